This design comes from an exercise in tuning for small area and a short achievable clock period on the open sky130 flow, not from production work.
At most, simulation tests tie the RTL to the original design; equivalence was not proved.
Runs are listed by start time; runs that overlapped did not see each other's results, and the first one shown may already differ from the original design.
The series may have gaps, and a smaller design here may also do less where the tests do not look.
For run 3, only the layout was checked, not whether the RTL still works.

File: flow/config.mk
export PLATFORM = sky130hd
export DESIGN_NAME = sw_top
export DESIGN_NICKNAME = sw_top
export VERILOG_FILES = /design/flow/design.v
export SDC_FILE = /design/flow/constraint.sdc
export NUM_CORES = 4
export LEC_CHECK = 0
export CAP_MARGIN = 20
export CORE_MARGIN = 2
export CORE_UTILIZATION = 40
export PLACE_DENSITY = 0.6
export SLEW_MARGIN = 20
File: flow/constraint.sdc
create_clock -name core_clock -period 11.0 [get_ports {clk}]
set_input_delay 2.2000 -clock core_clock [delete_from_list [all_inputs] [get_ports {clk}]]
set_output_delay 2.2000 -clock core_clock [all_outputs]
set_load 0.01 [all_outputs]
File: flow/design.v
module pe #(
  parameter int SCORE_W = 8     
)(
  input  logic                         clk,
  input  logic                         rst_n,
  input  logic                         compute_en,     
  input  logic                         clear_en,       
  input  logic                         in_valid,       
  input  logic                          read_load_en,
  input  logic       [1:0]              read_base_in,
  input  logic       [1:0]              ref_base_in,
  input  logic signed [SCORE_W-1:0]     in1_up,        
  input  logic signed [SCORE_W-1:0]     in2_diag,      
  output logic signed [SCORE_W-1:0]     out1,          
  output logic signed [SCORE_W-1:0]     out2,          
  output logic                          out_valid,
  output logic        [1:0]             dir,           
  output logic signed [SCORE_W-1:0]     pe_score      
);
  logic        [1:0]         read_r;
  logic        [SCORE_W-1:0] out1_r, out2_r;
  logic signed [SCORE_W-1:0] cand_diag, cand_up, cand_left;
  logic signed [SCORE_W-1:0] best_raw;
  logic signed [SCORE_W-1:0] best;
  logic        [1:0]         best_dir;
  logic signed [SCORE_W-1:0]     match_score;
  logic signed [SCORE_W-1:0]     gap_penalty;   
  always_comb begin
    match_score    = 8'sd9;     
    gap_penalty    = 8'sd5;     
  end
  always_comb begin
    cand_diag = '0;
    cand_up   = '0;
    cand_left = '0;
    best_raw  = '0;
    if (compute_en) begin
      cand_diag = (ref_base_in == read_r) ? in2_diag + match_score : in2_diag - match_score;
      cand_up   = in1_up   - gap_penalty;
      cand_left = out1_r  - gap_penalty;
      best_raw = cand_diag;
      if (cand_up   > best_raw) best_raw = cand_up;
      if (cand_left > best_raw) best_raw = cand_left;
      if (!in_valid || (best_raw <= 0)) begin
        best     = '0;
        best_dir = 2'd0;  
      end else begin
        best = best_raw;
        if (cand_diag == best_raw)      
          best_dir = 2'd1;  
        else if (cand_up == best_raw)   
          best_dir = 2'd2;  
        else                            
          best_dir = 2'd3;  
      end
    end else begin
      best     = '0;
      best_dir = 2'd0;
    end
  end
  always_ff @(posedge clk) begin
    if (!rst_n) begin
      read_r       <= '0;
      out1_r       <= '0;
      out2_r       <= '0;
    end else begin
      out1_r       <= '0;
      out2_r       <= '0;
      if (read_load_en) begin
        read_r     <= read_base_in;
      end
      if (clear_en) begin
        out1_r      <= '0;
        out2_r      <= '0;
      end else if (compute_en) begin
        out2_r      <= out1_r;
        out1_r      <= best;
      end
    end
  end
  assign out1      = out1_r;
  assign out2      = out2_r;
  assign out_valid = in_valid;
  assign dir       = best_dir;
  assign pe_score  = best;
endmodule
module systolic #(
  parameter int N       = 5,
  parameter int SCORE_W = 8
)(
  input  logic                         clk,
  input  logic                         rst_n,
  input  logic                         compute_en,
  input  logic                         clear_en,
  input  logic                         read_load_en,
  input  logic [N-1:0][1:0]            read_base_in,
  input  logic                         ref_valid_in,
  input  logic       [1:0]             ref_in,
  output logic [N-1:0][SCORE_W-1:0]     pe_score,
  output logic [N-1:0][1:0]              pe_dir,
  output logic [N-1:0]                   pe_valid
);
  logic [N-1:0][1:0] ref_pipe;
  logic [N-1:0]      v_pipe;
  logic [N-1:0][1:0] ref_to_pe;
  logic [N-1:0]      v_to_pe;
  assign ref_to_pe[0] = ref_in;
  assign v_to_pe[0]   = ref_valid_in;
  genvar gi;
  generate
    for (gi = 1; gi < N; gi++) begin 
      assign ref_to_pe[gi] = ref_pipe[gi];
      assign v_to_pe[gi]   = v_pipe[gi];
    end
  endgenerate
  always_ff @(posedge clk) begin
    ref_pipe[1] <= ref_in;
    v_pipe[1]   <= ref_valid_in;
    if (!rst_n) begin
      for (int k = 1; k < N; k++) begin
        ref_pipe[k] <= '0;
        v_pipe[k]   <= 1'b0;
      end
    end else if (clear_en) begin
      for (int k = 1; k < N; k++) begin
        ref_pipe[k] <= '0;
        v_pipe[k]   <= 1'b0;
      end
    end else if (compute_en) begin
      for (int k = N-1; k >= 2; k--) begin
        ref_pipe[k] <= ref_pipe[k-1];
        v_pipe[k]   <= v_pipe[k-1];
      end
    end
  end
  logic [N-1:0][SCORE_W-1:0] in1_up;
  logic [N-1:0][SCORE_W-1:0] in2_diag;
  logic [N-1:0][SCORE_W-1:0] out1;
  logic [N-1:0][SCORE_W-1:0] out2;
  generate
    for (gi = 0; gi < N; gi++) begin 
      if (gi == 0) begin
        assign in1_up[gi]   = '0;
        assign in2_diag[gi] = '0;
      end else begin
        assign in1_up[gi]   = out1[gi-1];
        assign in2_diag[gi] = out2[gi-1];
      end
    end
  endgenerate
  generate
    for (gi = 0; gi < N; gi++) begin 
      pe #(.SCORE_W(SCORE_W)) u_pe (
        .clk         (clk),
        .rst_n       (rst_n),
        .compute_en  (compute_en),
        .clear_en    (clear_en),
        .in_valid    (v_to_pe[gi]),
        .read_load_en(read_load_en),
        .read_base_in(read_base_in[gi]),
        .ref_base_in (ref_to_pe[gi]),
        .in1_up      (in1_up[gi]),
        .in2_diag    (in2_diag[gi]),
        .out1        (out1[gi]),
        .out2        (out2[gi]),
        .out_valid   (pe_valid[gi]),
        .dir         (pe_dir[gi]),
        .pe_score    (pe_score[gi])
      );
    end
  endgenerate
endmodule
module sw_top #(
  parameter int N       = 32,
  parameter int SCORE_W = 10
)(
  input  logic                   clk,
  input  logic                   rst_n,
  input  logic                   compute_en,
  input  logic                   clear_en,
  input  logic                   read_load_en,
  input  logic [2*N-1:0]         read_base_in,
  input  logic                   ref_valid_in,
  input  logic [1:0]             ref_in,
  output logic [SCORE_W*N-1:0]   pe_score,
  output logic [2*N-1:0]         pe_dir,
  output logic [N-1:0]           pe_valid
);
  systolic #(.N(N), .SCORE_W(SCORE_W)) u_sys (
    .clk          (clk),
    .rst_n        (rst_n),
    .compute_en   (compute_en),
    .clear_en     (clear_en),
    .read_load_en (read_load_en),
    .read_base_in (read_base_in),
    .ref_valid_in (ref_valid_in),
    .ref_in       (ref_in),
    .pe_score     (pe_score),
    .pe_dir       (pe_dir),
    .pe_valid     (pe_valid)
  );
endmodule
File: flow/run.sh
#!/bin/bash
# synth_recipe.tcl (not shown) runs the flow's synth.tcl, then flattens the netlist and writes it again
# the make line also repeats each setting of config.mk as NAME=value (left out here)
make -C /OpenROAD-flow-scripts/flow DESIGN_CONFIG=/design/flow/config.mk WORK_HOME=/design/flow/orfs CLKGATE_MAP_FILE= SYNTH_SCRIPT=/design/flow/synth_recipe.tcl finish
==> flow_metrics.py, run 1 <==
metrics = {
    "timing": {
        "finalCriticalPeriod_ns": 10.62,
        "fin_skew_ns": 0.0381,
        "relSlewSlack_pct": 21.4,
        "hold_viol": 0,
        "max_freq_mhz": 94.2,
        "slew_viol_final": 0,
        "setup_viol": 0,
        "setup_tns_ns": 0,
        "worst_pin_slew_ns": 1.17,
        "period_share_pct": 96.6,
    },
    "drt": {
        "firstDrtPassIters": 6,
        "vias": 80500,
        "avgViaCountPerCell": 5.86,
        "ant_nets": 0,
        "wl_per_cell_um": 22.0,
        "drt-total-wl_um": 303000,
        "drt_iter0_markers": 6826,
        "drc": 0,
    },
    "final_layout": {
        "fill_cells": 19800,
        "layout.nets": 12000,
        "drive_gt1_share_pct": 9.37,
        "area_growth_pct": 17.7,
    },
    "worst_setup_path": {
        "worst_r2r_endpoint": "u_sys.genblk3[30].u_pe.out1_r[4]",
        "crit_arrival_ns": 8.42,
        "worst-path-buf-inv": 4,
        "crit_path_start_kind": "flop",
        "required_ns": 8.80,
        "end_kind": "output pin",
        "critical_path_class": "reg -> out",
        "ff2ff_path_depth": 27,
        "cpMaxStageDelayCell": "clkdlybuf4s50_1",
        "crit_family": "compound AO/OA/AOI/OAI gates",
        "r2r_start": "u_sys.ref_pipe[60]",
        "crit_fanout": 14,
        "max_stage_delay_ns": 0.59,
        "regToRegSetupSlack_ns": 3.61,
        "crit_cells": 30,
    },
    "global_route": {
        "gr-total-overflow": 0,
        "grt_pass1_wl_um": 459000,
        "grt_pass1_vias": 78100,
        "grt_max_degree": 84,
        "antenna_found_initial": 8,
        "grt_util_all_layers_pct": 28.3,
    },
    "status": {
        "outcome": "complete, no violations",
    },
    "min_path": {
        "hold_path_class": "reg -> reg",
        "whs_path_depth": 2,
        "holdCritStartpoint": "u_sys.genblk3[7].u_pe.out1_r[1]",
        "holdPathEnd": "u_sys.genblk3[7].u_pe.out2_r[1]",
    },
    "cts": {
        "htree_levels": 3,
        "clock_latency_ns": 0.76,
        "cts_buffers": 100,
        "clk_pin_slew_ns": 0.06,
        "clockBufferDepth": 3,
        "clock-root-buffer": "clkbuf_16",
        "clkSinkCount": 787,
        "cts_tree": "built",
    },
    "yosys": {
        "dominantRegCellSynth": "dfxtp_1",
        "async_flop_share_pct": 0,
        "synth_top_cell_by_area": "dfxtp_1",
        "yosys-top-cells-area": "dfxtp_1 20%, ha_1 13%, xnor2_1 8.5%, nor2_1 6.0%, xor2_1 4.5%",
        "yosysSeqAreaShare_pct": 19.7,
        "synth_edf_count": 0,
        "ys_warn_count": 2,
        "synth.avg_cell_area_um2": 7.72,
        "ys_ff_latch": 787,
        "synth_top_area_share_pct": 19.7,
        "synth_area_mm2": 0.0801,
        "synth_cells": 10400,
        "synth.distinct_cells": 118,
    },
    "floorplan": {
        "rows": 164,
        "die_y_um": 452,
        "boundaryPins": 488,
        "start_util_pct": 40.2,
        "dieArea_mm2": 0.204,
        "chipWidth_um": 452,
        "fp.coreArea_mm2": 0.199,
    },
    "flow_run": {
        "drv_cap": 0,
    },
    "placement": {
        "port_buffers": 455,
        "place_hpwl_um": 234000,
        "place_congestion": 1.01,
    },
}
[stage by stage]
stage                     util [%]  setup slack [ns]  instances  hold WS, ns  area (µm²)
after floorplan                  -              1.65      10400        0.431       80400
after global placement        44.9             0.508      13500        0.448       89600
after detailed placement      44.9             0.426      13500        0.450       89600
after CTS                     46.7           0.00700      13700        0.457       93200
after global routing          47.3           -0.0764      13800        0.490       94400
final                         47.3             0.379      13800        0.442       94400
[Yosys cell counts, types with 203 or more instances]
| master | instances |
|---|---|
| ha_1 | 844 |
| nor3_1 | 275 |
| xor2_1 | 408 |
| dfxtp_1 | 787 |
| a21oi_1 | 544 |
| and3_1 | 297 |
| o21ai_0 | 433 |
| inv_1 | 591 |
| nor2b_1 | 218 |
| mux2i_1 | 284 |
| nand3_1 | 203 |
| nor2_1 | 1286 |
| xnor2_1 | 775 |
| clkbuf_1 | 336 |
| nand2_1 | 590 |
[worst reg2reg max path, cell delays in order (launching register included)]
cell and delay, ns:
dfxtp_1 0.36, xor2_1 0.27, nor2_2 0.10, inv_1 0.20, ha_1 0.30, a211oi_1 0.34, o21bai_1 0.15, a2111oi_0 0.41
nor3_1 0.15, xor2_2 0.21, inv_1 0.06, ha_1 0.18, or3_1 0.30, a221oi_1 0.29, a21o_1 0.19, a22o_1 0.25
a31oi_1 0.16, nor2_2 0.27, buf_4 0.16, mux2_2 0.38, ha_1 0.32, nand3_1 0.07, o32ai_1 0.45, a21o_4 0.23
buf_4 0.25, o2111ai_1 0.40, nand2b_1 0.51, nor2_1 0.33
[registers in the layout, summed over array words and instances, names as in the netlist]
| register | count |
|---|---|
| u_sys.genblk3.u_pe.out1_r | 320 |
| u_sys.ref_pipe | 62 |
| u_sys.genblk3.u_pe.out2_r | 310 |
| u_sys.genblk3.u_pe.read_r | 64 |
| u_sys.v_pipe | 31 |
[layout by cell type, fill, tap and decap left out, types with 44 or more instances in the layout]
cell	Yosys	final
a2111oi_0	55	45
a211oi_1	114	106
a21o_1	144	140
a21oi_1	544	531
a31oi_1	111	105
and2_1	83	81
and3_1	297	297
and4_1	44	44
buf_4	65	459
clkbuf_16	0	100
clkdlybuf4s50_1	0	443
conb_1	1	64
dfxtp_1	787	787
ha_1	844	842
inv_1	591	588
mux2_2	98	98
mux2i_1	284	276
nand2_1	590	583
nand2b_1	118	117
nand3_1	203	202
nand4_1	195	195
nor2_1	1286	1266
nor2b_1	218	216
nor3_1	275	268
nor4_1	102	100
o2111ai_1	55	53
o211ai_1	79	79
o21a_1	140	135
o21ai_0	433	421
o221ai_1	55	53
o22ai_1	65	63
o31ai_1	74	70
or2_2	48	46
or3_1	92	91
xnor2_1	775	759
xor2_1	408	394
[metal layers]
metal	global-route usage [%]	share of wire (%)	routed length (µm)	vias to the layer above
met5	0	0.0053	16	-
met4	16.3	6.2	18900	2
met3	3.40	5.6	16900	719
met2	46.1	46	138000	2974
met1	36.0	43	129000	38300
li1	-	-	-	38500
[cells by family (layout without fill, tap and decap cells)]
logic type,count (synthesis),count (layout),synth area share (%)
AOI/OAI and AO/OA,2331,2331,19.6
buffers and inverters,1083,1731,5.44
adders and majority gates,906,906,14.3
muxes,387,387,5.00
xor gates and xnor gates,1194,1194,13.2
and+or+nand+nor,3693,3693,22.7
DFF,787,787,19.7
other,1,67,0.00468
[cell type report]
| type | instances | area, µm² | share of cell area [%] |
|---|---|---|---|
| Multi-Input combinational cell | 8575 | 61300 | 65.0 |
| Sequential cell | 787 | 15800 | 16.7 |
| Timing Repair Buffer | 920 | 8130 | 8.62 |
| Tap cell | 2656 | 3320 | 3.52 |
| Clock buffer | 134 | 2830 | 3.00 |
| Inverter | 631 | 2380 | 2.52 |
| Clock inverter | 46 | 592 | 0.627 |
| Antenna cell | 3 | 7.51 | 0.00796 |
[worst max path at each step]
stage / start / to
floorplan: u_sys.ref_pipe[45] / pe_dir[44]
global placement: u_sys.ref_pipe[30] / pe_dir[30]
detailed placement: u_sys.ref_pipe[29] / pe_dir[28]
CTS: u_sys.ref_pipe[13] / pe_dir[13]
global route: u_sys.ref_pipe[47] / pe_dir[46]
finish: u_sys.ref_pipe[38] / pe_dir[38]
[what timing repair did]
item                       CTS  global route
setup endpoints to repair   42           200
resized for setup           35           198
hold buffers                 0             0
buffers inserted             5            33
pin swaps                    2            32
gates cloned                 0             1
Power of run 1 is not shown: the default activity estimate is doubtful for this run.
==> run 2, diff against run 1 <==
==> flow/design.v (replaced) <==
module pe #(
  parameter int W = 9
)(
  input  logic         clk,
  input  logic         adv,       
  input  logic         vnext,     
  input  logic         mnext,     
  input  logic [W-1:0] u,         
  input  logic [W-1:0] d,         
  output logic [W-1:0] s,
  output logic [1:0]   dir,
  output logic [W-1:0] o1
);
  logic [W-1:0] s_r, o1_r;
  logic [1:0]   dir_r;
  logic signed [W:0] ux, lx, dx, du, dl;
  assign ux = {1'b0, u};
  assign lx = {1'b0, s_r};
  assign dx = {1'b0, d};
  assign du = ux - dx;
  assign dl = lx - dx;
  logic u_ge_l;
  assign u_ge_l = (u >= s_r);
  logic [W-1:0] x;
  assign x = u_ge_l ? u : s_r;
  logic a_diag, b_diag;
  assign a_diag = (du <= 14) && (dl <= 14);
  assign b_diag = (du <= -4) && (dl <= -4);
  logic [W-1:0] dp9, dm9, xm5;
  assign dp9 = d + W'(9);
  assign dm9 = d - W'(9);
  assign xm5 = x - W'(5);
  logic         d_gt9, x_gt5;
  assign d_gt9 = (d > W'(9));
  assign x_gt5 = (x > W'(5));
  logic [W-1:0] a_val, b_val, nxt_val;
  logic [1:0]   a_dir, b_dir, nxt_dir;
  always_comb begin
    if (a_diag) begin a_val = dp9; a_dir = 2'd1; end
    else        begin a_val = xm5; a_dir = u_ge_l ? 2'd2 : 2'd3; end
    if (b_diag) begin
      if (d_gt9) begin b_val = dm9; b_dir = 2'd1; end
      else       begin b_val = '0;  b_dir = 2'd0; end
    end else begin
      if (x_gt5) begin b_val = xm5; b_dir = u_ge_l ? 2'd2 : 2'd3; end
      else       begin b_val = '0;  b_dir = 2'd0; end
    end
    if (!vnext) begin
      nxt_val = '0; nxt_dir = 2'd0;
    end else if (adv) begin
      nxt_val = mnext ? a_val : b_val;
      nxt_dir = mnext ? a_dir : b_dir;
    end else begin
      nxt_val = mnext ? W'(9) : '0;
      nxt_dir = mnext ? 2'd1 : 2'd0;
    end
  end
  always_ff @(posedge clk) begin
    s_r   <= nxt_val;
    dir_r <= nxt_dir;
    o1_r  <= adv ? s_r : '0;
  end
  assign s   = s_r;
  assign dir = dir_r;
  assign o1  = o1_r;
endmodule
module systolic #(
  parameter int N       = 32,
  parameter int SCORE_W = 10
)(
  input  logic                         clk,
  input  logic                         rst_n,
  input  logic                         compute_en,
  input  logic                         clear_en,
  input  logic                         read_load_en,
  input  logic [N-1:0][1:0]            read_base_in,
  input  logic                         ref_valid_in,
  input  logic       [1:0]             ref_in,
  output logic [N-1:0][SCORE_W-1:0]    pe_score,
  output logic [N-1:0][1:0]            pe_dir,
  output logic [N-1:0]                 pe_valid
);
  function automatic integer sw(input integer i);
    integer k;
    begin
      sw = 1;
      for (k = 1; k < 16; k = k + 1)
        if ((1 << k) <= 9*(i+1)) sw = k + 1;
    end
  endfunction
  localparam int WM = sw(N-1);
  logic adv, keep;
  assign keep = rst_n & ~clear_en;         
  assign adv  = keep & compute_en;         
  logic [N-1:0][1:0] read_r, read_nx;
  always_comb begin
    for (int k = 0; k < N; k++)
      read_nx[k] = !rst_n ? 2'b0 : read_load_en ? read_base_in[k] : read_r[k];
  end
  always_ff @(posedge clk) read_r <= read_nx;
  logic [N-1:1][1:0] ref_r, ref_nx;
  logic [N-1:1]      v_r, v_nx;
  always_comb begin
    ref_nx[1] = keep ? ref_in : 2'b0;
    v_nx[1]   = keep & ref_valid_in;
    for (int k = 2; k < N; k++) begin
      ref_nx[k] = !keep ? 2'b0 : compute_en ? ref_r[k-1] : ref_r[k];
      v_nx[k]   = keep & (compute_en ? v_r[k-1] : v_r[k]);
    end
  end
  always_ff @(posedge clk) begin
    ref_r <= ref_nx;
    v_r   <= v_nx;
  end
  logic o1_9, o1_4;        
  logic m0, s0_9, s0_4;
  assign m0   = (ref_in == read_r[0]);
  assign s0_9 = ref_valid_in & m0;
  assign s0_4 = ref_valid_in & ~m0 & o1_9;
  always_ff @(posedge clk) begin
    o1_9 <= adv & s0_9;
    o1_4 <= adv & s0_4;
  end
  logic [N-1:0][WM-1:0] s_v, o1_v;
  logic [N-1:0][1:0]    dir_v;
  assign s_v[0]  = s0_9 ? WM'(9) : s0_4 ? WM'(4) : '0;
  assign dir_v[0] = s0_9 ? 2'd1 : s0_4 ? 2'd3 : 2'd0;
  assign o1_v[0] = o1_9 ? WM'(9) : o1_4 ? WM'(4) : '0;
  genvar gi;
  generate
    for (gi = 1; gi < N; gi++) begin : g_pe
      localparam int W = sw(gi);
      logic [W-1:0] s, o1;
      logic [1:0]   dir;
      pe #(.W(W)) u_pe (
        .clk   (clk),
        .adv   (adv),
        .vnext (v_nx[gi]),
        .mnext (ref_nx[gi] == read_nx[gi]),
        .u     (W'(s_v[gi-1])),
        .d     (W'(o1_v[gi-1])),
        .s     (s),
        .dir   (dir),
        .o1    (o1)
      );
      assign s_v[gi]   = WM'(s);
      assign o1_v[gi]  = WM'(o1);
      assign dir_v[gi] = dir;
    end
  endgenerate
  generate
    for (gi = 0; gi < N; gi++) begin : g_out
      assign pe_score[gi] = compute_en ? SCORE_W'(s_v[gi]) : '0;
      assign pe_dir[gi]   = compute_en ? dir_v[gi] : 2'd0;
      assign pe_valid[gi] = (gi == 0) ? ref_valid_in : v_r[gi];
    end
  endgenerate
endmodule
module sw_top #(
  parameter int N       = 32,
  parameter int SCORE_W = 10
)(
  input  logic                   clk,
  input  logic                   rst_n,
  input  logic                   compute_en,
  input  logic                   clear_en,
  input  logic                   read_load_en,
  input  logic [2*N-1:0]         read_base_in,
  input  logic                   ref_valid_in,
  input  logic [1:0]             ref_in,
  output logic [SCORE_W*N-1:0]   pe_score,
  output logic [2*N-1:0]         pe_dir,
  output logic [N-1:0]           pe_valid
);
  systolic #(.N(N), .SCORE_W(SCORE_W)) u_sys (
    .clk          (clk),
    .rst_n        (rst_n),
    .compute_en   (compute_en),
    .clear_en     (clear_en),
    .read_load_en (read_load_en),
    .read_base_in (read_base_in),
    .ref_valid_in (ref_valid_in),
    .ref_in       (ref_in),
    .pe_score     (pe_score),
    .pe_dir       (pe_dir),
    .pe_valid     (pe_valid)
  );
endmodule
==> run 2 against run 1 <==
Effect of this change: critical path depth is 18 lower; critical path type is now in -> reg; via count is 16% lower; area after synthesis is 14% lower; non-clock buffer count is 479 lower; sequential share of layout area is 0.66 points higher; global-route usage is 1.2 points lower; critical endpoint is now u_sys.g_pe[18].u_pe.s_r[3]; hold slack better by 0.069 ns; setup slack better by 4.0 ns; still clean.
==> flow_metrics.py, run 2 <==
metrics = {
    "worst_setup_path": {
        "crit_path_start_kind": "input pin",
        "critical_path_class": "in -> reg",
        "setup.worst_path.start": "clear_en",
        "critical_path.cell_chain": "clkdlybuf4s50_1, nand2b_4, buf_4, nor2_1, xor2_1, nand2_1, nor4_1, a31oi_1, nor2_1, or2_1, nor2_1, o31a_1",
        "cpMaxStageDelayCell": "clkdlybuf4s50_1",
        "crit_arrival_ns": 7.17,
        "crit_fanout": 48,
        "end_kind": "flop",
        "r2r_start": "u_sys.g_pe[22].u_pe.s_r[4]",
        "max_stage_delay_ns": 1.09,
        "path_common_cell": "nor2_1",
        "required_ns": 11.59,
    },
    "timing": {
        "finalCriticalPeriod_ns": 6.58,
        "slew_viol_final": 0,
        "hold_viol": 0,
        "rsz0062_at_grt": "no",
        "worst_pin_slew_ns": 1.06,
        "relSlewSlack_pct": 28.6,
        "max_freq_mhz": 152,
        "fin_skew_ns": 0.0284,
        "period_share_pct": 59.8,
        "setup_tns_ns": 0,
        "setup_viol": 0,
    },
    "yosys": {
        "synth.most_common_cell": "nor2_1",
        "async_flop_share_pct": 0,
        "synth_common_cells": "932 x nor2_1, 828 x ha_1, 716 x inv_1",
        "synth-simple-area-share_pct": 23.2,
        "synth_compound_area_share_pct": 23.0,
        "ys_warn_count": 6,
        "synth.distinct_cells": 110,
        "yosysSeqAreaShare_pct": 19.6,
        "synth_top_area_share_pct": 19.6,
        "dominantRegCellSynth": "dfxtp_1",
        "synth_top_family_by_area": "simple AND/OR/NAND/NOR gates",
        "yosys-top-cells-area": "dfxtp_1 20%, ha_1 15%, nor2_1 5.1%, xnor2_1 5.0%, a21oi_1 3.9%",
        "ys_ff_latch": 674,
        "synth_edf_count": 0,
        "synthMuxAreaShare_pct": 4.53,
        "synth.avg_cell_area_um2": 7.65,
        "synth_xor_area_share_pct": 6.27,
        "synth_top_cell_by_area": "dfxtp_1",
        "synth_cells": 9001,
        "synth_area_mm2": 0.0688,
        "synthAdderAreaFrac_pct": 16.8,
    },
    "cts": {
        "cts_buffers": 89,
        "cts_setup_buffers": 0,
        "htree_levels": 3,
        "clk_pin_slew_ns": 0.06,
        "clockBufferDepth": 3,
        "cts_resized": 0,
        "clock_latency_ns": 0.70,
        "clock-root-buffer": "clkbuf_16",
        "clkSinkCount": 674,
        "cts_tree": "built",
        "cts_hold_buffers": 0,
    },
    "placement": {
        "placed_cells": 11500,
        "place_hpwl_um": 188000,
        "port_buffers": 401,
        "place_congestion": 0.964,
    },
    "floorplan": {
        "dieArea_mm2": 0.175,
        "rows": 152,
        "start_util_pct": 40.2,
        "die_y_um": 419,
        "boundaryPins": 488,
        "fp.coreArea_mm2": 0.171,
        "chipWidth_um": 419,
    },
    "final_layout": {
        "largest-register": "u_sys.g_pe.u_pe.s_r",
        "fill_cells": 17100,
        "mostFrequentLayoutCell": "nor2_1",
        "largest_register_ffs": 231,
        "drive_gt1_share_pct": 4.31,
        "layout.nets": 10200,
        "area_growth_pct": 13.0,
        "final_cells": 11700,
        "largestRegisters": "u_sys.g_pe.u_pe.s_r x231, u_sys.g_pe.u_pe.o1_r x222, u_sys.read_r x64",
        "final_cell_mix": "931 x nor2_1, 828 x ha_1, 716 x inv_1",
    },
    "flow_run": {
        "drv_cap": 0,
    },
    "drt": {
        "ant_nets": 0,
        "firstDrtPassIters": 6,
        "vias": 67800,
        "drt_iter0_markers": 5228,
        "avgViaCountPerCell": 5.82,
        "drt-total-wl_um": 247000,
        "drc": 0,
        "wl_per_cell_um": 21.2,
    },
    "global_route": {
        "grt_util_all_layers_pct": 27.0,
        "gr-usage-met2_pct": 45.9,
        "gr-total-overflow": 0,
        "grt_pass1_vias": 65300,
        "antenna_found_initial": 14,
        "use_met1_pct": 33.6,
        "grt_busiest_layer": "met2",
        "groute.layer.met3.usage_pct": 2.97,
        "grt_pass1_wl_um": 378000,
        "grt_max_degree": 141,
    },
    "min_path": {
        "holdCritStartpoint": "u_sys.g_pe[12].u_pe.o1_r[6]",
        "hold_path_class": "reg -> reg",
    },
    "status": {
        "outcome": "complete, no violations",
    },
}
run 2: logic make-up (layout without fill, tap and decap cells):
group / Yosys count / count (layout)
simple gates: 3195 / 3195
compound gates: 2374 / 2374
buf+inv: 1075 / 1331
fa+ha+maj: 888 / 888
flops: 674 / 674
xor+xnor: 493 / 493
mux: 301 / 301
other cells: 1 / 95
run 2: worst paths after layout:
check	to	slack (ns)	cells after the start
setup / recovery	u_sys.g_pe[18].u_pe.s_r[3]	4.42	12
hold / removal	u_sys.g_pe[13].u_pe.s_r[6]	0.51	2
setup reg to reg	u_sys.g_pe[22].u_pe.s_r[7]	5.98	17
hold reg to reg	u_sys.g_pe[13].u_pe.s_r[6]	0.51	2
run 2: per-stage QoR:
step | worst slack, ns | util (%) | area [µm²] | hold slack, ns
after floorplan | 4.67 | - | 69200 | 0.459
after global placement | 3.88 | 43.5 | 74600 | 0.502
after detailed placement | 3.77 | 43.5 | 74600 | 0.494
after CTS | 4.42 | 45.3 | 77700 | 0.507
after global routing | 4.18 | 45.4 | 77700 | 0.514
final | 4.42 | 45.4 | 77700 | 0.512
run 2: critical path: cells and delay by family:
family / cells / cell delay [ns]
and+or+nand+nor: 7 / 2.48
buffers and inverters: 2 / 1.67
AOI/OAI and AO/OA: 2 / 0.48
xor gates and xnor gates: 1 / 0.30
run 2: area by class of cell:
cell class	instances	area, µm²	share of cell area (%)
well taps	2310	2890	3.72
clock buffers	123	2590	3.33
diodes	9	22.5	0.0290
flip-flops and latches	674	13500	17.4
inverters	724	2720	3.50
clock inverters	43	524	0.674
multi-input cells	7337	51200	65.8
repair buffers	441	4320	5.56
run 2: layer usage:
| layer | share of wire (%) | up-vias |
|---|---|---|
| li1 | - | 32800 |
| met1 | 42 | 32200 |
| met2 | 47 | 2262 |
| met3 | 5.3 | 530 |
| met4 | 5.3 | 2 |
| met5 | 0.0053 | - |
Power of run 2 is not shown: the default activity estimate is doubtful for this run.
==> run 3, diff against run 2 <==
--- a/flow/design.v
+++ b/flow/design.v
@@ -12,37 +12,50 @@
   output logic [W-1:0] o1
 );
+  function automatic logic [W:0] add(input logic [W:0] a, input logic [W:0] b);
+    logic c;
+    c = 1'b0;
+    for (int k = 0; k <= W; k++) begin
+      add[k] = a[k] ^ b[k] ^ c;
+      c      = (a[k] & b[k]) | (c & (a[k] ^ b[k]));
+    end
+  endfunction
+  function automatic logic ge(input logic [W:0] a, input logic [W:0] b);
+    logic c;
+    c = 1'b1;
+    for (int k = 0; k <= W; k++)
+      c = (a[k] & ~b[k]) | (c & (a[k] | ~b[k]));
+    ge = c;
+  endfunction
   logic [W-1:0] s_r, o1_r;
   logic [1:0]   dir_r;
-  logic signed [W:0] ux, lx, dx, du, dl;
-  assign ux = {1'b0, u};
-  assign lx = {1'b0, s_r};
-  assign dx = {1'b0, d};
-  assign du = ux - dx;
-  assign dl = lx - dx;
+  logic [W:0] ue, le, de;
+  assign ue = {1'b0, u};
+  assign le = {1'b0, s_r};
+  assign de = {1'b0, d};
   logic u_ge_l;
-  assign u_ge_l = (u >= s_r);
-  logic [W-1:0] x;
-  assign x = u_ge_l ? u : s_r;
+  assign u_ge_l = ge(ue, le);
+  logic [W:0] xe;
+  assign xe = u_ge_l ? ue : le;
   logic a_diag, b_diag;
-  assign a_diag = (du <= 14) && (dl <= 14);
-  assign b_diag = (du <= -4) && (dl <= -4);
-  logic [W-1:0] dp9, dm9, xm5;
-  assign dp9 = d + W'(9);
-  assign dm9 = d - W'(9);
-  assign xm5 = x - W'(5);
-  logic         d_gt9, x_gt5;
-  assign d_gt9 = (d > W'(9));
-  assign x_gt5 = (x > W'(5));
+  assign a_diag = ge(add(de, (W+1)'(14)), xe);
+  assign b_diag = ge(de, add(xe, (W+1)'(4)));
+  logic [W:0] dp9, dm9, xm5;
+  assign dp9 = add(de, (W+1)'(9));
+  assign dm9 = add(de, ~(W+1)'(8));      
+  assign xm5 = add(xe, ~(W+1)'(4));      
+  logic d_gt9, x_gt5;
+  assign d_gt9 = ge(de, (W+1)'(10));
+  assign x_gt5 = ge(xe, (W+1)'(6));
   logic [W-1:0] a_val, b_val, nxt_val;
   logic [1:0]   a_dir, b_dir, nxt_dir;
   always_comb begin
-    if (a_diag) begin a_val = dp9; a_dir = 2'd1; end
-    else        begin a_val = xm5; a_dir = u_ge_l ? 2'd2 : 2'd3; end
+    if (a_diag) begin a_val = dp9[W-1:0]; a_dir = 2'd1; end
+    else        begin a_val = xm5[W-1:0]; a_dir = u_ge_l ? 2'd2 : 2'd3; end
     if (b_diag) begin
-      if (d_gt9) begin b_val = dm9; b_dir = 2'd1; end
-      else       begin b_val = '0;  b_dir = 2'd0; end
+      if (d_gt9) begin b_val = dm9[W-1:0]; b_dir = 2'd1; end
+      else       begin b_val = '0;         b_dir = 2'd0; end
     end else begin
-      if (x_gt5) begin b_val = xm5; b_dir = u_ge_l ? 2'd2 : 2'd3; end
-      else       begin b_val = '0;  b_dir = 2'd0; end
+      if (x_gt5) begin b_val = xm5[W-1:0]; b_dir = u_ge_l ? 2'd2 : 2'd3; end
+      else       begin b_val = '0;         b_dir = 2'd0; end
     end
     if (!vnext) begin
--- a/flow/config.mk
+++ b/flow/config.mk
@@ -8,5 +8,6 @@
 export CAP_MARGIN = 20
 export CORE_MARGIN = 2
-export CORE_UTILIZATION = 40
-export PLACE_DENSITY = 0.6
+export CORE_UTILIZATION = 60
+export PLACE_DENSITY = 0.7
+export SETUP_SLACK_MARGIN = 4.5
 export SLEW_MARGIN = 20
==> run 3 against run 2 <==
Effect of this change: maximum frequency increased by 1.9%; cell area fell by 25%; largest cell class unchanged; still clean on timing, DRC and antenna; critical path type is now in -> out; critical endpoint is now pe_dir[0]; clock skew shrank 0.0016 ns; hold slack better by 0.016 ns; die area fell by 50%.
==> flow_metrics.py, run 3 <==
metrics = {
    "placement": {
        "place_hpwl_um": 124000,
        "place_congestion": 0.977,
        "placed_cells": 7853,
        "port_buffers": 401,
    },
    "timing": {
        "period_share_pct": 58.7,
        "setup_tns_ns": 0,
        "setup_viol": 0,
        "finalCriticalPeriod_ns": 6.46,
        "fin_skew_ns": 0.0267,
        "worst_pin_slew_ns": 1.16,
        "hold_viol": 0,
        "rsz0062_at_grt": "yes",
        "max_freq_mhz": 155,
        "slew_viol_final": 0,
        "relSlewSlack_pct": 22.4,
    },
    "drt": {
        "wl_per_cell_um": 20.8,
        "firstDrtPassIters": 7,
        "ant_nets": 0,
        "drt_iter0_markers": 4804,
        "vias": 49700,
        "drt-total-wl_um": 166000,
        "drc": 0,
        "avgViaCountPerCell": 6.22,
    },
    "yosys": {
        "yosysSeqAreaShare_pct": 26.1,
        "synth_area_mm2": 0.0517,
        "async_flop_share_pct": 0,
        "ys_warn_count": 6,
        "dominantRegCellSynth": "dfxtp_1",
        "synth_top_area_share_pct": 26.1,
        "synth_top_cell_by_area": "dfxtp_1",
        "synth.most_common_cell": "nor2_1",
        "synth_edf_count": 0,
        "ys_ff_latch": 674,
        "yosys-top-cells-area": "dfxtp_1 26%, ha_1 14%, nor2_1 5.9%, inv_1 5.3%, mux2i_1 4.3%",
        "synth_common_cells": "808 x nor2_1, 723 x inv_1, 674 x dfxtp_1",
        "synth.distinct_cells": 114,
        "synth.avg_cell_area_um2": 7.91,
        "synth_cells": 6536,
    },
    "cts": {
        "clock-root-buffer": "clkbuf_16",
        "clockBufferDepth": 3,
        "cts_tree": "built",
        "clkSinkCount": 674,
        "cts_buffers": 78,
        "clock_latency_ns": 0.66,
        "htree_levels": 3,
        "cts_setup_buffers": 0,
        "clk_pin_slew_ns": 0.06,
    },
    "worst_setup_path": {
        "max_stage_delay_ns": 0.79,
        "worst-path-buf-inv": 2,
        "crit_fanout": 8,
        "crit_family": "buffers and inverters",
        "required_ns": 8.80,
        "end_kind": "output pin",
        "path_common_cell": "clkdlybuf4s50_1",
        "crit_arrival_ns": 4.26,
        "cpMaxStageDelayCell": "clkdlybuf4s50_1",
        "crit_path_start_kind": "input pin",
        "critical_path_class": "in -> out",
        "critical_path.cell_chain": "clkdlybuf4s50_1, nand2_1, a21o_1, a21oi_2, clkdlybuf4s50_1",
    },
    "global_route": {
        "grt_max_degree": 93,
        "gr-total-overflow": 0,
        "grt_pass1_vias": 46600,
        "grt_util_all_layers_pct": 35.9,
        "antenna_found_initial": 4,
        "grt_pass1_wl_um": 260000,
    },
    "floorplan": {
        "fp.coreArea_mm2": 0.0853,
        "die_y_um": 297,
        "boundaryPins": 488,
        "dieArea_mm2": 0.0885,
        "start_util_pct": 60.6,
        "chipWidth_um": 297,
        "rows": 107,
    },
    "final_layout": {
        "layout.nets": 7435,
        "area_growth_pct": 13.5,
        "fill_cells": 7186,
        "final_cell_mix": "805 x nor2_1, 722 x inv_1, 674 x dfxtp_1",
        "mostFrequentLayoutCell": "nor2_1",
        "final_cells": 7996,
        "largest_register_ffs": 231,
        "largestRegisters": "u_sys.g_pe.u_pe.s_r x231, u_sys.g_pe.u_pe.o1_r x222, u_sys.read_r x64",
        "drive_gt1_share_pct": 5.28,
        "largest-register": "u_sys.g_pe.u_pe.s_r",
    },
    "min_path": {
        "hold_path_class": "reg -> reg",
    },
    "flow_run": {
        "drv_cap": 0,
    },
    "status": {
        "outcome": "complete, no violations",
    },
}
-- run 3: kinds of logic after synthesis --
logic type	synth area share (%)
compound gates	20.6
xor+xnor	1.20
fa+ha+maj	17.3
buf+inv	8.54
flops	26.1
mux	6.63
other cells	0.00726
simple gates	19.6
-- run 3: repair_timing --
item                                    CTS  global route
hold buffers                              0             0
gates resized for setup                   9             6
gates cloned                              0             0
pin swaps                                 0             1
endpoints found under the setup margin   95           121
-- run 3: metal layers --
layer	share of wire, %	wire (µm)	track usage [%]	vias to the layer above
met4	4.6	7630	16.3	4
met3	8.1	13500	4.89	393
met1	43	70900	48.0	23500
met2	45	74300	57.6	2273
li1	-	-	-	23600
met5	0.016	26	0	-
-- run 3: worst reg2reg max path: stages (launching register included) --
cell and delay (ns):
dfxtp_1 0.56, inv_1 0.25, o221ai_1 0.28, o221ai_1 0.19, o2bb2ai_2 0.65, mux2i_1 0.48
inv_1 0.12, ha_1 0.20, ha_1 0.32, nand2b_1 0.11, a31oi_1 0.10, maj3_1 0.37
maj3_1 0.36, maj3_1 0.39, a21oi_1 0.15, o21ai_0 0.15, a21oi_1 0.37, nor2b_1 0.46
a221oi_1 0.15, a21oi_1 0.22
-- run 3: path summary, 6_finish.rpt --
path / endpoint / depth (start not counted) / slack, ns / startpoint
worst max-delay path: pe_dir[0] / 5 / 4.54 / ref_valid_in
worst min register to register: u_sys.g_pe[29].u_pe.s_r[2] / 2 / 0.53 / u_sys.g_pe[28].u_pe.o1_r[2]
worst max register to register: u_sys.g_pe[21].u_pe.s_r[3] / 19 / 5.02 / u_sys.g_pe[21].u_pe.s_r[6]
worst min-delay path: u_sys.g_pe[29].u_pe.s_r[2] / 2 / 0.53 / u_sys.g_pe[28].u_pe.o1_r[2]
-- run 3: area by class of cell --
cell class,count,area (µm²),share of cell area [%]
clock buffers,111,2210,3.76
flip-flops and latches,674,13500,23.0
diodes,1,2.50,0.00427
multi-input cells,4880,34200,58.3
repair buffers,421,4180,7.12
inverters,734,2760,4.71
well taps,1144,1430,2.44
clock inverters,31,407,0.693
-- run 3: per-stage QoR --
step / util, % / instance area [µm²] / hold WS [ns] / worst slack [ns]
CTS: 68.7 / 58600 / 0.523 / 4.51
global placement: 65.6 / 56000 / 0.491 / 3.92
floorplan: - / 52000 / 0.478 / 4.61
detailed placement: 65.6 / 56000 / 0.515 / 3.88
global route: 68.8 / 58700 / 0.563 / 4.46
finish: 68.8 / 58700 / 0.527 / 4.54
Power of run 3 is not shown: the default activity estimate is doubtful for this run.
==> run 4, diff against run 3 <==
--- a/flow/design.v
+++ b/flow/design.v
@@ -6,4 +6,5 @@
   input  logic         vnext,     
   input  logic         mnext,     
+  input  logic         mhold,     
   input  logic [W-1:0] u,         
   input  logic [W-1:0] d,         
@@ -37,34 +38,29 @@
   logic [W:0] xe;
   assign xe = u_ge_l ? ue : le;
-  logic a_diag, b_diag;
-  assign a_diag = ge(add(de, (W+1)'(14)), xe);
-  assign b_diag = ge(de, add(xe, (W+1)'(4)));
+  localparam logic [W:0] KM9 = (W+1)'((1 << (W+1)) - 9);    
+  localparam logic [W:0] KM5 = (W+1)'((1 << (W+1)) - 5);    
   logic [W:0] dp9, dm9, xm5;
   assign dp9 = add(de, (W+1)'(9));
-  assign dm9 = add(de, ~(W+1)'(8));      
-  assign xm5 = add(xe, ~(W+1)'(4));      
-  logic d_gt9, x_gt5;
-  assign d_gt9 = ge(de, (W+1)'(10));
-  assign x_gt5 = ge(xe, (W+1)'(6));
-  logic [W-1:0] a_val, b_val, nxt_val;
-  logic [1:0]   a_dir, b_dir, nxt_dir;
-  always_comb begin
-    if (a_diag) begin a_val = dp9[W-1:0]; a_dir = 2'd1; end
-    else        begin a_val = xm5[W-1:0]; a_dir = u_ge_l ? 2'd2 : 2'd3; end
-    if (b_diag) begin
-      if (d_gt9) begin b_val = dm9[W-1:0]; b_dir = 2'd1; end
-      else       begin b_val = '0;         b_dir = 2'd0; end
-    end else begin
-      if (x_gt5) begin b_val = xm5[W-1:0]; b_dir = u_ge_l ? 2'd2 : 2'd3; end
-      else       begin b_val = '0;         b_dir = 2'd0; end
-    end
+  assign dm9 = add(de, KM9);      
+  assign xm5 = add(xe, KM5);      
+  logic [W:0] t;
+  assign t = mnext ? dp9 : dm9;
+  logic diag;
+  assign diag = ge({~t[W], t[W-1:0]}, {~xm5[W], xm5[W-1:0]});
+  logic [W:0] best;
+  assign best = diag ? t : xm5;
+  logic pos;
+  assign pos = !best[W] && (best != '0);
+  logic [W-1:0] nxt_val;
+  logic [1:0]   nxt_dir;
+  always_comb begin
     if (!vnext) begin
       nxt_val = '0; nxt_dir = 2'd0;
     end else if (adv) begin
-      nxt_val = mnext ? a_val : b_val;
-      nxt_dir = mnext ? a_dir : b_dir;
+      nxt_val = pos ? best[W-1:0] : '0;
+      nxt_dir = !pos ? 2'd0 : diag ? 2'd1 : u_ge_l ? 2'd2 : 2'd3;
     end else begin
-      nxt_val = mnext ? W'(9) : '0;
-      nxt_dir = mnext ? 2'd1 : 2'd0;
+      nxt_val = mhold ? W'(9) : '0;
+      nxt_dir = mhold ? 2'd1 : 2'd0;
     end
   end
@@ -140,4 +136,16 @@
   assign dir_v[0] = s0_9 ? 2'd1 : s0_4 ? 2'd3 : 2'd0;
   assign o1_v[0] = o1_9 ? WM'(9) : o1_4 ? WM'(4) : '0;
+  logic [N-1:0][1:0] read_ld;
+  logic [N-1:1]      m_adv, m_hold;
+  always_comb begin
+    for (int k = 0; k < N; k++)
+      read_ld[k] = read_load_en ? read_base_in[k] : read_r[k];
+    m_adv[1]  = (ref_in == read_ld[1]);
+    m_hold[1] = m_adv[1];
+    for (int k = 2; k < N; k++) begin
+      m_adv[k]  = (ref_r[k-1] == read_ld[k]);
+      m_hold[k] = (ref_r[k]   == read_ld[k]);
+    end
+  end
   genvar gi;
   generate
@@ -150,5 +158,6 @@
         .adv   (adv),
         .vnext (v_nx[gi]),
-        .mnext (ref_nx[gi] == read_nx[gi]),
+        .mnext (m_adv[gi]),
+        .mhold (m_hold[gi]),
         .u     (W'(s_v[gi-1])),
         .d     (W'(o1_v[gi-1])),
==> flow/flow/run.sh (new file) <==
#!/bin/bash
set -uo pipefail
MARGIN=${MARGIN:-5.5}
bash standard.sh "BUFFER_PORTS_ARGS=-buffer_cell sky130_fd_sc_hd__buf_1" \
  SETUP_SLACK_MARGIN=$MARGIN finish > standard.log 2>&1
==> flow/standard.sh (new file) <==
#!/bin/bash
# synth_recipe.tcl (not shown) runs the flow's synth.tcl, then flattens the netlist and writes it again
# the make line also repeats each setting of config.mk as NAME=value (left out here)
make -C /OpenROAD-flow-scripts/flow DESIGN_CONFIG=/design/flow/config.mk WORK_HOME=/design/flow/orfs CLKGATE_MAP_FILE= SYNTH_SCRIPT=/design/flow/synth_recipe.tcl "${@:-finish}"
--- a/flow/config.mk
+++ b/flow/config.mk
@@ -10,4 +10,4 @@
 export CORE_UTILIZATION = 60
 export PLACE_DENSITY = 0.7
-export SETUP_SLACK_MARGIN = 4.5
+export SETUP_SLACK_MARGIN = 5
 export SLEW_MARGIN = 20
removed: flow/run.sh
==> run 4 against run 3 <==
Effect of this change: cell area fell by 4.2%; via count fell by 7.5%; setup slack improved by 0.97 ns; non-clock buffer count rose by 100; wire length fell by 6.8%; clock skew fell by 0.012 ns; critical endpoint is now pe_score[0]; first-iteration DRC count fell by 34%; synthesized cell count fell by 4.9%; count of clock-buffer cells in the layout rose by 1; register-to-register slack improved by 0.54 ns; maximum frequency rose by 18%.
==> flow_metrics.py, run 4 <==
metrics = {
    "cts": {
        "cts_buffers": 78,
        "clock_latency_ns": 0.62,
        "htree_levels": 3,
        "cts_tree": "built",
        "clockBufferDepth": 3,
        "clk_pin_slew_ns": 0.06,
        "cts_hold_buffers": 0,
        "clkSinkCount": 674,
        "clock-root-buffer": "clkbuf_16",
    },
    "yosys": {
        "synth_top_area_share_pct": 27.2,
        "ys_ff_latch": 674,
        "synth.most_common_cell": "nor2_1",
        "synth.avg_cell_area_um2": 7.97,
        "synth_area_mm2": 0.0496,
        "yosys-top-cells-area": "dfxtp_1 27%, ha_1 13%, nor2_1 6.8%, mux2i_1 6.5%, inv_1 5.1%",
        "synth.distinct_cells": 112,
        "synth_top_cell_by_area": "dfxtp_1",
        "yosysSeqAreaShare_pct": 27.2,
        "synth_cells": 6218,
        "async_flop_share_pct": 0,
        "ys_warn_count": 6,
        "synth_common_cells": "898 x nor2_1, 674 x dfxtp_1, 667 x inv_1",
        "dominantRegCellSynth": "dfxtp_1",
        "synth_edf_count": 0,
    },
    "floorplan": {
        "chipWidth_um": 291,
        "die_y_um": 291,
        "boundaryPins": 488,
        "fp.coreArea_mm2": 0.0820,
        "start_util_pct": 60.5,
        "dieArea_mm2": 0.0849,
        "rows": 105,
    },
    "flow_run": {
        "drv_cap": 0,
    },
    "worst_setup_path": {
        "required_ns": 8.80,
        "crit_family": "simple AND/OR/NAND/NOR gates",
        "regToRegSetupSlack_ns": 5.56,
        "crit_fanout": 4,
        "r2r_start": "u_sys.g_pe[18].u_pe.s_r[5]",
        "max_stage_delay_ns": 0.46,
        "setup.worst_path.start": "ref_in[1]",
        "ff2ff_path_depth": 21,
        "critical_path_class": "in -> out",
        "crit_cells": 5,
        "worst-path-buf-inv": 2,
        "crit_arrival_ns": 3.28,
        "crit_end": "pe_score[0]",
        "cpMaxStageDelayCell": "or3_4",
        "crit_path_start_kind": "input pin",
        "critical_path.cell_chain": "clkbuf_4, xor2_4, or3_4, nor2_2, buf_1",
        "worst_r2r_endpoint": "u_sys.g_pe[18].u_pe.s_r[0]",
        "end_kind": "output pin",
    },
    "global_route": {
        "grt_pass1_wl_um": 237000,
        "gr-usage-met2_pct": 56.3,
        "gr-total-overflow": 0,
        "grt_max_degree": 75,
        "groute.layer.met3.usage_pct": 4.94,
        "use_met1_pct": 45.0,
        "grt_util_all_layers_pct": 34.5,
        "grt_pass1_vias": 42900,
        "grt_busiest_layer": "met2",
        "antenna_found_initial": 16,
    },
    "timing": {
        "worst_pin_slew_ns": 0.998,
        "hold_viol": 0,
        "finalCriticalPeriod_ns": 5.48,
        "relSlewSlack_pct": 33.5,
        "slew_viol_final": 0,
        "max_freq_mhz": 182,
        "setup_tns_ns": 0,
        "period_share_pct": 49.8,
        "rsz0062_at_grt": "yes",
        "setup_viol": 0,
        "fin_skew_ns": 0.0143,
    },
    "drt": {
        "drt_iter0_markers": 3162,
        "vias": 46000,
        "ant_nets": 0,
        "drt-total-wl_um": 155000,
        "firstDrtPassIters": 8,
        "drc": 0,
        "avgViaCountPerCell": 5.93,
        "wl_per_cell_um": 20.0,
    },
    "final_layout": {
        "fill_cells": 7068,
        "mostFrequentLayoutCell": "nor2_1",
        "final_cell_mix": "884 x nor2_1, 664 x inv_1, 657 x dfxtp_1",
        "drive_gt1_share_pct": 9.27,
        "largest-register": "u_sys.g_pe.u_pe.s_r",
        "area_growth_pct": 13.4,
        "largest_register_ffs": 231,
        "layout.nets": 7219,
        "largestRegisters": "u_sys.g_pe.u_pe.s_r x231, u_sys.g_pe.u_pe.o1_r x222, u_sys.read_r x64",
    },
    "status": {
        "outcome": "complete, no violations",
    },
    "placement": {
        "place_congestion": 0.958,
        "port_buffers": 401,
        "place_hpwl_um": 111000,
    },
    "min_path": {
        "hold_path_class": "reg -> reg",
    },
}
-- run 4: changes by cell type after synthesis, moves of 49 or more --
cell      change
mux2i_1     +104
o21ai_0      -86
inv_1        -56
nand2b_1     -70
mux2_2       -49
nor2_1       +90
o22ai_1      -53
a22oi_1      -70
and2_1       +56
a222oi_1     -89
a21oi_1      +55
nand2_1     -147
ha_1         -49
xnor2_1      +67
-- run 4: stage by stage --
step	hold slack [ns]	utilization, %	cell area (µm²)	setup WS (ns)	instances
6_report	0.516	68.6	56200	5.52	7755
5_1_grt	0.551	68.6	56200	5.38	7755
4_1_cts	0.524	67.0	54900	5.51	7673
3_5_place_dp	0.511	62.8	51500	3.61	7509
3_3_place_gp	0.495	62.8	51500	3.67	7509
2_1_floorplan	0.468	-	50000	5.50	6303
-- run 4: worst min-delay path by stage --
stage | from | endpoint | slack [ns] | cells after the start
floorplan | u_sys.g_pe[12].u_pe.s_r[0] | u_sys.g_pe[12].u_pe.o1_r[0] | 0.47 | 2
global placement | u_sys.ref_r[60] | u_sys.ref_r[60] | 0.49 | 2
detailed placement | u_sys.ref_r[61] | u_sys.ref_r[61] | 0.51 | 2
CTS | u_sys.ref_r[61] | u_sys.ref_r[61] | 0.52 | 2
global route | u_sys.v_r[1] | u_sys.g_pe[2].u_pe.s_r[1] | 0.55 | 2
finish | u_sys.ref_r[61] | u_sys.ref_r[61] | 0.52 | 2
-- run 4: routing by layer --
| layer | vias to the layer above | share of wire, % |
|---|---|---|
| li1 | 22200 | - |
| met1 | 21700 | 43 |
| met2 | 1653 | 46 |
| met3 | 355 | 6.8 |
| met4 | 10 | 4.6 |
| met5 | - | 0.050 |
-- run 4: logic make-up after synthesis --
family                   Yosys count  synth area share, %
AND/OR/NAND/NOR                 2137                 20.8
AO/OA/AOI/OAI                   1223                 16.5
buffers and inverters            960                 8.24
flip-flops                       674                 27.2
adder cells (fa/ha/maj)          659                 16.0
multiplexers                     387                 8.01
XOR/XNOR                         177                 3.19
other                              1              0.00756
-- run 4: worst reg2reg max path, stage by stage, from the launching register on --
cell and delay [ns]:
dfxtp_1 0.39, inv_1 0.20, maj3_1 0.38, maj3_1 0.37, a31o_2 0.27, and3_1 0.21, or2_2 0.32, ha_1 0.19
inv_1 0.05, ha_1 0.13, inv_1 0.04, ha_1 0.17, ha_1 0.18, ha_1 0.32, or2_2 0.32, a2111oi_1 0.52
nor3_1 0.14, o21ai_1 0.28, a221oi_4 0.12, buf_12 0.20, or2_2 0.27, a31o_2 0.24
-- run 4: cell type report --
class	instances	area, µm²	area share [%]
flip-flops and latches	674	13500	24.1
inverters	672	2540	4.52
clock buffers	112	2300	4.10
well taps	1070	1340	2.38
clock inverters	26	380	0.677
diodes	5	12.5	0.0223
repair inverters	1	8.76	0.0156
multi-input cells	4674	33300	59.3
repair buffers	521	2770	4.92
-- run 4: what timing repair did --
action,CTS,global route
resized for setup,86,159
pin swaps,9,40
endpoints found under the setup margin,538,267
buffers inserted,18,69
cloned,8,8
Power of run 4 is not shown: the default activity estimate is doubtful for this run.
==> run 5, diff against run 4 <==
==> flow/flow/run.sh (replaced) <==
#!/bin/bash
# Layout flow: the standard ORFS flow (standard.sh, unchanged synthesis),
# with these changes to how the layout is made:
#  - the port buffers are sky130_fd_sc_hd__buf_1 cells instead of the
#    default (a clock delay buffer), so timing repair can size them;
#  - clock tree: smaller clock buffers, larger sink clusters, no dummy loads.
# The full output of the flow goes to standard.log; ORFS keeps its own
# per-step logs under orfs/logs.
set -uo pipefail
MARGIN=${MARGIN:-5.5}
bash standard.sh "BUFFER_PORTS_ARGS=-buffer_cell sky130_fd_sc_hd__buf_1" \
  SETUP_SLACK_MARGIN=$MARGIN \
  "CTS_ARGS=-sink_clustering_enable -repair_clock_nets -dont_use_dummy_load -buf_list {sky130_fd_sc_hd__clkbuf_8} -sink_clustering_size 14 -sink_clustering_max_diameter 70" \
  finish > standard.log 2>&1
==> run 5 against run 4 <==
Effect of this change: count of clock-buffer cells in the layout fell by 54; sequential share of layout area up 0.89 points; sequential cell count unchanged.
==> flow_metrics.py, run 5 <==
metrics = {
    "global_route": {
        "grt_pass1_wl_um": 234000,
        "gr-total-overflow": 0,
        "grt_busiest_layer": "met2",
        "gr-usage-met2_pct": 56.2,
        "grt_util_all_layers_pct": 34.2,
        "antenna_found_initial": 19,
        "grt_pass1_vias": 42300,
        "groute.layer.met3.usage_pct": 4.09,
        "use_met1_pct": 45.2,
        "grt_max_degree": 67,
    },
    "worst_setup_path": {
        "crit_path_start_kind": "input pin",
        "max_stage_delay_ns": 0.19,
        "crit_arrival_ns": 3.30,
        "path_common_cell": "clkbuf_16",
        "critical_path_class": "in -> out",
        "ff2ff_path_depth": 25,
        "crit_fanout": 19,
        "regToRegSetupSlack_ns": 5.62,
        "critical_path.cell_chain": "clkbuf_16, buf_16, buf_6, clkbuf_16, and2_1, buf_1",
        "r2r_start": "u_sys.g_pe[31].u_pe.s_r[0]",
        "required_ns": 8.80,
        "crit_family": "buffers and inverters",
        "end_kind": "output pin",
        "cpMaxStageDelayCell": "clkbuf_16",
        "worst_r2r_endpoint": "u_sys.g_pe[31].u_pe.dir_r[0]",
        "worst-path-buf-inv": 5,
    },
    "drt": {
        "firstDrtPassIters": 6,
        "ant_nets": 0,
        "avgViaCountPerCell": 5.96,
        "drt-total-wl_um": 154000,
        "drc": 0,
        "wl_per_cell_um": 20.0,
        "drt_iter0_markers": 3449,
        "vias": 45700,
    },
    "yosys": {
        "synth.distinct_cells": 112,
        "synth-simple-area-share_pct": 20.8,
        "yosys-top-cells-area": "dfxtp_1 27%, ha_1 13%, nor2_1 6.8%, mux2i_1 6.5%, inv_1 5.1%",
        "ys_warn_count": 6,
        "synth.most_common_cell": "nor2_1",
        "synth.avg_cell_area_um2": 7.97,
        "synth_cells": 6218,
        "dominantRegCellSynth": "dfxtp_1",
        "synth_top_cell_by_area": "dfxtp_1",
        "synth_top_family_by_area": "simple AND/OR/NAND/NOR gates",
        "synth_compound_area_share_pct": 16.5,
        "synth_edf_count": 0,
        "synth_top_area_share_pct": 27.2,
        "synthAdderAreaFrac_pct": 16.0,
        "async_flop_share_pct": 0,
        "ys_ff_latch": 674,
        "yosysSeqAreaShare_pct": 27.2,
        "synth_common_cells": "898 x nor2_1, 674 x dfxtp_1, 667 x inv_1",
        "synth_area_mm2": 0.0496,
        "synth_xor_area_share_pct": 3.19,
        "synthMuxAreaShare_pct": 8.01,
    },
    "cts": {
        "clock-root-buffer": "clkbuf_8",
        "cts_tree": "built",
        "cts_buffers": 58,
        "clockBufferDepth": 3,
        "cts_hold_buffers": 0,
        "clk_pin_slew_ns": 0.09,
        "htree_levels": 2,
        "clock_latency_ns": 0.73,
        "clkSinkCount": 674,
    },
    "min_path": {
        "holdPathEnd": "u_sys.ref_r[61]",
        "holdCritStartpoint": "u_sys.ref_r[61]",
        "hold_path_class": "reg -> reg",
        "whs_path_depth": 2,
    },
    "timing": {
        "setup_viol": 0,
        "fin_skew_ns": 0.0411,
        "hold_viol": 0,
        "slew_viol_final": 0,
        "worst_pin_slew_ns": 0.990,
        "setup_tns_ns": 0,
        "rsz0062_at_grt": "yes",
        "period_share_pct": 50.0,
        "max_freq_mhz": 182,
        "finalCriticalPeriod_ns": 5.50,
        "relSlewSlack_pct": 34.0,
    },
    "placement": {
        "port_buffers": 401,
        "place_congestion": 0.958,
        "place_hpwl_um": 111000,
    },
    "floorplan": {
        "fp.coreArea_mm2": 0.0820,
        "dieArea_mm2": 0.0849,
        "boundaryPins": 488,
        "rows": 105,
        "start_util_pct": 60.5,
        "chipWidth_um": 291,
        "die_y_um": 291,
    },
    "final_layout": {
        "mostFrequentLayoutCell": "nor2_1",
        "largestRegisters": "u_sys.g_pe.u_pe.s_r x231, u_sys.g_pe.u_pe.o1_r x222, u_sys.read_r x64",
        "layout.nets": 7195,
        "final_cell_mix": "886 x nor2_1, 663 x inv_1, 657 x dfxtp_1",
        "largest_register_ffs": 231,
        "drive_gt1_share_pct": 8.11,
        "largest-register": "u_sys.g_pe.u_pe.s_r",
        "area_growth_pct": 9.41,
    },
    "status": {
        "outcome": "complete, no violations",
    },
    "flow_run": {
        "drv_cap": 0,
    },
}
-- run 5: cell counts after synthesis --
No cell type changed its count.
-- run 5: metrics by stage --
step                setup slack [ns]  hold WS, ns  cell area [µm²]  std cells  util (%)
finish                          5.50        0.526            54200       7676      66.2
detailed placement              3.61        0.511            51500       7509      62.8
floorplan                       5.50        0.468            50000       6303         -
global placement                3.67        0.495            51500       7509      62.8
global route                    5.43        0.561            54200       7673      66.2
CTS                             5.45        0.533            53000       7595      64.7
-- run 5: worst register-to-register path: cells and delay by family (launching register included) --
| kind | cells | cell delay [ns] |
|---|---|---|
| buffers and inverters | 4 | 0.31 |
| muxes | 1 | 0.23 |
| and+or+nand+nor | 4 | 0.89 |
| DFF | 1 | 0.36 |
| adders and majority gates | 12 | 2.82 |
| AOI/OAI and AO/OA | 4 | 0.62 |
-- run 5: cell type report --
type | count | area [µm²]
timing repair buffer | 517 | 2770
inverter | 672 | 2540
clock buffer | 58 | 798
sequential | 674 | 13500
tap | 1070 | 1340
multi-input combinational | 4674 | 33200
antenna | 10 | 25.0
timing repair inverter | 1 | 8.76
fill | 7267 | 27700
-- run 5: per-layer routing --
layer,part of all wire [%],up-vias
met1,43,21600
met4,4.0,10
li1,-,22100
met5,0.042,-
met3,6.8,325
met2,46,1653
-- run 5: worst max path at each step --
stage	end	start	cells past startpoint
after floorplan	u_sys.g_pe[13].u_pe.dir_r[0]	read_load_en	17
after global placement	u_sys.g_pe[18].u_pe.s_r[0]	read_load_en	14
after detailed placement	u_sys.g_pe[18].u_pe.s_r[0]	read_load_en	14
after CTS	pe_score[297]	compute_en	6
after global routing	u_sys.g_pe[18].u_pe.s_r[0]	u_sys.g_pe[18].u_pe.s_r[5]	21
final	pe_score[64]	compute_en	6
-- run 5: what timing repair did --
action	4_1_cts	5_1_grt
setup buffers	19	63
resized for setup	81	142
pin swaps	9	34
gates cloned	9	8
endpoints found under the hold margin	0	0
setup endpoints to repair	522	293
-- run 5: cell families (layout without fill, tap and decap cells) --
| logic type | count (synthesis) | in the layout |
|---|---|---|
| mux | 387 | 387 |
| simple gates | 2137 | 2138 |
| fa+ha+maj | 659 | 662 |
| xor+xnor | 177 | 177 |
| buf+inv | 960 | 1248 |
| other cells | 1 | 96 |
| flops | 674 | 674 |
| compound gates | 1223 | 1224 |
Power of run 5 is not shown: the default activity estimate is doubtful for this run.
==> run 6, diff against run 5 <==
==> flow/flow/run.sh (replaced) <==
#!/bin/bash
# Layout flow: the standard ORFS flow (standard.sh, unchanged synthesis),
# with these changes to how the layout is made:
#  - the port buffers are sky130_fd_sc_hd__buf_1 cells instead of the
#    default (a clock delay buffer), so timing repair can size them;
#  - clock tree: larger sink clusters, no dummy loads.
# The full output of the flow goes to standard.log; ORFS keeps its own
# per-step logs under orfs/logs.
set -uo pipefail
MARGIN=${MARGIN:-5.5}
bash standard.sh "BUFFER_PORTS_ARGS=-buffer_cell sky130_fd_sc_hd__buf_1" \
  SETUP_SLACK_MARGIN=$MARGIN \
  "CTS_ARGS=-sink_clustering_enable -repair_clock_nets -dont_use_dummy_load -buf_list {sky130_fd_sc_hd__clkbuf_16} -sink_clustering_size 22 -sink_clustering_max_diameter 90" \
  finish > standard.log 2>&1
==> run 6 against run 5 <==
Effect of this change: critical path depth is 1 lower; hold slack got worse by 0.0063 ns; sequential share of layout area down 0.12 points; global-route usage is 0.17 points lower.
==> flow_metrics.py, run 6 <==
metrics = {
    "timing": {
        "fin_hold_ws_ns": 0.520,
        "setup_tns_ns": 0,
        "slew_viol_final": 0,
        "fin_skew_ns": 0.0327,
        "hold_viol": 0,
        "setup_viol": 0,
        "rsz0062_at_grt": "yes",
        "worst_pin_slew_ns": 1.01,
        "setup_slack_ns": 5.50,
        "relSlewSlack_pct": 32.7,
        "finalCriticalPeriod_ns": 5.50,
        "max_freq_mhz": 182,
        "period_share_pct": 50.0,
    },
    "final_layout": {
        "largest_register_ffs": 231,
        "drive_gt1_share_pct": 8.05,
        "final_cell_mix": "884 x nor2_1, 664 x inv_1, 658 x dfxtp_1",
        "layout.nets": 7179,
        "area_growth_pct": 9.87,
        "largestRegisters": "u_sys.g_pe.u_pe.s_r x231, u_sys.g_pe.u_pe.o1_r x222, u_sys.read_r x64",
        "fin_util_pct": 66.4,
        "mostFrequentLayoutCell": "nor2_1",
        "largest-register": "u_sys.g_pe.u_pe.s_r",
    },
    "drt": {
        "drt-total-wl_um": 153000,
        "vias": 45600,
        "wl_per_cell_um": 20.0,
        "firstDrtPassIters": 6,
        "ant_nets": 0,
        "drc": 0,
        "drt_iter0_markers": 3211,
        "avgViaCountPerCell": 5.96,
    },
    "placement": {
        "port_buffers": 401,
        "place_congestion": 0.958,
        "place_hpwl_um": 111000,
        "place_ws_ns": 3.61,
    },
    "yosys": {
        "async_flop_share_pct": 0,
        "yosys-top-cells-area": "dfxtp_1 27%, ha_1 13%, nor2_1 6.8%, mux2i_1 6.5%, inv_1 5.1%",
        "synth_area_mm2": 0.0496,
        "synth.distinct_cells": 112,
        "ys_warn_count": 6,
        "synth_common_cells": "898 x nor2_1, 674 x dfxtp_1, 667 x inv_1",
        "synth_top_area_share_pct": 27.2,
        "synth.avg_cell_area_um2": 7.97,
        "ys_ff_latch": 674,
        "dominantRegCellSynth": "dfxtp_1",
        "synth_top_cell_by_area": "dfxtp_1",
        "synth_edf_count": 0,
        "yosysSeqAreaShare_pct": 27.2,
        "synth_cells": 6218,
        "synth.most_common_cell": "nor2_1",
    },
    "min_path": {
        "hold_path_class": "reg -> reg",
    },
    "global_route": {
        "grt_pass1_vias": 42200,
        "grt_pass1_wl_um": 233000,
        "grt_max_degree": 67,
        "grt_util_all_layers_pct": 34.0,
        "antenna_found_initial": 15,
        "gr-total-overflow": 0,
    },
    "floorplan": {
        "fp.coreArea_mm2": 0.0820,
        "chipWidth_um": 291,
        "die_y_um": 291,
        "boundaryPins": 488,
        "dieArea_mm2": 0.0849,
        "start_util_pct": 60.5,
        "rows": 105,
    },
    "cts": {
        "cts_tree": "built",
        "htree_levels": 2,
        "clkSinkCount": 674,
        "cts_buffers": 40,
        "clock_latency_ns": 0.61,
        "clock-root-buffer": "clkbuf_16",
        "clk_pin_slew_ns": 0.07,
        "clockBufferDepth": 3,
    },
    "worst_setup_path": {
        "crit_fanout": 45,
        "crit_path_start_kind": "input pin",
        "critical_path_class": "in -> out",
        "end_kind": "output pin",
        "crit_arrival_ns": 3.30,
        "required_ns": 8.80,
    },
    "flow_run": {
        "drv_cap": 0,
    },
    "status": {
        "outcome": "complete, no violations",
    },
}
-- run 6: cell count changes in the layout (fill, tap and decap cells not counted), moves of 3 or more --
| cell | previous run | this run |
|---|---|---|
| xnor2_2 | 6 | 9 |
| mux2i_1 | 302 | 291 |
| clkbuf_16 | 2 | 41 |
| xnor2_1 | 93 | 90 |
| o31ai_1 | 40 | 43 |
| o31ai_2 | 8 | 5 |
| buf_4 | 95 | 100 |
| dfxtp_4 | 9 | 6 |
| mux2i_2 | 19 | 32 |
| clkbuf_8 | 59 | 0 |
| diode_2 | 10 | 5 |
| nor2_4 | 18 | 22 |
-- run 6: worst paths after layout --
path	start	depth (start not counted)	to	slack, ns
worst max-delay path	compute_en	5	pe_score[13]	5.50
worst max register to register	u_sys.g_pe[22].u_pe.s_r[5]	22	u_sys.g_pe[23].u_pe.s_r[3]	5.63
worst min-delay path	u_sys.ref_r[61]	2	u_sys.ref_r[61]	0.52
worst min register to register	u_sys.ref_r[61]	2	u_sys.ref_r[61]	0.52
-- run 6: per-layer routing --
metal,global-route usage [%],wire [µm],up-vias,share of wire (%)
li1,-,-,22100,-
met1,44.8,66200,21600,43
met2,56.3,70700,1604,46
met3,4.18,10100,307,6.6
met4,13.7,6130,10,4.0
met5,0,69,-,0.045
-- run 6: repair_timing --
| item | in CTS | in global routing |
|---|---|---|
| gates resized for setup | 94 | 144 |
| hold buffers | 0 | 0 |
| cloned | 8 | 7 |
| setup endpoints to repair | 539 | 273 |
| setup buffers | 25 | 61 |
| pin swaps | 12 | 39 |
-- run 6: stage by stage --
stage,instance area [µm²],std cells
2_1_floorplan,50000,6303
3_3_place_gp,51500,7509
3_5_place_dp,51500,7509
4_1_cts,53300,7582
5_1_grt,54500,7655
6_report,54500,7655
-- run 6: logic make-up (layout without fill, tap and decap cells) --
group                      Yosys count  count (layout)  share of synthesized area (%)
DFF                                674             674                           27.2
and+or+nand+nor                   2137            2139                           20.8
xor gates and xnor gates           177             177                           3.19
muxes                              387             387                           8.01
AOI/OAI and AO/OA                 1223            1224                           16.5
buffers and inverters              960            1232                           8.24
other                                1              91                        0.00756
adders and majority gates          659             661                           16.0
-- run 6: worst max-delay path: stages --
cell and delay (ns):
clkbuf_16 0.21, inv_16 0.10, buf_16 0.20, nor2_2 0.26, buf_1 0.20
-- run 6: final cells by class --
class                      count  area, µm²
antenna                        5       12.5
fill                        7242      27500
multi-input combinational   4674      33300
inverter                     672       2540
sequential                   674      13500
clock buffer                  40       1000
timing repair inverter         1       8.76
tap                         1070       1340
timing repair buffer         519       2740
Power of run 6 is not shown: the default activity estimate is doubtful for this run.
==> run 7, diff against run 6 <==
--- a/flow/design.v
+++ b/flow/design.v
@@ -8,6 +8,8 @@
   input  logic         mhold,     
   input  logic [W-1:0] u,         
+  input  logic [W:0]   um5,       
   input  logic [W-1:0] d,         
   output logic [W-1:0] s,
+  output logic [W:0]   sm5,       
   output logic [1:0]   dir,
   output logic [W-1:0] o1
@@ -28,4 +30,7 @@
     ge = c;
   endfunction
+  localparam logic [W:0] K9  = (W+1)'(9);
+  localparam logic [W:0] KM9 = (W+1)'((1 << (W+1)) - 9);    
+  localparam logic [W:0] KM5 = (W+1)'((1 << (W+1)) - 5);    
   logic [W-1:0] s_r, o1_r;
   logic [1:0]   dir_r;
@@ -34,14 +39,13 @@
   assign le = {1'b0, s_r};
   assign de = {1'b0, d};
+  logic [W:0] lm5;
+  assign lm5 = add(le, KM5);
   logic u_ge_l;
   assign u_ge_l = ge(ue, le);
-  logic [W:0] xe;
-  assign xe = u_ge_l ? ue : le;
-  localparam logic [W:0] KM9 = (W+1)'((1 << (W+1)) - 9);    
-  localparam logic [W:0] KM5 = (W+1)'((1 << (W+1)) - 5);    
-  logic [W:0] dp9, dm9, xm5;
-  assign dp9 = add(de, (W+1)'(9));
-  assign dm9 = add(de, KM9);      
-  assign xm5 = add(xe, KM5);      
+  logic [W:0] xm5;
+  assign xm5 = u_ge_l ? um5 : lm5;
+  logic [W:0] dp9, dm9;
+  assign dp9 = add(de, K9);
+  assign dm9 = add(de, KM9);
   logic [W:0] t;
   assign t = mnext ? dp9 : dm9;
@@ -71,4 +75,5 @@
   end
   assign s   = s_r;
+  assign sm5 = lm5;
   assign dir = dir_r;
   assign o1  = o1_r;
@@ -132,8 +137,11 @@
   end
   logic [N-1:0][WM-1:0] s_v, o1_v;
+  logic [N-1:0][WM:0]   sm5_v;            
   logic [N-1:0][1:0]    dir_v;
   assign s_v[0]  = s0_9 ? WM'(9) : s0_4 ? WM'(4) : '0;
   assign dir_v[0] = s0_9 ? 2'd1 : s0_4 ? 2'd3 : 2'd0;
   assign o1_v[0] = o1_9 ? WM'(9) : o1_4 ? WM'(4) : '0;
+  assign sm5_v[0] = s0_9 ? (WM+1)'(4) : s0_4 ? (WM+1)'((1 << (WM+1)) - 1)
+                                             : (WM+1)'((1 << (WM+1)) - 5);
   logic [N-1:0][1:0] read_ld;
   logic [N-1:1]      m_adv, m_hold;
@@ -153,4 +161,5 @@
       localparam int W = sw(gi);
       logic [W-1:0] s, o1;
+      logic [W:0]   sm5;
       logic [1:0]   dir;
       pe #(.W(W)) u_pe (
@@ -161,6 +170,8 @@
         .mhold (m_hold[gi]),
         .u     (W'(s_v[gi-1])),
+        .um5   (sm5_v[gi-1][W:0]),
         .d     (W'(o1_v[gi-1])),
         .s     (s),
+        .sm5   (sm5),
         .dir   (dir),
         .o1    (o1)
@@ -168,4 +179,5 @@
       assign s_v[gi]   = WM'(s);
       assign o1_v[gi]  = WM'(o1);
+      assign sm5_v[gi] = {{(WM-W){sm5[W]}}, sm5};
       assign dir_v[gi] = dir;
     end
==> flow/flow/run.sh (replaced) <==
#!/bin/bash
# Layout flow: the standard ORFS flow (standard.sh, unchanged synthesis),
# with these changes to how the layout is made:
#  - the port buffers are sky130_fd_sc_hd__buf_1 cells instead of the
#    default (a clock delay buffer), so timing repair can size them;
#  - clock tree: smaller clock buffers, larger sink clusters, no dummy loads.
# The full output of the flow goes to standard.log; ORFS keeps its own
# per-step logs under orfs/logs.
set -uo pipefail
MARGIN=${MARGIN:-5.5}
bash standard.sh "BUFFER_PORTS_ARGS=-buffer_cell sky130_fd_sc_hd__buf_1" \
  SETUP_SLACK_MARGIN=$MARGIN \
  "CTS_ARGS=-sink_clustering_enable -repair_clock_nets -dont_use_dummy_load -buf_list {sky130_fd_sc_hd__clkbuf_8} -sink_clustering_size 14 -sink_clustering_max_diameter 70" \
  finish > standard.log 2>&1
==> run 7 against run 6 <==
Effect of this change: still clean; via count fell by 0.51%; first-iteration DRC count rose by 13%; maximum frequency rose by 0.50%; largest cell class unchanged.
==> flow_metrics.py, run 7 <==
metrics = {
    "yosys": {
        "synth_top_area_share_pct": 27.0,
        "ys_ff_latch": 674,
        "synth.avg_cell_area_um2": 8.11,
        "synth_top_cell_by_area": "dfxtp_1",
        "synth_edf_count": 0,
        "synth_common_cells": "942 x nor2_1, 721 x inv_1, 674 x dfxtp_1",
        "async_flop_share_pct": 0,
        "ys_warn_count": 6,
        "synth_area_mm2": 0.0500,
        "yosysSeqAreaShare_pct": 27.0,
        "synth.most_common_cell": "nor2_1",
        "synth_cells": 6163,
        "dominantRegCellSynth": "dfxtp_1",
        "yosys-top-cells-area": "dfxtp_1 27%, ha_1 13%, mux2i_1 11%, nor2_1 7.1%, inv_1 5.4%",
        "synth.distinct_cells": 109,
    },
    "min_path": {
        "hold_path_class": "reg -> reg",
    },
    "timing": {
        "slew_viol_final": 0,
        "fin_skew_ns": 0.0561,
        "period_share_pct": 49.8,
        "setup_tns_ns": 0,
        "rsz0062_at_grt": "yes",
        "worst_pin_slew_ns": 1.10,
        "hold_viol": 0,
        "finalCriticalPeriod_ns": 5.48,
        "max_freq_mhz": 183,
        "setup_viol": 0,
        "relSlewSlack_pct": 26.7,
    },
    "drt": {
        "drt-total-wl_um": 158000,
        "avgViaCountPerCell": 6.01,
        "ant_nets": 0,
        "drc": 0,
        "wl_per_cell_um": 21.0,
        "firstDrtPassIters": 7,
        "vias": 45400,
        "drt_iter0_markers": 3621,
    },
    "cts": {
        "clockBufferDepth": 3,
        "clk_pin_slew_ns": 0.09,
        "clock_latency_ns": 0.75,
        "clkSinkCount": 674,
        "htree_levels": 2,
        "cts_tree": "built",
        "clock-root-buffer": "clkbuf_8",
        "cts_buffers": 61,
    },
    "worst_setup_path": {
        "max_stage_delay_ns": 0.30,
        "crit_arrival_ns": 3.28,
        "critical_path.cell_chain": "clkbuf_16, inv_16, buf_16, nor2_1, buf_1",
        "crit_path_start_kind": "input pin",
        "crit_fanout": 46,
        "critical_path_class": "in -> out",
        "end_kind": "output pin",
        "required_ns": 8.80,
        "cpMaxStageDelayCell": "buf_16",
    },
    "global_route": {
        "grt_util_all_layers_pct": 35.3,
        "gr-total-overflow": 0,
        "antenna_found_initial": 10,
        "grt_max_degree": 69,
        "grt_pass1_vias": 42800,
        "grt_pass1_wl_um": 240000,
    },
    "floorplan": {
        "die_y_um": 293,
        "rows": 105,
        "chipWidth_um": 293,
        "boundaryPins": 488,
        "fp.coreArea_mm2": 0.0822,
        "start_util_pct": 60.8,
        "dieArea_mm2": 0.0856,
    },
    "final_layout": {
        "layout.nets": 7074,
        "largest-register": "u_sys.g_pe.u_pe.s_r",
        "mostFrequentLayoutCell": "nor2_1",
        "area_growth_pct": 7.30,
        "final_cell_mix": "929 x nor2_1, 719 x inv_1, 674 x dfxtp_1",
        "largest_register_ffs": 231,
        "largestRegisters": "u_sys.g_pe.u_pe.s_r x231, u_sys.g_pe.u_pe.o1_r x222, u_sys.read_r x64",
        "drive_gt1_share_pct": 5.93,
        "fill_cells": 7421,
    },
    "status": {
        "outcome": "complete, no violations",
    },
    "flow_run": {
        "drv_cap": 0,
    },
    "placement": {
        "port_buffers": 401,
        "place_congestion": 0.983,
        "place_hpwl_um": 118000,
    },
}
-- run 7: cell count changes in the layout (fill, tap and decap cells not counted), moves of 31 or more --
cell       delta
nor2_1       +45
mux2i_1     +217
clkbuf_8     +61
o21ai_0      +43
nand2_1      -40
clkbuf_16    -39
inv_1        +55
a211oi_1     -31
nor3_1       -33
and2_1       -90
buf_4        -59
and3_1       -74
a21oi_1     -112
-- run 7: final timing paths --
check	depth (start not counted)	end	slack [ns]	start
worst max-delay path	5	pe_score[157]	5.52	compute_en
worst min-delay path	2	u_sys.ref_r[61]	0.54	u_sys.ref_r[61]
worst max register to register	13	u_sys.g_pe[25].u_pe.s_r[3]	6.18	u_sys.g_pe[24].u_pe.s_r[0]
worst min register to register	2	u_sys.ref_r[61]	0.54	u_sys.ref_r[61]
-- run 7: stage by stage --
step	util (%)	area, µm²	worst slack [ns]	hold WS, ns	instances
5_1_grt	65.2	53600	5.44	0.558	7547
3_3_place_gp	63.2	51900	3.77	0.498	7455
4_1_cts	64.8	53300	5.50	0.535	7525
6_report	65.2	53600	5.52	0.539	7550
2_1_floorplan	-	50500	5.44	0.465	6248
3_5_place_dp	63.2	51900	3.74	0.510	7455
-- run 7: cell type report --
cell class                 count  area (µm²)  area share, %
clock buffer                  61         840           1.57
inverter                     726        2740           5.11
sequential                   674       13500           25.2
timing repair inverter         2        17.5         0.0327
antenna                        5        12.5         0.0233
timing repair buffer         453        2150           4.01
tap                         1070        1340           2.50
multi-input combinational   4559       33000           61.6
-- run 7: per-layer routing --
metal	share of wire, %	vias to the layer above	track usage [%]	wire length (µm)
met5	0.049	-	0	77
met4	4.1	12	15.3	6550
met3	7.2	343	5.39	11500
met2	45	1713	56.3	70700
met1	44	21500	47.2	69500
li1	-	21800	-	-
-- run 7: what timing repair did --
action / in CTS / in global routing
buffers inserted: 2 / 17
pin swaps: 3 / 7
hold buffers: 0 / 0
gates cloned: 7 / 1
setup endpoints to repair: 382 / 267
gates resized for setup: 58 / 47
-- run 7: worst max-delay path, delay by kind of cell --
family,cells,cell delay (ns)
buf+inv,4,0.84
simple gates,1,0.13
-- run 7: cells by family (layout without fill, tap and decap cells) --
kind of cell             Yosys count  count (layout)  share of synthesized area (%)
AND/OR/NAND/NOR                 1926            1926                           17.9
AO/OA/AOI/OAI                   1094            1094                           14.9
buffers and inverters           1015            1242                           8.58
flip-flops                       674             674                           27.0
adder cells (fa/ha/maj)          662             662                           15.9
multiplexers                     618             618                           12.6
XOR/XNOR                         173             173                           3.09
other                              1              91                        0.00751
Power of run 7 is not shown: the default activity estimate is doubtful for this run.
==> run 8, diff against run 7 <==
--- a/flow/design.v
+++ b/flow/design.v
@@ -116,8 +116,8 @@
   logic [N-1:1]      v_r, v_nx;
   always_comb begin
-    ref_nx[1] = keep ? ref_in : 2'b0;
+    ref_nx[1] = ref_in;
     v_nx[1]   = keep & ref_valid_in;
     for (int k = 2; k < N; k++) begin
-      ref_nx[k] = !keep ? 2'b0 : compute_en ? ref_r[k-1] : ref_r[k];
+      ref_nx[k] = compute_en ? ref_r[k-1] : ref_r[k];
       v_nx[k]   = keep & (compute_en ? v_r[k-1] : v_r[k]);
     end
==> run 8 against run 7 <==
Effect of this change: still clean on timing, DRC and antenna; clock skew down 0.013 ns; setup slack about the same; sequential cell count unchanged; register-to-register slack better by 0.31 ns; first-iteration DRC count up 0.19%; cell area down 1.1%; maximum frequency about the same; hold slack worse by 0.047 ns; non-clock buffer count down 16; critical path depth unchanged; sequential share of layout area up 1.4 points; largest cell class unchanged.
==> flow_metrics.py, run 8 <==
metrics = {
    "status": {
        "outcome": "complete, no violations",
    },
    "yosys": {
        "synth_edf_count": 60,
        "synth.distinct_cells": 116,
        "dominantRegCellSynth": "dfxtp_1",
        "yosysSeqAreaShare_pct": 28.4,
        "synth_top_area_share_pct": 24.8,
        "synth.avg_cell_area_um2": 8.19,
        "synth_common_cells": "826 x nor2_1, 722 x inv_1, 614 x dfxtp_1",
        "ys_ff_latch": 674,
        "synth_cells": 6055,
        "synth_top_cell_by_area": "dfxtp_1",
        "yosys-top-cells-area": "dfxtp_1 25%, ha_1 13%, mux2i_1 7.9%, nor2_1 6.2%, inv_1 5.5%",
        "synth_area_mm2": 0.0496,
        "ys_warn_count": 6,
        "async_flop_share_pct": 0,
        "synth.most_common_cell": "nor2_1",
    },
    "floorplan": {
        "chipWidth_um": 292,
        "die_y_um": 292,
        "start_util_pct": 60.5,
        "boundaryPins": 488,
        "dieArea_mm2": 0.0850,
        "fp.coreArea_mm2": 0.0820,
        "rows": 105,
    },
    "cts": {
        "clockBufferDepth": 3,
        "clock-root-buffer": "clkbuf_8",
        "clk_pin_slew_ns": 0.09,
        "clock_latency_ns": 0.74,
        "clkSinkCount": 674,
        "htree_levels": 2,
        "cts_buffers": 59,
        "cts_tree": "built",
        "cts_hold_buffers": 0,
    },
    "timing": {
        "period_share_pct": 49.8,
        "setup_viol": 0,
        "hold_viol": 0,
        "worst_pin_slew_ns": 1.11,
        "fin_skew_ns": 0.0429,
        "finalCriticalPeriod_ns": 5.48,
        "slew_viol_final": 0,
        "max_freq_mhz": 183,
        "relSlewSlack_pct": 25.6,
        "setup_tns_ns": 0,
        "rsz0062_at_grt": "yes",
    },
    "final_layout": {
        "largestRegisters": "u_sys.g_pe.u_pe.s_r x231, u_sys.g_pe.u_pe.o1_r x222, u_sys.read_r x64",
        "largest-register": "u_sys.g_pe.u_pe.s_r",
        "mostFrequentLayoutCell": "nor2_1",
        "final_cell_mix": "814 x nor2_1, 722 x inv_1, 614 x dfxtp_1",
        "layout.nets": 6979,
        "area_growth_pct": 6.85,
        "fill_cells": 7330,
        "largest_register_ffs": 231,
        "drive_gt1_share_pct": 5.74,
        "fin_util_pct": 64.7,
        "final_cell_area_mm2": 0.0530,
    },
    "worst_setup_path": {
        "critical_path.cell_chain": "buf_2, xnor2_1, nand3_2, a21oi_4, buf_1",
        "crit_fanout": 6,
        "crit_arrival_ns": 3.28,
        "max_stage_delay_ns": 0.25,
        "end_kind": "output pin",
        "critical_path_class": "in -> out",
        "worst-path-buf-inv": 2,
        "crit_path_start_kind": "input pin",
        "required_ns": 8.80,
        "crit_family": "buffers and inverters",
        "cpMaxStageDelayCell": "xnor2_1",
    },
    "min_path": {
        "hold_path_class": "reg -> reg",
    },
    "drt": {
        "vias": 44800,
        "wl_per_cell_um": 20.7,
        "avgViaCountPerCell": 6.01,
        "firstDrtPassIters": 6,
        "drc": 0,
        "drt-total-wl_um": 155000,
        "drt_iter0_markers": 3628,
        "ant_nets": 0,
    },
    "global_route": {
        "gr-total-overflow": 0,
        "grt_pass1_vias": 42500,
        "gr-usage-met2_pct": 55.4,
        "grt_util_all_layers_pct": 34.7,
        "grt_max_degree": 156,
        "grt_pass1_wl_um": 236000,
        "grt_busiest_layer": "met2",
        "antenna_found_initial": 12,
        "groute.layer.met3.usage_pct": 5.11,
        "use_met1_pct": 46.7,
    },
    "placement": {
        "place_congestion": 1.00,
        "placed_area_mm2": 0.0516,
        "port_buffers": 401,
        "place_hpwl_um": 117000,
    },
    "flow_run": {
        "drv_cap": 0,
    },
}
[run 8: cell types whose count changed in the layout (fill, tap and decap cells not counted), moves of 25 or more]
cell | previous run | this run
dfxtp_1 | 674 | 614
edfxtp_1 | 0 | 60
maj3_1 | 114 | 88
mux2i_1 | 508 | 382
nand2_1 | 275 | 341
nor2_1 | 929 | 814
o211ai_1 | 63 | 38
[run 8: kinds of logic after synthesis]
group	Yosys count	synth area share (%)
other	1	0.00756
DFF	674	28.4
buffers and inverters	985	8.43
and+or+nand+nor	1908	18.0
AOI/OAI and AO/OA	1172	16.0
muxes	503	10.5
xor gates and xnor gates	182	3.27
adders and majority gates	630	15.4
[run 8: worst reg2reg max path: stages, from the launching register on]
cell and delay, ns:
dfxtp_1 0.53, nor2b_1 0.09, maj3_1 0.36, maj3_1 0.36, maj3_2 0.34, nor4_2 0.38
or2_1 0.56, mux2i_1 0.42, o22ai_1 0.17, o31ai_1 0.35, o211a_1 0.42, o21ai_0 0.21
o221ai_1 0.21
[run 8: timing repair]
item | CTS | global route
gates resized for setup | 39 | 43
gates cloned | 4 | 3
setup buffers | 2 | 8
endpoints found under the setup margin | 474 | 238
pin swaps | 1 | 4
[run 8: per-stage QoR]
step	hold slack, ns	std cells	setup slack [ns]
2_1_floorplan	0.429	6140	5.51
3_3_place_gp	0.439	7374	3.94
3_5_place_dp	0.447	7374	3.80
4_1_cts	0.463	7439	5.48
5_1_grt	0.497	7458	5.35
6_report	0.492	7460	5.52
[run 8: final timing paths]
check                                       to  slack (ns)                       start  depth (start not counted)
hold / removal                  u_sys.ref_r[2]        0.49              u_sys.ref_r[0]                          0
setup / recovery                     pe_dir[0]        5.52                   ref_in[0]                          5
setup reg to reg  u_sys.g_pe[27].u_pe.dir_r[0]        6.49  u_sys.g_pe[26].u_pe.s_r[0]                         12
hold reg to reg                 u_sys.ref_r[2]        0.49              u_sys.ref_r[0]                          0
[run 8: routing by layer]
| layer | share of wire (%) | up-vias |
|---|---|---|
| li1 | - | 21600 |
| met1 | 43 | 21100 |
| met2 | 45 | 1763 |
| met3 | 7.3 | 345 |
| met4 | 4.4 | 8 |
| met5 | 0.036 | - |
[run 8: final cells by class]
cell class,instances,area (µm²),share of cell area (%)
Clock buffer,59,812,1.53
Sequential cell,674,14100,26.6
Inverter,727,2750,5.18
Multi-Input combinational cell,4481,32000,60.3
Tap cell,1070,1340,2.53
Timing Repair Buffer,437,2020,3.81
Timing Repair inverter,2,20.0,0.0378
Antenna cell,10,25.0,0.0472
Power of run 8 is not shown: the default activity estimate is doubtful for this run.
==> run 9, diff against run 8 <==
--- a/flow/flow/run.sh
+++ b/flow/flow/run.sh
@@ -8,5 +8,5 @@
 # per-step logs under orfs/logs.
 set -uo pipefail
-MARGIN=${MARGIN:-5.5}
+MARGIN=${MARGIN:-5.3}
 bash standard.sh "BUFFER_PORTS_ARGS=-buffer_cell sky130_fd_sc_hd__buf_1" \
   SETUP_SLACK_MARGIN=$MARGIN \
==> run 9 against run 8 <==
Effect of this change: sequential share of layout area grew 0.056 points; final cell count barely moved; hold slack lost 0.0077 ns; first-iteration DRC count decreased by 6.6%; wire length down 1.6%; register-to-register slack worse by 0.22 ns; maximum frequency fell by 3.0%; non-clock buffer count up 9; critical endpoint is now pe_dir[37]; cell area is 0.21% lower; global-route usage decreased by 0.45 points; largest cell class unchanged; setup slack worse by 0.17 ns; area after synthesis did not move.
==> flow_metrics.py, run 9 <==
metrics = {
    "final_layout": {
        "final_cell_mix": "819 x nor2_1, 722 x inv_1, 614 x dfxtp_1",
        "multi_input_area_mm2": 0.0319,
        "largest-register": "u_sys.g_pe.u_pe.s_r",
        "largestRegisters": "u_sys.g_pe.u_pe.s_r x231, u_sys.g_pe.u_pe.o1_r x222, u_sys.read_r x64",
        "fill_cells": 7277,
        "drive_gt1_share_pct": 5.71,
        "largest_register_ffs": 231,
        "area_growth_pct": 6.63,
        "mostFrequentLayoutCell": "nor2_1",
        "layout.nets": 6987,
        "seq_area_mm2": 0.0141,
    },
    "status": {
        "outcome": "complete, no violations",
    },
    "yosys": {
        "synthMuxAreaShare_pct": 10.5,
        "yosys-top-cells-area": "dfxtp_1 25%, ha_1 13%, mux2i_1 7.9%, nor2_1 6.2%, inv_1 5.5%",
        "synth.distinct_cells": 116,
        "synth.avg_cell_area_um2": 8.19,
        "synth_compound_area_share_pct": 16.0,
        "synth-simple-area-share_pct": 18.0,
        "synth_area_mm2": 0.0496,
        "synth_common_cells": "826 x nor2_1, 722 x inv_1, 614 x dfxtp_1",
        "synthAdderAreaFrac_pct": 15.4,
        "synth.most_common_cell": "nor2_1",
        "synth_xor_area_share_pct": 3.27,
        "synth_top_cell_by_area": "dfxtp_1",
        "synth_cells": 6055,
        "dominantRegCellSynth": "dfxtp_1",
        "yosysSeqAreaShare_pct": 28.4,
        "async_flop_share_pct": 0,
        "synth_edf_count": 60,
        "synth_top_area_share_pct": 24.8,
        "synth_top_family_by_area": "simple AND/OR/NAND/NOR gates",
        "ys_ff_latch": 674,
        "ys_warn_count": 6,
    },
    "worst_setup_path": {
        "crit_end": "pe_dir[37]",
        "end_kind": "output pin",
        "regToRegSetupSlack_ns": 6.27,
        "crit_path_start_kind": "input pin",
        "crit_arrival_ns": 3.45,
        "worst_r2r_endpoint": "u_sys.g_pe[22].u_pe.s_r[7]",
        "critical_path_class": "in -> out",
        "required_ns": 8.80,
        "r2r_start": "u_sys.g_pe[22].u_pe.s_r[0]",
        "ff2ff_path_depth": 14,
        "crit_fanout": 69,
        "setup.worst_path.start": "compute_en",
    },
    "flow_run": {
        "drv_cap": 0,
    },
    "timing": {
        "hold_viol": 0,
        "rsz0062_at_grt": "yes",
        "worst_pin_slew_ns": 0.994,
        "finalCriticalPeriod_ns": 5.65,
        "slew_viol_final": 0,
        "relSlewSlack_pct": 33.7,
        "max_freq_mhz": 177,
        "setup_viol": 0,
        "period_share_pct": 51.3,
        "fin_skew_ns": 0.0701,
        "setup_tns_ns": 0,
    },
    "drt": {
        "drt_iter0_markers": 3390,
        "drc": 0,
        "drt-total-wl_um": 152000,
        "avgViaCountPerCell": 5.98,
        "firstDrtPassIters": 9,
        "vias": 44600,
        "ant_nets": 0,
        "wl_per_cell_um": 20.4,
    },
    "cts": {
        "clock_latency_ns": 0.76,
        "cts_hold_buffers": 0,
        "clock-root-buffer": "clkbuf_8",
        "clkSinkCount": 674,
        "clk_pin_slew_ns": 0.09,
        "clockBufferDepth": 3,
        "cts_buffers": 59,
        "cts_tree": "built",
        "htree_levels": 2,
    },
    "floorplan": {
        "dieArea_mm2": 0.0850,
        "rows": 105,
        "die_y_um": 292,
        "chipWidth_um": 292,
        "start_util_pct": 60.5,
        "fp.coreArea_mm2": 0.0820,
        "boundaryPins": 488,
    },
    "global_route": {
        "antenna_found_initial": 11,
        "grt_max_degree": 119,
        "gr-total-overflow": 0,
        "grt_util_all_layers_pct": 34.3,
        "grt_pass1_wl_um": 234000,
        "grt_pass1_vias": 42000,
    },
    "placement": {
        "place_hpwl_um": 117000,
        "port_buffers": 401,
        "place_congestion": 0.986,
    },
    "min_path": {
        "hold_path_class": "reg -> reg",
    },
}
==> run 9: cell counts after synthesis <==
No cell type changed its count.
==> run 9: repair_timing <==
| item | CTS | global route |
|---|---|---|
| resized for setup | 26 | 43 |
| endpoints found under the setup margin | 326 | 235 |
| buffers inserted | 0 | 20 |
| cloned | 1 | 1 |
| pin swaps | 1 | 6 |
==> run 9: how the worst min path moves through the flow <==
stage	depth (start not counted)	from	slack (ns)	endpoint
global route	0	u_sys.ref_r[1]	0.49	u_sys.ref_r[3]
CTS	0	u_sys.ref_r[0]	0.49	u_sys.ref_r[2]
floorplan	0	u_sys.ref_r[0]	0.43	u_sys.ref_r[2]
finish	0	u_sys.ref_r[0]	0.48	u_sys.ref_r[2]
global placement	0	u_sys.ref_r[1]	0.47	u_sys.ref_r[3]
detailed placement	0	u_sys.ref_r[1]	0.47	u_sys.ref_r[3]
==> run 9: kinds of logic (layout without fill, tap and decap cells) <==
logic type               after synthesis  count (layout)
AO/OA/AOI/OAI                       1172            1172
XOR/XNOR                             182             182
adder cells (fa/ha/maj)              630             630
buffers and inverters                985            1233
flip-flops                           674             674
multiplexers                         503             503
other                                  1              93
AND/OR/NAND/NOR                     1908            1908
==> run 9: worst max-delay path, stage by stage <==
cell and delay, ns:
clkbuf_8 0.31, buf_16 0.38, and2_1 0.30, buf_1 0.19
==> run 9: cell type report <==
cell class	instances	area share [%]
diodes	7	0.0331
clock buffers	59	1.54
inverters	727	5.19
multi-input cells	4481	60.3
flip-flops and latches	674	26.6
well taps	1070	2.53
repair buffers	446	3.71
repair inverters	1	0.0166
==> run 9: metrics by stage <==
step	area, µm²	setup WS [ns]	hold slack [ns]	utilization (%)	cells
final	52900	5.35	0.484	64.5	7465
after global routing	52900	5.22	0.492	64.5	7464
after CTS	52500	5.29	0.492	64.0	7437
after detailed placement	51500	3.79	0.472	62.9	7377
after global placement	51500	3.90	0.473	62.9	7377
after floorplan	49900	5.37	0.429	-	6140
==> run 9: metal layers <==
metal  global-route usage (%)  wire, µm
met5                        0        47
met4                     13.6      6560
met3                     5.24     10500
met2                     56.0     69200
met1                     45.4     65900
Power of run 9 is not shown: the default activity estimate is doubtful for this run.
==> run 10, diff against run 9 <==
--- a/flow/flow/run.sh
+++ b/flow/flow/run.sh
@@ -8,5 +8,5 @@
 # per-step logs under orfs/logs.
 set -uo pipefail
-MARGIN=${MARGIN:-5.3}
+MARGIN=${MARGIN:-5.5}
 bash standard.sh "BUFFER_PORTS_ARGS=-buffer_cell sky130_fd_sc_hd__buf_1" \
   SETUP_SLACK_MARGIN=$MARGIN \
--- a/flow/config.mk
+++ b/flow/config.mk
@@ -8,6 +8,6 @@
 export CAP_MARGIN = 20
 export CORE_MARGIN = 2
-export CORE_UTILIZATION = 60
-export PLACE_DENSITY = 0.7
+export CORE_UTILIZATION = 70
+export PLACE_DENSITY = 0.8
 export SETUP_SLACK_MARGIN = 5
 export SLEW_MARGIN = 20
==> run 10 against run 9 <==
Effect of this change: hold slack got worse by 0.0072 ns; setup slack improved by 0.15 ns; die area fell by 14%; still clean; clock skew fell by 0.012 ns; highest routed layer unchanged; wire length rose by 2.5%; maximum frequency rose by 2.7%; final cell count fell by 1.6%; area after synthesis did not move.
==> flow_metrics.py, run 10 <==
metrics = {
    "cts": {
        "htree_levels": 2,
        "clk_pin_slew_ns": 0.09,
        "cts_tree": "built",
        "clock_latency_ns": 0.75,
        "clock-root-buffer": "clkbuf_8",
        "clkSinkCount": 674,
        "cts_hold_buffers": 0,
        "cts_buffers": 57,
        "clockBufferDepth": 3,
    },
    "drt": {
        "drc": 0,
        "drt_iter0_markers": 5175,
        "vias": 46300,
        "avgViaCountPerCell": 6.31,
        "wl_per_cell_um": 21.3,
        "firstDrtPassIters": 8,
        "ant_nets": 0,
        "drt-total-wl_um": 156000,
    },
    "floorplan": {
        "fp.coreArea_mm2": 0.0701,
        "dieArea_mm2": 0.0730,
        "chipWidth_um": 270,
        "boundaryPins": 488,
        "rows": 97,
        "start_util_pct": 70.7,
        "die_y_um": 270,
    },
    "yosys": {
        "yosysSeqAreaShare_pct": 28.4,
        "synth_edf_count": 60,
        "ys_warn_count": 6,
        "yosys-top-cells-area": "dfxtp_1 25%, ha_1 13%, mux2i_1 7.9%, nor2_1 6.2%, inv_1 5.5%",
        "async_flop_share_pct": 0,
        "synth_top_cell_by_area": "dfxtp_1",
        "synth.distinct_cells": 116,
        "synth_cells": 6055,
        "synth_top_area_share_pct": 24.8,
        "synth_area_mm2": 0.0496,
        "synth_common_cells": "826 x nor2_1, 722 x inv_1, 614 x dfxtp_1",
        "dominantRegCellSynth": "dfxtp_1",
        "synth.avg_cell_area_um2": 8.19,
        "synth.most_common_cell": "nor2_1",
        "ys_ff_latch": 674,
    },
    "final_layout": {
        "layout.nets": 6989,
        "drive_gt1_share_pct": 6.07,
        "multi_input_area_mm2": 0.0321,
        "largestRegisters": "u_sys.g_pe.u_pe.s_r x231, u_sys.g_pe.u_pe.o1_r x222, u_sys.read_r x64",
        "mostFrequentLayoutCell": "nor2_1",
        "fin_util_pct": 75.5,
        "fill_cells": 5399,
        "final_cell_mix": "817 x nor2_1, 722 x inv_1, 614 x dfxtp_1",
        "largest-register": "u_sys.g_pe.u_pe.s_r",
        "seq_area_mm2": 0.0141,
        "largest_register_ffs": 231,
        "final_cells": 7342,
        "area_growth_pct": 6.74,
    },
    "timing": {
        "rsz0062_at_grt": "yes",
        "fin_hold_ws_ns": 0.477,
        "setup_tns_ns": 0,
        "finalCriticalPeriod_ns": 5.50,
        "worst_pin_slew_ns": 1.09,
        "slew_viol_final": 0,
        "relSlewSlack_pct": 26.9,
        "max_freq_mhz": 182,
        "period_share_pct": 50.0,
        "hold_viol": 0,
        "fin_skew_ns": 0.0581,
        "setup_viol": 0,
    },
    "status": {
        "outcome": "complete, no violations",
    },
    "global_route": {
        "grt_max_degree": 121,
        "grt_pass1_vias": 43800,
        "antenna_found_initial": 15,
        "grt_pass1_wl_um": 239000,
        "gr-total-overflow": 0,
        "grt_util_all_layers_pct": 40.5,
    },
    "placement": {
        "placed_cells": 7244,
        "port_buffers": 401,
        "place_congestion": 1.01,
        "place_hpwl_um": 116000,
    },
    "worst_setup_path": {
        "crit_fanout": 6,
        "end_kind": "output pin",
        "required_ns": 8.80,
        "crit_arrival_ns": 3.30,
        "setup.worst_path.start": "ref_valid_in",
        "r2r_start": "u_sys.g_pe[18].u_pe.s_r[0]",
        "crit_path_start_kind": "input pin",
        "critical_path_class": "in -> out",
    },
    "min_path": {
        "holdCritStartpoint": "u_sys.ref_r[1]",
        "hold_path_class": "reg -> reg",
    },
    "flow_run": {
        "drv_cap": 0,
    },
}
-- run 10: cell counts after synthesis --
No cell type changed its count.
-- run 10: cell type report --
type	instances	share of cell area (%)
antenna	12	0.0567
clock buffer	57	1.48
inverter	727	5.18
multi-input combinational	4481	60.6
sequential	674	26.6
tap	940	2.22
timing repair buffer	449	3.83
timing repair inverter	2	0.0331
-- run 10: worst max-delay path, stage by stage --
cell     delay (ns)
buf_1          0.25
nand2_1        0.11
a21o_2         0.31
a21oi_4        0.26
buf_1          0.18
-- run 10: final timing paths --
path                                                     end  slack, ns  cells after the start
worst min-delay path                          u_sys.ref_r[3]       0.48                      0
worst max-delay path                               pe_dir[0]       5.50                      5
worst min register to register                u_sys.ref_r[3]       0.48                      0
worst max register to register  u_sys.g_pe[18].u_pe.dir_r[0]       6.16                     17
-- run 10: logic make-up (layout without fill, tap and decap cells) --
| kind of cell | Yosys count | in the layout | synth area share [%] |
|---|---|---|---|
| and+or+nand+nor | 1908 | 1908 | 18.0 |
| buffers and inverters | 985 | 1235 | 8.43 |
| adders and majority gates | 630 | 630 | 15.4 |
| DFF | 674 | 674 | 28.4 |
| other | 1 | 98 | 0.00756 |
| AOI/OAI and AO/OA | 1172 | 1172 | 16.0 |
| muxes | 503 | 503 | 10.5 |
| xor gates and xnor gates | 182 | 182 | 3.27 |
-- run 10: through the flow --
step,instance area (µm²),setup slack [ns]
finish,53000,5.50
global route,52900,5.47
CTS,52500,5.50
detailed placement,51400,3.54
global placement,51400,3.76
floorplan,49900,5.51
-- run 10: what timing repair did --
item,4_1_cts,5_1_grt
gates resized for setup,47,48
setup buffers,9,14
pin swaps,2,7
endpoints found under the setup margin,465,166
cloned,5,1
-- run 10: per-layer routing --
metal | share of wire, % | wire [µm] | track usage (%) | vias up
li1 | - | - | - | 21600
met1 | 40 | 62500 | 52.5 | 21800
met2 | 45 | 69700 | 64.0 | 2402
met3 | 9.4 | 14700 | 7.41 | 535
met4 | 5.8 | 9060 | 21.8 | 18
met5 | 0.072 | 112 | 0 | -
Power of run 10 is not shown: the default activity estimate is doubtful for this run.
==> run 11, diff against run 10 <==
--- a/flow/flow/run.sh
+++ b/flow/flow/run.sh
@@ -8,5 +8,5 @@
 # per-step logs under orfs/logs.
 set -uo pipefail
-MARGIN=${MARGIN:-5.5}
+MARGIN=${MARGIN:-5.65}
 bash standard.sh "BUFFER_PORTS_ARGS=-buffer_cell sky130_fd_sc_hd__buf_1" \
   SETUP_SLACK_MARGIN=$MARGIN \
--- a/flow/config.mk
+++ b/flow/config.mk
@@ -8,6 +8,6 @@
 export CAP_MARGIN = 20
 export CORE_MARGIN = 2
-export CORE_UTILIZATION = 70
-export PLACE_DENSITY = 0.8
+export CORE_UTILIZATION = 60
+export PLACE_DENSITY = 0.7
 export SETUP_SLACK_MARGIN = 5
 export SLEW_MARGIN = 20
==> run 11 against run 10 <==
Effect of this change: still clean on timing, DRC and antenna; final cell count grew 2.2%; clock skew up 0.012 ns; setup slack improved by 0.15 ns; core utilization is 9.9 points lower; first-iteration DRC count is 32% lower; synthesized cell count unchanged; critical endpoint is now pe_dir[58]; highest routed layer unchanged.
==> flow_metrics.py, run 11 <==
metrics = {
    "worst_setup_path": {
        "setup.worst_path.start": "compute_en",
        "critical_path_class": "in -> out",
        "end_kind": "output pin",
        "r2r_start": "u_sys.g_pe[17].u_pe.s_r[0]",
        "required_ns": 8.80,
        "crit_fanout": 18,
        "crit_path_start_kind": "input pin",
        "crit_arrival_ns": 3.15,
    },
    "final_layout": {
        "largestRegisters": "u_sys.g_pe.u_pe.s_r x231, u_sys.g_pe.u_pe.o1_r x222, u_sys.read_r x64",
        "largest-register": "u_sys.g_pe.u_pe.s_r",
        "largest_register_ffs": 231,
        "area_growth_pct": 8.44,
        "final_cell_mix": "811 x nor2_1, 722 x inv_1, 614 x dfxtp_1",
        "drive_gt1_share_pct": 7.35,
        "mostFrequentLayoutCell": "nor2_1",
        "layout.nets": 7020,
    },
    "drt": {
        "drc": 0,
        "drt_iter0_markers": 3537,
        "ant_nets": 0,
        "drt-total-wl_um": 157000,
        "firstDrtPassIters": 9,
        "vias": 45200,
        "avgViaCountPerCell": 6.02,
        "wl_per_cell_um": 21.0,
    },
    "placement": {
        "place_hpwl_um": 116000,
        "place_congestion": 0.997,
        "port_buffers": 401,
    },
    "timing": {
        "slew_viol_final": 0,
        "setup_tns_ns": 0,
        "worst_pin_slew_ns": 1.04,
        "relSlewSlack_pct": 30.3,
        "fin_skew_ns": 0.0706,
        "hold_viol": 0,
        "rsz0062_at_grt": "yes",
        "finalCriticalPeriod_ns": 5.35,
        "period_share_pct": 48.6,
        "max_freq_mhz": 187,
        "setup_viol": 0,
    },
    "floorplan": {
        "start_util_pct": 60.5,
        "boundaryPins": 488,
        "chipWidth_um": 292,
        "dieArea_mm2": 0.0850,
        "die_y_um": 292,
        "rows": 105,
        "fp.coreArea_mm2": 0.0820,
    },
    "global_route": {
        "gr-total-overflow": 0,
        "grt_max_degree": 121,
        "grt_pass1_vias": 42400,
        "grt_pass1_wl_um": 239000,
        "grt_util_all_layers_pct": 35.1,
        "antenna_found_initial": 10,
    },
    "yosys": {
        "synth.most_common_cell": "nor2_1",
        "ys_warn_count": 6,
        "synth_top_area_share_pct": 24.8,
        "async_flop_share_pct": 0,
        "synth_common_cells": "826 x nor2_1, 722 x inv_1, 614 x dfxtp_1",
        "synth.distinct_cells": 116,
        "synth_cells": 6055,
        "synth_top_cell_by_area": "dfxtp_1",
        "yosysSeqAreaShare_pct": 28.4,
        "synth.avg_cell_area_um2": 8.19,
        "ys_ff_latch": 674,
        "synth_area_mm2": 0.0496,
        "synth_edf_count": 60,
        "dominantRegCellSynth": "dfxtp_1",
        "yosys-top-cells-area": "dfxtp_1 25%, ha_1 13%, mux2i_1 7.9%, nor2_1 6.2%, inv_1 5.5%",
    },
    "cts": {
        "clock-root-buffer": "clkbuf_8",
        "cts_buffers": 60,
        "clock_latency_ns": 0.75,
        "clk_pin_slew_ns": 0.09,
        "clkSinkCount": 674,
        "cts_hold_buffers": 0,
        "clockBufferDepth": 3,
        "htree_levels": 2,
        "cts_tree": "built",
    },
    "min_path": {
        "holdCritStartpoint": "u_sys.ref_r[0]",
        "hold_path_class": "reg -> reg",
    },
    "status": {
        "outcome": "complete, no violations",
    },
    "flow_run": {
        "drv_cap": 0,
    },
}
run 11: cell counts after synthesis:
No cell type changed its count.
run 11: layout make-up:
class                      instances  area (µm²)
timing repair buffer             475        2420
clock buffer                      60         826
fill                            7313       28200
multi-input combinational       4482       32300
antenna                           10        25.0
tap                             1070        1340
inverter                         727        2760
timing repair inverter             3        33.8
sequential                       674       14100
run 11: through the flow:
| stage | util [%] | setup slack, ns | hold slack [ns] | area (µm²) | cells |
|---|---|---|---|---|---|
| detailed placement | 63.0 | 3.75 | 0.455 | 51700 | 7374 |
| global placement | 63.0 | 3.92 | 0.437 | 51700 | 7374 |
| finish | 65.6 | 5.65 | 0.474 | 53800 | 7501 |
| CTS | 64.7 | 5.61 | 0.474 | 53000 | 7450 |
| global route | 65.6 | 5.63 | 0.486 | 53800 | 7496 |
| floorplan | - | 5.62 | 0.429 | 50100 | 6140 |
run 11: routing by layer:
metal	GRT usage, %	share of wire (%)	wire length, µm
met3	4.98	7.3	11500
met5	0	0.015	24
met2	57.5	45	71300
met4	14.7	4.4	6880
met1	46.4	43	67600
run 11: worst max-delay path, stage by stage:
cell and delay, ns:
clkbuf_16 0.20, buf_16 0.18, buf_16 0.18, and2_1 0.19, buf_1 0.16
run 11: worst paths after layout:
| check | endpoint | cells after the start | slack [ns] |
|---|---|---|---|
| min reg2reg | u_sys.ref_r[2] | 0 | 0.47 |
| max | pe_dir[58] | 5 | 5.65 |
| max reg2reg | u_sys.g_pe[18].u_pe.dir_r[0] | 17 | 6.40 |
| min | u_sys.ref_r[2] | 0 | 0.47 |
run 11: logic make-up after synthesis:
family	Yosys count	synth area share [%]
fa+ha+maj	630	15.4
xor+xnor	182	3.27
buf+inv	985	8.43
compound gates	1172	16.0
mux	503	10.5
other cells	1	0.00756
simple gates	1908	18.0
flops	674	28.4
run 11: repair_timing:
action / in CTS / in global routing
resized for setup: 60 / 84
endpoints found under the setup margin: 589 / 272
setup buffers: 7 / 37
cloned: 9 / 4
pin swaps: 3 / 12
Power of run 11 is not shown: the default activity estimate is doubtful for this run.

## re-timing with driven ports
The results above use ideal ports. As a check the final layouts listed here were re-extracted and re-timed, cells and wires unchanged.
Step 1, drivers: a clkbuf_16 drives clk and a buf_2 each remaining input, both assumed.
Step 2 times the ports against the registers' clock, not the clock port: input delays grow and output delays shrink by t, the midpoint of the rising clock arrivals with the driver on.
a / b / c = ideal / step 1 / step 2; a / b = the first two.
run | t, ns | slack for setup (ns) | worst setup path at the end | clock arrival spread, ns | slew at the worst register clock pin (ns)
run 1 | 0.841 | 0.379 / 0.286 / 1.127 | register to output | 0.049 / 0.049 | 0.07 / 0.07
run 2 | 0.768 | 4.420 / 4.379 / 3.621 | input to register | 0.033 / 0.033 | 0.07 / 0.07
run 3 | 0.727 | 4.543 / 4.519 / 4.519 | input to output | 0.027 / 0.028 | 0.07 / 0.07
run 4 | 0.688 | 5.517 / 5.212 / 4.872 | input to register | 0.015 / 0.015 | 0.06 / 0.06
run 5 | 0.777 | 5.500 / 5.160 / 4.854 | input to register | 0.049 / 0.050 | 0.10 / 0.10
run 6 | 0.662 | 5.495 / 5.185 / 4.883 | input to register | 0.040 / 0.040 | 0.10 / 0.10
run 7 | 0.793 | 5.523 / 5.443 / 4.800 | input to register | 0.064 / 0.063 | 0.10 / 0.10
run 8 | 0.786 | 5.523 / 5.390 / 4.879 | input to register | 0.052 / 0.052 | 0.11 / 0.11
run 9 | 0.793 | 5.355 / 5.322 / 4.705 | input to register | 0.073 / 0.073 | 0.10 / 0.10
run 10 | 0.783 | 5.501 / 5.292 / 4.706 | input to register | 0.059 / 0.059 | 0.11 / 0.11
run 11 | 0.788 | 5.650 / 5.315 / 4.841 | input to register | 0.087 / 0.088 | 0.10 / 0.10
After both steps every run listed still meets setup and hold. The setup slack of run 11, which loses most, moves by -0.335 ns with the drivers and by -0.809 ns with both steps.
